Background: an optimization exercise with open tools, aiming at a short achievable clock period and few clock cycles. Do not read the settings as production practice.
RTL that was checked went through simulation tests only; none was proved equivalent to the original.
Order is by start time. A run may have started before the one above it ended, and the first run may already hold edits.
Not every run is shown, and edits may drop behaviour that the tests do not exercise.
Function not checked in runs 1 and 2: the RTL went through the layout flow alone.
Power figures rest on the tool's default switching activity, not on a simulated workload.

==> flow/config.mk <==
export PLATFORM = sky130hd
export DESIGN_NAME = kgprisc_core
export DESIGN_NICKNAME = kgprisc_core
export VERILOG_FILES = /design/flow/design.v
export SDC_FILE = /design/flow/constraint.sdc
export NUM_CORES = 4
export LEC_CHECK = 0
export CAP_MARGIN = 20
export CORE_MARGIN = 2
export CORE_UTILIZATION = 25
export SETUP_SLACK_MARGIN = 0.6
export SLEW_MARGIN = 20
==> flow/constraint.sdc <==
create_clock -name core_clock -period 16.0 [get_ports {clk}]
set_input_delay 3.2000 -clock core_clock [delete_from_list [all_inputs] [get_ports {clk}]]
set_output_delay 3.2000 -clock core_clock [all_outputs]
set_load 0.01 [all_outputs]
==> flow/design.v <==
`timescale 1ns / 1ps
module kgprisc_core (
    input clk,
    input reset,
    output [9:0] imem_addr,
    input [31:0] imem_rdata,
    output [9:0] dmem_addr,
    output [31:0] dmem_wdata,
    output dmem_we,
    input [31:0] dmem_rdata
    );
    reg [31:0] fa;           
    reg [31:0] pc_d;         
    reg        dv;           
    reg [31:0] rf [0:31];    
    reg [31:0] rv;           
    reg [31:0] zf;           
    reg        cf;           
    reg [31:0] xa, xb, xs, xpred;
    reg [4:0]  xd;
    reg        xwen, xload, xstore, xsetc, xbr;
    reg        xadd, xneg, xand, xxor, xshl, xshr;
    reg [31:0] mres;
    reg        mz;
    reg [4:0]  md;
    reg        mwen, mload;
    reg [9:0]  da;
    reg [31:0] dwd;
    reg        dwe;
    assign imem_addr  = fa[9:0];
    assign dmem_addr  = da;
    assign dmem_wdata = dwd;
    assign dmem_we    = dwe;
    wire [32:0] sum = {1'b0, xa} + {1'b0, xb};
    wire [31:0] neg = (~xb) + 32'd1;
    wire        sh_big = |xb[31:5];
    wire [31:0] shl = sh_big ? 32'd0 : (xa << xb[4:0]);
    wire [31:0] shr = sh_big ? 32'd0 : (xa >> xb[4:0]);
    wire [31:0] xres = ({32{xadd}} & sum[31:0]) |
                       ({32{xneg}} & neg) |
                       ({32{xand}} & (xa & xb)) |
                       ({32{xxor}} & (xa ^ xb)) |
                       ({32{xshl}} & shl) |
                       ({32{xshr}} & shr);
    wire        xzero = (xres == 32'd0);
    wire        xcarry = sum[32];
    wire        xfwd = xwen & ~xload;
    wire        xredir = xbr & (xa != xpred);
    wire [31:0] mval = mload ? dmem_rdata : mres;
    wire        mzero = mload ? (dmem_rdata == 32'd0) : mz;
    wire [31:0] iw = imem_rdata;
    wire [2:0]  op = iw[31:29];
    wire [4:0]  rs = iw[28:24];
    wire [4:0]  rt = iw[23:19];
    wire [3:0]  rf4 = iw[13:10];    
    wire [3:0]  lf4 = iw[3:0];      
    wire opR  = (op == 3'b000);
    wire opI  = (op == 3'b001);
    wire opLS = (op == 3'b010);
    wire opB1 = (op == 3'b011);
    wire opB2 = (op == 3'b100);
    wire opB3 = (op == 3'b101);
    wire r_add  = opR & (rf4 == 4'd0);
    wire r_comp = opR & (rf4 == 4'd1);
    wire r_and  = opR & (rf4 == 4'd2);
    wire r_xor  = opR & (rf4 == 4'd3);
    wire r_shli = opR & (rf4 == 4'd4);
    wire r_shri = opR & ((rf4 == 4'd5) | (rf4 == 4'd8));
    wire r_shlv = opR & (rf4 == 4'd6);
    wire r_shrv = opR & ((rf4 == 4'd7) | (rf4 == 4'd9));
    wire r_valid = r_add | r_comp | r_and | r_xor | r_shli | r_shri | r_shlv | r_shrv;
    wire i_addi  = opI & (lf4 == 4'd0);
    wire i_compi = opI & (lf4 == 4'd1);
    wire ls_lw   = opLS & ~iw[0];
    wire ls_sw   = opLS & iw[0];
    wire b_b     = opB1 & (lf4 == 4'd0);
    wire b_bl    = opB1 & (lf4 == 4'd1);
    wire b_bcy   = opB1 & (lf4 == 4'd2);
    wire b_bncy  = opB1 & (lf4 == 4'd3);
    wire b_br    = opB2;
    wire b_bltz  = opB3 & (lf4 == 4'd0);
    wire b_bz    = opB3 & (lf4 == 4'd1);
    wire b_bnz   = opB3 & (lf4 == 4'd2);
    wire use_rs = r_add | r_and | r_xor | r_shli | r_shri | r_shlv | r_shrv |
                  i_addi | opLS | b_br | b_bltz | b_bz | b_bnz;
    wire use_rt = r_add | r_comp | r_and | r_xor | r_shlv | r_shrv | ls_sw;
    wire selx_a = xfwd & (xd == rs);
    wire selm_a = mwen & (md == rs);
    wire selx_b = xfwd & (xd == rt);
    wire selm_b = mwen & (md == rt);
    wire [31:0] rfa = rv[rs] ? rf[rs] : 32'd0;
    wire [31:0] rfb = rv[rt] ? rf[rt] : 32'd0;
    wire [31:0] vala = selx_a ? xres : selm_a ? mval : rfa;
    wire [31:0] valb = selx_b ? xres : selm_b ? mval : rfb;
    wire [31:0] rf0  = rv[0] ? rf[0] : 32'd0;
    wire [31:0] val0 = (xfwd & (xd == 5'd0)) ? xres : (mwen & (md == 5'd0)) ? mval : rf0;
    wire [31:0] rf31 = rv[31] ? rf[31] : 32'd0;
    wire [31:0] val31 = (xfwd & (xd == 5'd31)) ? xres : (mwen & (md == 5'd31)) ? mval : rf31;
    wire z_rs = selx_a ? xzero : selm_a ? mzero : (~rv[rs] | zf[rs]);
    wire s_rs = vala[31];
    wire c_now = xsetc ? xcarry : cf;
    wire xl = xwen & xload;
    wire stall = xl & ((use_rs & (xd == rs)) | (use_rt & (xd == rt)) |
                       (b_bl & (xd == 5'd0)));
    wire taken = b_b | b_bl | b_br |
                 (b_bcy & c_now) | (b_bncy & ~c_now) |
                 (b_bltz & s_rs) | (b_bz & z_rs) | (b_bnz & ~z_rs);
    wire [31:0] pc1 = pc_d + 32'd1;
    wire [31:0] target = b_br ? val31 :
                         opB3 ? {12'd0, iw[23:4]} : {7'd0, iw[28:4]};
    wire go = dv & ~stall & ~xredir;
    wire wr_rs = r_valid | i_addi | i_compi;
    wire d_wen = wr_rs | ls_lw | b_bl;
    wire [4:0] d_dst = ls_lw ? rt : b_bl ? 5'd31 : rs;
    wire use_imm = r_shli | r_shri | opI | opLS | b_bl;
    wire [31:0] imm = opI  ? {{12{iw[23]}}, iw[23:4]} :
                      opLS ? {{14{iw[18]}}, iw[18:1]} :
                      b_bl ? pc1 : {27'd0, iw[18:14]};
    always @(posedge clk) begin
        if (reset)
            fa <= 32'd1;
        else if (xredir)
            fa <= xa;
        else if (dv & stall)
            fa <= pc_d;
        else if (dv & taken)
            fa <= target;
        else
            fa <= fa + 32'd1;
        pc_d <= fa;
    end
    always @(posedge clk or posedge reset) begin
        if (reset)
            dv <= 1'b0;
        else
            dv <= ~(xredir | (dv & (stall | taken)));
    end
    always @(posedge clk) begin
        xa <= b_bl ? val0 : vala;
        xb <= use_imm ? imm : valb;
        xs <= valb;
        xpred <= val31;
        xd <= d_dst;
        xadd <= r_add | i_addi | opLS | b_bl;
        xneg <= r_comp | i_compi;
        xand <= r_and;
        xxor <= r_xor;
        xshl <= r_shli | r_shlv;
        xshr <= r_shri | r_shrv;
    end
    always @(posedge clk or posedge reset) begin
        if (reset) begin
            xwen   <= 1'b0;
            xload  <= 1'b0;
            xstore <= 1'b0;
            xsetc  <= 1'b0;
            xbr    <= 1'b0;
        end else begin
            xwen   <= go & d_wen;
            xload  <= go & ls_lw;
            xstore <= go & ls_sw;
            xsetc  <= go & (r_add | i_addi | opLS | b_bl);
            xbr    <= go & b_br;
        end
    end
    always @(posedge clk) begin
        mres <= xres;
        mz   <= xzero;
        md   <= xd;
        da   <= sum[9:0];
        dwd  <= xs;
    end
    always @(posedge clk or posedge reset) begin
        if (reset) begin
            mwen  <= 1'b0;
            mload <= 1'b0;
            dwe   <= 1'b0;
            cf    <= 1'b0;
        end else begin
            mwen  <= xwen;
            mload <= xload;
            dwe   <= xstore;
            if (xsetc)
                cf <= xcarry;
        end
    end
    always @(posedge clk) begin
        if (mwen) begin
            rf[md] <= mval;
            zf[md] <= mzero;
        end
    end
    always @(posedge clk or posedge reset) begin
        if (reset)
            rv <= 32'd0;
        else if (mwen)
            rv[md] <= 1'b1;
    end
endmodule
==> flow/run.sh <==
#!/bin/bash
# synth_recipe.tcl (not shown) runs the flow's synth.tcl, then flattens the netlist and writes it again
# the make line also repeats each setting of config.mk as NAME=value (left out here)
make -C /OpenROAD-flow-scripts/flow DESIGN_CONFIG=/design/flow/config.mk WORK_HOME=/design/flow/orfs CLKGATE_MAP_FILE= SYNTH_SCRIPT=/design/flow/synth_recipe.tcl finish
==> results of run 1 <==
==> cell type report <==
class	instances	area, um^2	area share, %
Timing Repair Buffer	270	2360	2.88
Inverter	94	353	0.431
Tap cell	3743	4680	5.72
Sequential cell	1381	38400	46.9
Antenna cell	23	57.6	0.0703
Clock buffer	186	3930	4.80
Multi-Input combinational cell	2967	30900	37.7
Clock inverter	84	1200	1.47
==> per-stage QoR <==
| stage | power [mW] | area (um^2) | std cells | hold slack, ns |
|---|---|---|---|---|
| after floorplan | 5.47 | 70900 | 4854 | 0.310 |
| final | 9.93 | 81900 | 8748 | 0.324 |
| after CTS | 9.92 | 81800 | 8724 | 0.322 |
| after detailed placement | 6.30 | 76700 | 8454 | 0.312 |
| after global placement | 6.29 | 76700 | 8453 | 0.313 |
| after global routing | 10.2 | 81900 | 8744 | 0.328 |
==> power by group through the flow <==
stage | registers [mW] | logic [mW] | clock network (mW)
3_5_place_dp | 4.37 | 1.93 | 0
6_report | 4.31 | 1.99 | 3.64
5_1_grt | 4.32 | 2.06 | 3.82
2_1_floorplan | 4.27 | 1.20 | 0
4_1_cts | 4.30 | 1.93 | 3.69
3_3_place_gp | 4.37 | 1.92 | 0
==> cells by family (layout without fill, tap and decap cells) <==
kind of cell    Yosys count  after routing
xor+xnor                155            155
buf+inv                 506            634
mux                     929            929
flops                  1381           1381
other cells               0             23
fa+ha+maj                43             43
compound gates          831            831
simple gates           1009           1009
==> layer usage <==
metal  global-route usage (%)  part of all wire, %  up-vias
met2                     29.3                   46     3545
met1                     23.3                   37    26200
met3                     4.93                   11      810
li1                         -                    -    19800
met5                        0                0.018        -
met4                     11.0                  6.6        8
==> worst max path at each step <==
stage	to
final	fa[4]
after global routing	fa[31]
after CTS	fa[31]
after detailed placement	fa[31]
after global placement	fa[31]
after floorplan	fa[24]
==> registers in the layout (all words and copies together) (netlist names), 5 cells and up <==
register,flops
rf,1024
dwd,32
fa,32
mres,32
pc_d,32
rv,32
xa,32
xb,32
xpred,32
xs,32
zf,32
da,10
md,5
xd,5
==> placed cells by master (no fill, tap or decap), types with 86 or more instances in the layout <==
| master | count |
|---|---|
| edfxtp_1 | 1056 |
| mux4_2 | 697 |
| nand2_1 | 309 |
| dfxtp_1 | 279 |
| o21ai_0 | 207 |
| mux2i_1 | 183 |
| nor2_1 | 178 |
| nand3_1 | 154 |
| buf_4 | 152 |
| clkbuf_16 | 149 |
| clkdlybuf4s50_1 | 108 |
| a21oi_1 | 107 |
| inv_1 | 86 |
==> impl_metrics.csv, run 1 <==
group,metric,value,unit
outcome,status,"timing/DRC/antenna clean",
timing,setup_tns,0,ns
timing,timing.fmax,129,MHz
cts,htree_levels,4,
timing,period_minus_slack,7.77,ns
die,start_util,25.1,%
routing,vias,50300,
cts,cts_setup_buffers,0,
power_and_ir_drop,vdd_drop_max,0.0815,mV
worst_setup_path,arrival,8.49,ns
synthesis,syn_avg_cell_area,14.6,um^2
power_and_ir_drop,p_leak,26.6,nW
cts,clockBufferDepth,3,
synthesis,syn_area,0.0709,mm^2
finish,nFillCells,27900,
placed_design,numPortBuffers,118,
synthesis,yosysMostFrequentCell,"edfxtp_1",
timing,skew,0.0721,ns
power_and_ir_drop,p_sw,3.04,mW
power_and_ir_drop,comb_power_share,20.0,%
timing,relSlewSlack,15.2,%
placed_design,place_congestion,0.976,
worst_setup_path,cp-end-kind,"register",
synthesis,yosys-top-cells-count,"edfxtp_1 (1,056), mux4_2 (697), nand2_1 (312)",
worst_hold_path,hp-start,"xs[25]",
worst_hold_path,min_path_cells,0,
synthesis,synth_area_leader_cell,"edfxtp_1",
worst_hold_path,worst_hold_path.endpoint,"dwd[25]",
worst_setup_path,path_buf_inv,2,
synthesis,synth_compound_area_share,7.93,%
power_and_ir_drop,p_per_area,121,mW/mm^2
finish,area_growth,15.5,%
die,die_width,537,um
global_routing,grt_pass1_wl,385000,um
worst_setup_path,cp.required,16.72,ns
die,coreArea,0.282,mm^2
finish,drive_gt1_share,24.7,%
die,die-area,0.288,mm^2
worst_setup_path,crit_family,"simple AND/OR/NAND/NOR gates",
finish,final_nets,4971,
placed_design,post-dp-hpwl,175000,um
synthesis,synth_fp_nets,4963,
power_and_ir_drop,intPower,6.89,mW
die,core.rowCount,195,
timing,tightest_slew,1.27,ns
finish,utilization,29.0,%
cts,root_buffer,"clkbuf_16",
worst_setup_path,reg2reg_slack,9.05,ns
cts,insertion_delay,0.85,ns
synthesis,synth_fa_ha_area_share,0.769,%
routing,wl,277000,um
synthesis,synth_top_family_by_area,"multiplexers",
power_and_ir_drop,switching_share,30.6,%
synthesis,synth.area.mux_share,25.5,%
worst_setup_path,worstSetupPathType,"input port to register",
die,boundaryPins,119,
worst_setup_path,timing.rr.start,"xb[2]",
global_routing,grt_util_all_layers,18.7,%
synthesis,synthTopCellsByArea,"edfxtp_1 (45%), mux4_2 (22%), dfxtp_1 (8.0%), mux2i_1 (2.6%), nand2_1 (1.7%)",
cts,cts-resized-gates,0,
synthesis,seq_area_frac_synth,54.2,%
worst_hold_path,min_path_type,"register to register",
routing,first_pass_iters,9,
worst_setup_path,reg2reg_to,"fa[19]",
worst_setup_path,crit_fanout,29,
synthesis,yosys_warnings,1,
cts,cts_tree,"done",
routing,antenna_left,0,
synthesis,yosys.area_share.simple,6.87,%
synthesis,async_reset_ff_share,3.04,%
timing,drv_slew,0,
routing,wl_per_cell,31.7,um
cts,cts_sinks,1381,
worst_setup_path,r2r_cells,14,
synthesis,synth-edff-count,1056,
worst_setup_path,cp_slowest_cell,"a31oi_4",
synthesis,synth_ff_type,"edfxtp_1",
routing,drcViolationCount,0,
global_routing,antenna_found_initial,19,
timing,hold_violations,0,
placed_design,dp_slack,7.57,ns
worst_setup_path,cp_common_cell,"or2_2",
power_and_ir_drop,p_seq_share,43.4,%
timing,setup_ws,8.23,ns
power_and_ir_drop,pwr-share-clk,36.6,%
worst_setup_path,start_kind,"input port",
worst_setup_path,critPathMaxStageDelay,0.90,ns
synthesis,postSynthCellCount,4854,
cts,cts_made_buffers,148,
timing,rsz0062_at_grt,"false",
cts,ctsHoldBuffers,0,
die,die_h,537,um
job,cap_violations,0,
worst_setup_path,crit_path_start,"dmem_rdata[26]",
synthesis,ys_ff_latch,1381,
global_routing,grt-ovfl-total,0,
routing,via_per_inst,5.75,
synthesis,synth.top_cell.area_share,44.7,%
cts,cts.clk_slew.worst_paths,0.06,ns
routing,drtIter0Drc,7619,
worst_setup_path,crit_chain,"clkdlybuf4s50_1 > nor4_2 > nand4_1 > o31ai_2 > buf_4 > or2_2 > a31oi_1 > nand4b_1 > o311ai_0 > or3b_1 > or2_2 > a31oi_4 > nand3_1 > a22o_1",
global_routing,grt_max_degree,89,
synthesis,synthXorXnorAreaFrac,1.91,%
synthesis,ys_types,87,
worst_setup_path,cp.depth,14,
global_routing,grt_pass1_vias,49000,
timing,setup_viol,0,
timing,fin_crit_sh,48.6,%
==> run 2, diff against run 1 <==
==> flow/flow/run.sh (new file) <==
#!/bin/bash
set -euo pipefail
bash standard.sh synth > synth.log 2>&1
bash standard.sh SETUP_SLACK_MARGIN=11 finish > layout.log 2>&1
==> flow/standard.sh (new file) <==
#!/bin/bash
# synth_recipe.tcl (not shown) runs the flow's synth.tcl, then flattens the netlist and writes it again
# the make line also repeats each setting of config.mk as NAME=value (left out here)
make -C /OpenROAD-flow-scripts/flow DESIGN_CONFIG=/design/flow/config.mk WORK_HOME=/design/flow/orfs CLKGATE_MAP_FILE= SYNTH_SCRIPT=/design/flow/synth_recipe.tcl "${@:-finish}"
--- a/flow/config.mk
+++ b/flow/config.mk
@@ -10,3 +10,2 @@
 export CORE_UTILIZATION = 25
-export SETUP_SLACK_MARGIN = 0.6
 export SLEW_MARGIN = 20
removed: flow/run.sh
==> impl_metrics.csv, run 2 <==
group,metric,value,unit
synthesis,synth_ff_type,"edfxtp_1",
global_routing,grt_pass1_wl,407000,um
timing,drv_slew,0,
placed_design,post-dp-hpwl,176000,um
timing,relSlewSlack,18.7,%
synthesis,synth.top_cell.area_share,44.7,%
synthesis,seq_area_frac_synth,54.2,%
placed_design,placed_area,0.0769,mm^2
routing,route.met2.wl,133000,um
cts,ctsHoldBuffers,0,
cts,clockBufferDepth,3,
die,coreArea,0.282,mm^2
power_and_ir_drop,p_per_area,116,mW/mm^2
routing,first_pass_iters,8,
finish,top_register,"rf",
timing,setup_viol,0,
synthesis,async_reset_ff_share,3.04,%
timing,rsz0062_at_grt,"true",
cts,insertion_delay,0.82,ns
synthesis,syn_area,0.0709,mm^2
synthesis,synthTopCellsByArea,"edfxtp_1 (45%), mux4_2 (22%), dfxtp_1 (8.0%), mux2i_1 (2.6%), nand2_1 (1.7%)",
synthesis,synth_area_leader_cell,"edfxtp_1",
cts,htree_levels,4,
finish,fin_area,0.0881,mm^2
worst_setup_path,cp.required,16.73,ns
routing,wl,301000,um
finish,final_nets,5253,
worst_setup_path,crit_fanout,31,
routing,vias,53100,
routing,drcViolationCount,0,
synthesis,synth-edff-count,1056,
power_and_ir_drop,total_power,10.2,mW
global_routing,grt_pass1_vias,50400,
finish,layout_common_cells,"edfxtp_1 (1,056), mux4_2 (697), nand2_1 (307), dfxtp_1 (266), buf_4 (221)",
synthesis,syn_avg_cell_area,14.6,um^2
power_and_ir_drop,p_leak,29.4,nW
timing,hold_violations,0,
finish,area_growth,24.3,%
job,cap_violations,0,
global_routing,grt-ovfl-total,0,
cts,cts_sinks,1381,
worst_setup_path,start_kind,"input port",
cts,root_buffer,"clkbuf_16",
cts,cts.clk_slew.worst_paths,0.06,ns
synthesis,synth_fp_nets,4963,
finish,final_common_cell,"edfxtp_1",
routing,met3_length,38500,um
die,die_h,537,um
timing,skew,0.0491,ns
timing,period_minus_slack,5.92,ns
worst_setup_path,arrival,6.65,ns
placed_design,numPortBuffers,118,
worst_hold_path,min_path_type,"register to register",
global_routing,antenna_found_initial,22,
routing,antenna_left,0,
synthesis,postSynthCellCount,4854,
routing,via_per_inst,5.88,
synthesis,yosys-top-cells-count,"edfxtp_1 (1,056), mux4_2 (697), nand2_1 (312)",
die,die-area,0.288,mm^2
die,core.rowCount,195,
outcome,status,"timing/DRC/antenna clean",
timing,setup_tns,0,ns
routing,drtIter0Drc,8625,
global_routing,grt_max_degree,68,
die,die_width,537,um
routing,wl_met1,108000,um
synthesis,ys_ff_latch,1381,
worst_setup_path,worstSetupPathType,"input port to register",
power_and_ir_drop,vdd_drop_max,0.101,mV
die,start_util,25.1,%
synthesis,yosys_warnings,1,
timing,fin_crit_sh,37.0,%
global_routing,grt_util_all_layers,20.0,%
cts,cts_tree,"done",
finish,largest_register_ffs,1024,
die,boundaryPins,119,
timing,timing.fmax,169,MHz
timing,tightest_slew,1.22,ns
routing,wl_per_cell,33.4,um
placed_design,place_congestion,0.941,
routing,highest_layer,"met5",
worst_setup_path,cp-end-kind,"register",
finish,drive_gt1_share,32.8,%
synthesis,ys_types,87,
cts,cts_made_buffers,152,
synthesis,yosysMostFrequentCell,"edfxtp_1",
## run 2: cell types whose count changed in the layout (fill, tap and decap cells not counted), sizes merged, moves of 2 or more
cell,before,now
buf,161,401
bufbuf,0,16
bufinv,19,10
clkbuf,187,237
clkdlybuf4s15,0,8
clkdlybuf4s50,108,49
clkinv,56,47
diode,23,20
dlygate4sd2,0,39
dlymetal6s2s,0,5
mux2,47,49
## run 2: area by class of cell
type / count / area [um^2]
Antenna cell: 20 / 50.0
Clock buffer: 213 / 4260
Clock inverter: 67 / 672
Fill cell: 27300 / 194000
Inverter: 94 / 357
Multi-Input combinational cell: 2973 / 32500
Sequential cell: 1381 / 38500
Tap cell: 3743 / 4680
Timing Repair Buffer: 542 / 7110
## run 2: final timing paths
path,slack [ns],startpoint,cells after the start,to
max in group asynchronous,11.89,reset,3,rv[0]
min in group asynchronous,2.95,reset,2,dwe
setup reg to reg,10.37,xb[0],15,fa[15]
setup / recovery,10.08,imem_rdata[26],14,fa[0]
hold / removal,0.32,xs[0],0,dwd[0]
hold reg to reg,0.32,xs[0],0,dwd[0]
## run 2: per-stage QoR
stage               setup WS (ns)  util (%)  instances  hold WS, ns
floorplan                    9.80         -       4854        0.310
global placement             6.93      27.2       8450        0.312
detailed placement           6.93      27.2       8451        0.312
CTS                         10.29      30.3       8881        0.318
global route                10.03      31.2       9027        0.320
finish                      10.08      31.2       9033        0.323
## run 2: critical path, cell delays in order
cell and delay [ns]:
buf_16 0.18, xor2_1 0.21, nor4_2 0.33, nand3_2 0.19
buf_12 0.29, or2_4 0.28, nor2_1 0.09, nand4b_1 0.11
o311ai_1 0.11, or3b_4 0.45, o21ai_1 0.39, mux2_4 0.44
nand3b_1 0.14, a41oi_2 0.18
## run 2: report_power, final
part	total, mW	internal [mW]	leakage, nW	switching [mW]
Sequential	4.30	4.10	12.6	0.199
Combinational	2.41	0.958	14.4	1.45
Clock	3.55	2.03	2.40	1.52
## run 2: per-layer routing
metal | track usage, % | up-vias
met5 | 0 | -
met3 | 5.61 | 972
li1 | - | 20400
met4 | 12.2 | 14
met2 | 30.4 | 4334
met1 | 25.3 | 27400
## run 2: repair_timing
action                     in CTS  in global routing
buffers inserted              110                104
setup endpoints to repair     190                121
pin swaps                      46                 77
resized for setup             451                183
gates cloned                   40                 28
## run 2: cell families (layout without fill, tap and decap cells)
kind of cell,after synthesis,in the layout,synth area share (%)
xor gates and xnor gates,155,155,1.91
and+or+nand+nor,1009,1011,6.87
AOI/OAI and AO/OA,831,832,7.93
muxes,929,932,25.5
buffers and inverters,506,916,2.81
adders and majority gates,43,43,0.769
other,0,20,0
DFF,1381,1381,54.2
==> run 3, diff against run 2 <==
--- a/flow/design.v
+++ b/flow/design.v
@@ -14,2 +14,9 @@
     reg        dv;           
+    reg        ptk_d;        
+    reg [31:0] ptg_d;        
+    localparam BN = 8;
+    localparam BI = 3;
+    reg [BN-1:0]   bval;
+    reg [9-BI:0]   btag [0:BN-1];
+    reg [31:0]     btgt [0:BN-1];
     reg [31:0] rf [0:31];    
@@ -110,2 +117,8 @@
                          opB3 ? {12'd0, iw[23:4]} : {7'd0, iw[28:4]};
+    wire [BI-1:0] fidx = fa[BI-1:0];
+    wire          fhit = bval[fidx] & (btag[fidx] == fa[9:BI]);
+    wire          lbl = opB1 | opB3;              
+    wire [31:0]   dnext = taken ? target : pc1;
+    wire          dmis = ptk_d ? (~taken | (target != ptg_d)) : taken;
+    wire [BI-1:0] didx = pc_d[BI-1:0];
     wire go = dv & ~stall & ~xredir;
@@ -125,4 +138,6 @@
             fa <= pc_d;
-        else if (dv & taken)
-            fa <= target;
+        else if (dv & dmis)
+            fa <= dnext;
+        else if (fhit)
+            fa <= btgt[fidx];
         else
@@ -130,2 +145,8 @@
         pc_d <= fa;
+        ptk_d <= fhit;
+        ptg_d <= btgt[fidx];
+        if (dv & ~stall & ~xredir & lbl & taken) begin
+            btag[didx] <= pc_d[9:BI];
+            btgt[didx] <= target;
+        end
     end
@@ -135,3 +156,13 @@
         else
-            dv <= ~(xredir | (dv & (stall | taken)));
+            dv <= ~(xredir | (dv & (stall | dmis)));
+    end
+    always @(posedge clk or posedge reset) begin
+        if (reset)
+            bval <= {BN{1'b0}};
+        else if (dv & ~stall & ~xredir) begin
+            if (lbl & taken)
+                bval[didx] <= 1'b1;
+            else if (ptk_d & ~taken)
+                bval[didx] <= 1'b0;
+        end
     end
==> flow/flow/run.sh (replaced) <==
#!/bin/bash
set -euo pipefail
bash standard.sh synth > synth.log 2>&1
bash standard.sh SETUP_SLACK_MARGIN=11.5 MATCH_CELL_FOOTPRINT=0 finish > layout.log 2>&1
==> impl_metrics.csv, run 3 <==
group,metric,value,unit
timing,hold_violations,0,
power_and_ir_drop,comb_power_share,23.9,%
finish,largest_register_ffs,1024,
synthesis,seq_area_frac_synth,55.4,%
routing,vias,65100,
synthesis,synth_ff_type,"edfxtp_1",
die,die_h,597,um
synthesis,yosys-top-cells-count,"edfxtp_1 (1,368), mux4_2 (782), clkbuf_1 (328)",
synthesis,syn_area,0.0879,mm^2
cts,cts_made_buffers,191,
synthesis,yosys_warnings,1,
cts,clockBufferDepth,4,
timing,skew,0.103,ns
die,coreArea,0.350,mm^2
routing,first_pass_iters,9,
placed_design,place_congestion,1.01,
synthesis,synth_fp_nets,6067,
placed_design,post-dp-hpwl,240000,um
synthesis,synth-edff-count,1368,
worst_setup_path,r2r_cells,21,
worst_setup_path,timing.rr.start,"xa[9]",
finish,area_growth,26.7,%
routing,drtIter0Drc,10200,
die,start_util,25.1,%
die,die-area,0.356,mm^2
worst_setup_path,cp-end-kind,"register",
synthesis,yosysMostFrequentCell,"edfxtp_1",
synthesis,synth.top_cell.area_share,46.8,%
power_and_ir_drop,pwr-share-clk,34.1,%
cts,htree_levels,4,
worst_setup_path,cp.required,16.76,ns
synthesis,ys_ff_latch,1734,
power_and_ir_drop,p_sw,4.00,mW
cts,ctsHoldBuffers,0,
worst_setup_path,crit_fanout,7,
die,core.rowCount,217,
cts,insertion_delay,0.91,ns
placed_design,dp_slack,6.92,ns
finish,drive_gt1_share,37.8,%
power_and_ir_drop,p_per_area,115,mW/mm^2
synthesis,ys_types,109,
timing,setup_tns,0,ns
global_routing,grt_util_all_layers,21.1,%
cts,root_buffer,"clkbuf_16",
job,cap_violations,0,
worst_setup_path,crit_path_start,"dmem_rdata[0]",
die,boundaryPins,119,
timing,setup_ws,9.62,ns
power_and_ir_drop,intPower,8.76,mW
routing,drcViolationCount,0,
timing,tightest_slew,1.19,ns
global_routing,antenna_found_initial,38,
timing,timing.fmax,157,MHz
global_routing,grt_pass1_wl,527000,um
routing,via_per_inst,5.80,
worst_hold_path,min_path_type,"register to register",
routing,antenna_left,0,
power_and_ir_drop,vdd_drop_max,0.0804,mV
synthesis,postSynthCellCount,5956,
power_and_ir_drop,switching_share,31.3,%
outcome,status,"timing/DRC/antenna clean",
global_routing,grt-ovfl-total,0,
timing,setup_viol,0,
power_and_ir_drop,p_seq_share,42.0,%
worst_setup_path,reg2reg_to,"fa[13]",
timing,relSlewSlack,20.1,%
worst_setup_path,reg2reg_slack,9.85,ns
power_and_ir_drop,total_power,12.8,mW
global_routing,grt_max_degree,65,
synthesis,synth_area_leader_cell,"edfxtp_1",
timing,period_minus_slack,6.38,ns
timing,rsz0062_at_grt,"true",
finish,nFillCells,33700,
timing,drv_slew,0,
placed_design,numPortBuffers,118,
worst_setup_path,worstSetupPathType,"input port to register",
timing,fin_crit_sh,39.9,%
power_and_ir_drop,p_leak,36.9,nW
routing,wl_per_cell,34.8,um
cts,cts_sinks,1734,
worst_setup_path,start_kind,"input port",
finish,final_common_cell,"edfxtp_1",
finish,final_nets,6567,
cts,cts_tree,"done",
routing,wl,391000,um
cts,cts.clk_slew.worst_paths,0.06,ns
finish,top_register,"rf",
finish,layout_common_cells,"edfxtp_1 (1,368), mux4_2 (782), buf_4 (335), dfxtp_1 (271), nand2_1 (268)",
worst_setup_path,arrival,7.13,ns
global_routing,grt_pass1_vias,62900,
synthesis,synthTopCellsByArea,"edfxtp_1 (47%), mux4_2 (20%), dfxtp_1 (7.2%), mux2i_1 (2.4%), dfrtp_1 (1.4%)",
synthesis,async_reset_ff_share,2.88,%
worst_setup_path,crit_path_end,"fa[13]",
die,die_width,597,um
synthesis,syn_avg_cell_area,14.8,um^2
[run 3: cell types whose count changed in the layout (fill, tap and decap cells not counted), sizes merged, moves of 45 or more]
| cell | before | now |
|---|---|---|
| mux4 | 697 | 782 |
| edfxtp | 1056 | 1368 |
| mux2 | 49 | 107 |
| buf | 401 | 662 |
| clkbuf | 237 | 321 |
| nor2 | 214 | 309 |
| clkdlybuf4s50 | 49 | 4 |
[run 3: metal layers]
layer  wire length, um  track usage, %
met1            141000            25.9
met2            177000            32.8
met3             43000            5.64
met4             29700            13.7
met5                82               0
[run 3: how the worst min path moves through the flow]
| stage | depth (start not counted) | end | from |
|---|---|---|---|
| 6_report | 0 | dwd[16] | xs[16] |
| 5_1_grt | 0 | dwd[31] | xs[31] |
| 4_1_cts | 0 | dwd[16] | xs[16] |
| 3_5_place_dp | 0 | dwd[20] | xs[20] |
| 3_3_place_gp | 0 | dwd[9] | xs[9] |
| 2_1_floorplan | 0 | dwd[0] | xs[0] |
[run 3: final cells by class]
cell class                 count  area (um^2)  area share [%]
sequential                  1734        48700            43.8
multi-input combinational   3626        40600            36.5
timing repair buffer         773         9650            8.67
tap                         4599         5750            5.17
clock buffer                 240         5080            4.56
clock inverter               100          898           0.807
inverter                     130          505           0.454
antenna                       27         67.6          0.0607
[run 3: power by group through the flow]
stage	Sequential, mW	Combinational, mW	Clock, mW
floorplan	5.29	1.54	0
global placement	5.45	2.41	0
detailed placement	5.45	2.41	0
CTS	5.34	2.86	4.42
global route	5.36	3.13	4.59
finish	5.36	3.05	4.36
[run 3: cell families (layout without fill, tap and decap cells)]
logic type / Yosys count / after routing / synth area share (%)
xor gates and xnor gates: 170 / 170 / 1.69
AOI/OAI and AO/OA: 1033 / 1033 / 8.18
buffers and inverters: 605 / 1243 / 2.84
DFF: 1734 / 1734 / 55.4
other: 0 / 27 / 0
muxes: 1103 / 1104 / 23.9
adders and majority gates: 45 / 45 / 0.649
and+or+nand+nor: 1266 / 1274 / 7.39
[run 3: repair_timing]
item	4_1_cts	5_1_grt
setup endpoints to repair	1225	628
cloned	97	18
hold endpoints to repair	0	0
buffers inserted	252	103
pin swaps	140	85
resized for setup	1115	211
[run 3: worst max-delay path, cell delays in order]
cell and delay, ns:
clkbuf_2 0.22, nor4_4 0.34, buf_4 0.21, nand4_1 0.31
nor4_2 0.27, nand4_1 0.20, o21ai_4 0.19, nor2_2 0.06
nor3_2 0.11, buf_4 0.16, a311oi_2 0.04, a21o_2 0.23
buf_4 0.14, nor4_4 0.31, buf_6 0.20, buf_12 0.12
buf_12 0.09, mux2i_4 0.40, o221a_1 0.25, o21ai_1 0.06
[run 3: through the flow]
| stage | area (um^2) | instances | hold slack [ns] | util, % |
|---|---|---|---|---|
| finish | 111000 | 11200 | 0.322 | 31.8 |
| global route | 111000 | 11200 | 0.326 | 31.8 |
| detailed placement | 95400 | 10400 | 0.314 | 27.3 |
| floorplan | 89500 | 5956 | 0.310 | - |
| global placement | 95400 | 10400 | 0.316 | 27.3 |
| CTS | 109000 | 11100 | 0.321 | 31.2 |
Testbench counts for the RTL of run 3, summed over its fixed seeds: cycles 19,322.
==> run 4, diff against run 3 <==
--- a/flow/design.v
+++ b/flow/design.v
@@ -23,5 +23,8 @@
     reg [31:0] rv;           
-    reg [31:0] zf;           
     reg        cf;           
-    reg [31:0] xa, xb, xs, xpred;
+    reg [31:0] xa, xb, xs, xbt, xnd;
+    reg [9:0]  xpc;
+    reg [31:0] xpc1;
+    reg        xiss, xlbl, xtke, xptk;
+    reg        xbltz, xbz, xbnz;
     reg [4:0]  xd;
@@ -30,3 +33,2 @@
     reg [31:0] mres;
-    reg        mz;
     reg [4:0]  md;
@@ -54,5 +56,7 @@
     wire        xfwd = xwen & ~xload;
-    wire        xredir = xbr & (xa != xpred);
+    wire        xact = (xbltz & xa[31]) | (xbz & ~(|xa)) | (xbnz & (|xa));
+    wire        xtk = xtke | xact;
+    wire [31:0] xrtgt = xbr ? xa : xtk ? xbt : xpc1;
+    wire        xredir = xiss & (xrtgt != xnd);
     wire [31:0] mval = mload ? dmem_rdata : mres;
-    wire        mzero = mload ? (dmem_rdata == 32'd0) : mz;
     wire [31:0] iw = imem_rdata;
@@ -104,5 +108,4 @@
     wire [31:0] rf31 = rv[31] ? rf[31] : 32'd0;
-    wire [31:0] val31 = (xfwd & (xd == 5'd31)) ? xres : (mwen & (md == 5'd31)) ? mval : rf31;
-    wire z_rs = selx_a ? xzero : selm_a ? mzero : (~rv[rs] | zf[rs]);
-    wire s_rs = vala[31];
+    wire [31:0] val31 = (xfwd & (xd == 5'd31)) ? xres :
+                        (mwen & ~mload & (md == 5'd31)) ? mres : rf31;
     wire c_now = xsetc ? xcarry : cf;
@@ -111,5 +114,7 @@
                        (b_bl & (xd == 5'd0)));
-    wire taken = b_b | b_bl | b_br |
-                 (b_bcy & c_now) | (b_bncy & ~c_now) |
-                 (b_bltz & s_rs) | (b_bz & z_rs) | (b_bnz & ~z_rs);
+    wire taken_e = b_b | b_bl | b_br | (b_bcy & c_now) | (b_bncy & ~c_now);
+    wire regc = b_bltz | b_bz | b_bnz;
+    wire act_x = (b_bltz & xres[31]) | (b_bz & xzero) | (b_bnz & ~xzero);
+    wire prd_r = selx_a ? act_x : (ptk_d | b_bnz);
+    wire taken = taken_e | (regc & prd_r);
     wire [31:0] pc1 = pc_d + 32'd1;
@@ -120,5 +125,10 @@
     wire          lbl = opB1 | opB3;              
-    wire [31:0]   dnext = taken ? target : pc1;
-    wire          dmis = ptk_d ? (~taken | (target != ptg_d)) : taken;
-    wire [BI-1:0] didx = pc_d[BI-1:0];
+    wire          ptk_l = ptk_d & ~b_br;
+    wire          mis_t = ~ptk_l;
+    wire          mis_n = ptk_d;
+    wire [31:0]   fseq = fhit ? btgt[fidx] : fa + 32'd1;
+    wire [31:0]   fa_t = reset ? 32'd1 : xredir ? xrtgt : (dv & stall) ? pc_d :
+                         (dv & mis_t) ? target : fseq;
+    wire [31:0]   fa_n = reset ? 32'd1 : xredir ? xrtgt : (dv & stall) ? pc_d :
+                         (dv & mis_n) ? pc1 : fseq;
     wire go = dv & ~stall & ~xredir;
@@ -132,14 +142,3 @@
     always @(posedge clk) begin
-        if (reset)
-            fa <= 32'd1;
-        else if (xredir)
-            fa <= xa;
-        else if (dv & stall)
-            fa <= pc_d;
-        else if (dv & dmis)
-            fa <= dnext;
-        else if (fhit)
-            fa <= btgt[fidx];
-        else
-            fa <= fa + 32'd1;
+        fa <= taken ? fa_t : fa_n;
         pc_d <= fa;
@@ -147,5 +146,5 @@
         ptg_d <= btgt[fidx];
-        if (dv & ~stall & ~xredir & lbl & taken) begin
-            btag[didx] <= pc_d[9:BI];
-            btgt[didx] <= target;
+        if (xlbl & xtk) begin
+            btag[xpc[BI-1:0]] <= xpc[9:BI];
+            btgt[xpc[BI-1:0]] <= xbt;
         end
@@ -156,3 +155,3 @@
         else
-            dv <= ~(xredir | (dv & (stall | dmis)));
+            dv <= ~(xredir | (dv & (stall | (taken ? mis_t : mis_n))));
     end
@@ -161,8 +160,6 @@
             bval <= {BN{1'b0}};
-        else if (dv & ~stall & ~xredir) begin
-            if (lbl & taken)
-                bval[didx] <= 1'b1;
-            else if (ptk_d & ~taken)
-                bval[didx] <= 1'b0;
-        end
+        else if (xlbl & xtk)
+            bval[xpc[BI-1:0]] <= 1'b1;
+        else if (xiss & xptk)
+            bval[xpc[BI-1:0]] <= 1'b0;
     end
@@ -172,3 +169,7 @@
         xs <= valb;
-        xpred <= val31;
+        xnd <= taken ? (ptk_l ? ptg_d : target) : pc1;
+        xbt <= target;
+        xpc1 <= pc1;
+        xpc <= pc_d[9:0];
+        xptk <= ptk_d;
         xd <= d_dst;
@@ -188,3 +189,15 @@
             xbr    <= 1'b0;
+            xiss   <= 1'b0;
+            xlbl   <= 1'b0;
+            xtke   <= 1'b0;
+            xbltz  <= 1'b0;
+            xbz    <= 1'b0;
+            xbnz   <= 1'b0;
         end else begin
+            xiss   <= go;
+            xlbl   <= go & lbl;
+            xtke   <= go & taken_e;
+            xbltz  <= go & b_bltz;
+            xbz    <= go & b_bz;
+            xbnz   <= go & b_bnz;
             xwen   <= go & d_wen;
@@ -198,3 +211,2 @@
         mres <= xres;
-        mz   <= xzero;
         md   <= xd;
@@ -220,3 +232,2 @@
             rf[md] <= mval;
-            zf[md] <= mzero;
         end
==> impl_metrics.csv, run 4 <==
group,metric,value,unit
routing,via_per_inst,5.82,
synthesis,ys_ff_latch,1782,
die,core.rowCount,215,
synthesis,yosys-top-cells-count,"edfxtp_1 (1,336), mux4_2 (779), dfxtp_1 (390)",
power_and_ir_drop,p_leak,36.1,nW
timing,timing.fmax,197,MHz
finish,final_nets,6306,
cts,root_buffer,"clkbuf_16",
routing,vias,63700,
worst_setup_path,cp_common_cell,"mux4_2",
routing,wl,374000,um
finish,layout_common_cells,"edfxtp_1 (1,336), mux4_2 (779), dfxtp_1 (332), nand2_1 (331), buf_4 (294)",
synthesis,synth.area.mux_share,24.2,%
routing,wl_per_cell,34.2,um
power_and_ir_drop,total_power,13.5,mW
timing,setup_tns,0,ns
timing,setup_viol,0,
global_routing,antenna_found_initial,28,
finish,area_growth,25.9,%
synthesis,synth-edff-count,1336,
worst_setup_path,worstSetupPathType,"input port to register",
routing,antenna_left,0,
global_routing,grt-ovfl-total,0,
synthesis,seq_area_frac_synth,57.1,%
synthesis,synth_compound_area_share,7.95,%
cts,cts_tree,"done",
cts,cts_made_buffers,188,
worst_setup_path,crit_family,"multiplexers",
die,die-area,0.351,mm^2
finish,largest_register_ffs,1024,
timing,drv_slew,0,
synthesis,synthTopCellsByArea,"edfxtp_1 (46%), mux4_2 (20%), dfxtp_1 (9.0%), mux2i_1 (2.8%), dfrtp_1 (1.6%)",
finish,fin_area,0.109,mm^2
finish,nFillCells,33100,
power_and_ir_drop,p_per_area,124,mW/mm^2
synthesis,synth_fa_ha_area_share,0.660,%
synthesis,syn_avg_cell_area,15.0,um^2
finish,final_common_cell,"edfxtp_1",
worst_setup_path,cp_slowest_cell,"mux4_2",
worst_hold_path,min_path_type,"register to register",
timing,tightest_slew,1.31,ns
synthesis,synthXorXnorAreaFrac,1.41,%
cts,insertion_delay,0.93,ns
cts,cts.clk_slew.worst_paths,0.06,ns
finish,top_register,"rf",
routing,drcViolationCount,0,
synthesis,yosys_warnings,1,
die,die_h,592,um
timing,hold_violations,0,
cts,clockBufferDepth,4,
synthesis,async_reset_ff_share,3.14,%
placed_design,placed_area,0.0933,mm^2
worst_setup_path,arrival,5.83,ns
synthesis,synth.top_cell.area_share,46.4,%
synthesis,yosysMostFrequentCell,"edfxtp_1",
worst_setup_path,critPathMaxStageDelay,0.51,ns
worst_setup_path,cp-end-kind,"register",
outcome,status,"timing/DRC/antenna clean",
timing,skew,0.135,ns
die,coreArea,0.344,mm^2
placed_design,post-dp-hpwl,208000,um
global_routing,grt_max_degree,75,
synthesis,postSynthCellCount,5766,
placed_design,place_congestion,0.985,
die,boundaryPins,119,
routing,first_pass_iters,9,
cts,htree_levels,4,
routing,drtIter0Drc,11100,
synthesis,yosys.area_share.simple,5.90,%
worst_setup_path,start_kind,"input port",
synthesis,synth_ff_type,"edfxtp_1",
cts,cts_sinks,1782,
global_routing,grt_pass1_wl,502000,um
die,start_util,25.2,%
placed_design,placedCellCount,10100,
synthesis,synth_area_leader_cell,"edfxtp_1",
synthesis,synth_top_family_by_area,"multiplexers",
global_routing,grt_pass1_vias,60700,
finish,fin_cells,10900,
synthesis,ys_types,93,
timing,period_minus_slack,5.07,ns
timing,relSlewSlack,11.5,%
synthesis,synth_fp_nets,5877,
power_and_ir_drop,vdd_drop_max,0.0931,mV
worst_setup_path,path_buf_inv,2,
worst_setup_path,crit_fanout,13,
placed_design,numPortBuffers,118,
finish,drive_gt1_share,37.3,%
timing,rsz0062_at_grt,"true",
synthesis,syn_area,0.0865,mm^2
worst_setup_path,crit_chain,"buf_16 > mux4_2 > mux4_2 > mux2_4 > nand2_8 > buf_4 > o221ai_1 > o21a_1 > a221o_1",
job,cap_violations,0,
timing,fin_crit_sh,31.7,%
worst_setup_path,cp.required,16.76,ns
die,die_width,592,um
global_routing,grt_util_all_layers,20.4,%
[run 4: cell count changes in the layout (fill, tap and decap cells not counted), moves of 34 or more]
cell	before	now
nor2_1	258	182
a21oi_1	124	193
nand2_1	268	331
dfxtp_1	271	332
xnor2_1	113	58
mux2i_1	131	173
buf_4	335	294
clkdlybuf4s50_1	4	44
buf_12	101	67
[run 4: repair_timing]
action                                  CTS  global route
hold buffers                              0             0
buffers inserted                        198            78
gates cloned                            122            27
pin swaps                               130           117
endpoints found under the setup margin  298           564
gates resized for setup                 849           354
[run 4: path summary, 6_finish.rpt]
kind / endpoint / from / cells past startpoint / slack [ns]
min in group asynchronous: dv / reset / 4 / 3.23
max in group asynchronous: rv[0] / reset / 4 / 12.03
max reg2reg: fa[22] / xa[0] / 19 / 11.09
max: xb[12] / imem_rdata[20] / 9 / 10.93
min reg2reg: dwd[3] / xs[3] / 0 / 0.33
min: dwd[3] / xs[3] / 0 / 0.33
[run 4: cells by family after synthesis]
kind of cell	count (synthesis)
DFF	1782
adders and majority gates	45
buffers and inverters	590
xor gates and xnor gates	139
muxes	1106
AOI/OAI and AO/OA	1039
and+or+nand+nor	1065
[run 4: area by class of cell]
cell class,count,area (um^2),area share [%]
Sequential cell,1782,49400,45.4
Tap cell,4557,5700,5.24
Clock buffer,243,5170,4.75
Multi-Input combinational cell,3421,38200,35.1
Timing Repair inverter,11,80.1,0.0736
Antenna cell,46,115,0.106
Clock inverter,97,1070,0.984
Inverter,123,524,0.482
Timing Repair Buffer,668,8510,7.82
[run 4: stage by stage]
step | hold WS, ns | setup slack (ns) | util, %
final | 0.327 | 10.93 | 31.7
after global routing | 0.332 | 10.95 | 31.7
after CTS | 0.328 | 11.01 | 30.9
after detailed placement | 0.315 | 7.18 | 27.1
after global placement | 0.315 | 7.27 | 27.1
after floorplan | 0.310 | 10.55 | -
[run 4: metal layers]
metal | wire length [um] | share of wire (%) | up-vias | track usage, %
met3 | 44600 | 12 | 1523 | 5.39
met5 | 108 | 0.029 | - | 0
li1 | - | - | 24300 | -
met1 | 123000 | 33 | 32500 | 23.5
met4 | 39500 | 11 | 20 | 17.5
met2 | 167000 | 45 | 5323 | 31.8
[run 4: power breakdown]
group / switching [mW] / total (mW) / internal (mW)
logic: 1.97 / 3.36 / 1.38
registers: 0.323 / 5.66 / 5.33
clock network: 1.93 / 4.52 / 2.59
total: 4.22 / 13.5 / 9.31
Testbench counts for the RTL of run 4, summed over its fixed seeds: cycles 19,458.
==> run 5, diff against run 4 <==
--- a/flow/design.v
+++ b/flow/design.v
@@ -53,3 +53,6 @@
                        ({32{xshr}} & shr);
-    wire        xzero = (xres == 32'd0);
+    wire [31:0] zchk = (xa ^ xb) ^ {xa[30:0] | xb[30:0], 1'b0};
+    wire        xzf = (xadd & ~(|zchk)) | (xneg & ~(|xb)) |
+                      (xand & ~(|(xa & xb))) | (xxor & (xa == xb));
+    wire        xshf = xshl | xshr;
     wire        xcarry = sum[32];
@@ -101,6 +104,22 @@
     wire selm_b = mwen & (md == rt);
-    wire [31:0] rfa = rv[rs] ? rf[rs] : 32'd0;
-    wire [31:0] rfb = rv[rt] ? rf[rt] : 32'd0;
-    wire [31:0] vala = selx_a ? xres : selm_a ? mval : rfa;
-    wire [31:0] valb = selx_b ? xres : selm_b ? mval : rfb;
+    wire [31:0] osa = (32'd1 << rs) & rv;
+    wire [31:0] osb = (32'd1 << rt) & rv;
+    reg  [31:0] rfa, rfb;
+    integer k;
+    always @(*) begin
+        rfa = 32'd0;
+        rfb = 32'd0;
+        for (k = 0; k < 32; k = k + 1) begin
+            rfa = rfa | ({32{osa[k]}} & rf[k]);
+            rfb = rfb | ({32{osb[k]}} & rf[k]);
+        end
+    end
+    wire [31:0] byp_a = selx_a ? xres : mval;
+    wire [31:0] byp_b = selx_b ? xres : mval;
+    wire        srf_a = ~b_bl & ~selx_a & ~selm_a;
+    wire        srf_b = ~use_imm & ~selx_b & ~selm_b;
+    wire        srf_s = ~selx_b & ~selm_b;
+    wire [31:0] oth_a = b_bl ? val0 : ((selx_a | selm_a) ? byp_a : 32'd0);
+    wire [31:0] oth_b = use_imm ? imm : ((selx_b | selm_b) ? byp_b : 32'd0);
+    wire [31:0] oth_s = (selx_b | selm_b) ? byp_b : 32'd0;
     wire [31:0] rf0  = rv[0] ? rf[0] : 32'd0;
@@ -116,4 +135,4 @@
     wire regc = b_bltz | b_bz | b_bnz;
-    wire act_x = (b_bltz & xres[31]) | (b_bz & xzero) | (b_bnz & ~xzero);
-    wire prd_r = selx_a ? act_x : (ptk_d | b_bnz);
+    wire act_x = (b_bz & xzf) | (b_bnz & ~xzf);
+    wire prd_r = (selx_a & ~xshf & ~b_bltz) ? act_x : (ptk_d | b_bnz);
     wire taken = taken_e | (regc & prd_r);
@@ -166,5 +185,5 @@
     always @(posedge clk) begin
-        xa <= b_bl ? val0 : vala;
-        xb <= use_imm ? imm : valb;
-        xs <= valb;
+        xa <= ({32{srf_a}} & rfa) | oth_a;
+        xb <= ({32{srf_b}} & rfb) | oth_b;
+        xs <= ({32{srf_s}} & rfb) | oth_s;
         xnd <= taken ? (ptk_l ? ptg_d : target) : pc1;
--- a/flow/config.mk
+++ b/flow/config.mk
@@ -10,2 +10,3 @@
 export CORE_UTILIZATION = 25
+export PLACE_DENSITY = 0.8
 export SLEW_MARGIN = 20
==> impl_metrics.csv, run 5 <==
group,metric,value,unit
die,die_h,582,um
outcome,status,"stopped before the end",
synthesis,yosys_warnings,1,
synthesis,ys_types,101,
die,core.rowCount,212,
synthesis,synth-edff-count,1336,
die,die_width,582,um
synthesis,synth_ff_type,"edfxtp_1",
cts,cts_sinks,1782,
cts,ctsHoldBuffers,0,
synthesis,yosys-top-cells-count,"edfxtp_1 (1,336), a22oi_1 (593), clkbuf_1 (476)",
outcome,stop_error,"[ERROR GRT-0232] Routing congestion too high. Check the congestion heatmap in the GUI.",
placed_design,post-dp-hpwl,251000,um
synthesis,synth_fp_nets,6929,
synthesis,postSynthCellCount,6787,
cts,clockBufferDepth,3,
synthesis,yosysMostFrequentCell,"edfxtp_1",
global_routing,grt_util_all_layers,34.4,%
global_routing,grt-ovfl-total,3,
synthesis,synthTopCellsByArea,"edfxtp_1 (48%), dfxtp_1 (9.3%), a22oi_1 (5.3%), mux4_2 (3.5%), a221oi_1 (2.7%)",
synthesis,syn_avg_cell_area,12.3,um^2
placed_design,place_congestion,1.04,
die,start_util,25.1,%
cts,root_buffer,"clkbuf_16",
synthesis,synth.top_cell.area_share,48.0,%
cts,htree_levels,4,
die,boundaryPins,119,
global_routing,grt_max_degree,61,
synthesis,syn_area,0.0836,mm^2
synthesis,ys_ff_latch,1782,
synthesis,synth_area_leader_cell,"edfxtp_1",
placed_design,numPortBuffers,118,
cts,cts_made_buffers,178,
outcome,failing_step,"global routing",
synthesis,async_reset_ff_share,3.14,%
synthesis,seq_area_frac_synth,59.0,%
-- run 5: cell count changes after synthesis, sizes merged, moves of 90 or more --
| cell | delta |
|---|---|
| mux4 | -650 |
| a22oi | +555 |
| a221oi | +243 |
| a22o | +220 |
| nand4 | +219 |
| clkbuf | +154 |
| mux2i | -114 |
| nor2 | +95 |
| nor3 | +90 |
-- run 5: layer usage --
layer	GRT overflow	global-route usage, %
met3	1	31.7
met1	0	31.1
met4	0	33.4
met2	1	41.4
met5	1	28.9
-- run 5: how the worst max path moves through the flow --
stage	start	end	cells after the start
4_1_cts	imem_rdata[28]	fa[10]	15
3_5_place_dp	imem_rdata[25]	fa[0]	14
3_3_place_gp	imem_rdata[26]	fa[0]	14
2_1_floorplan	xa[1]	btag[0][0]	8
-- run 5: power by group through the flow --
stage / registers [mW] / clock network [mW] / logic, mW
4_1_cts: 5.61 / 4.39 / 2.77
3_5_place_dp: 5.73 / 0 / 2.42
3_3_place_gp: 5.73 / 0 / 2.41
2_1_floorplan: 5.53 / 0 / 1.60
-- run 5: metrics by stage --
step / std cells / hold slack (ns) / setup WS (ns) / area, um^2 / power (mW)
2_1_floorplan: 6787 / 0.310 / 10.10 / 86800 / 7.13
3_3_place_gp: 10900 / 0.313 / 8.49 / 91700 / 8.13
3_5_place_dp: 10900 / 0.316 / 8.49 / 91700 / 8.14
4_1_cts: 11800 / 0.327 / 11.07 / 108000 / 12.8
-- run 5: cells by family after synthesis --
family / share of synthesized area (%)
AOI/OAI and AO/OA: 18.5
and+or+nand+nor: 9.70
DFF: 59.0
xor gates and xnor gates: 1.70
buffers and inverters: 3.71
adders and majority gates: 1.16
muxes: 6.17
-- run 5: repair_timing --
| item | CTS |
|---|---|
| pin swaps | 269 |
| setup endpoints to repair | 262 |
| gates resized for setup | 1164 |
| setup buffers | 451 |
| cloned | 105 |
Testbench counts for the RTL of run 5, summed over its fixed seeds: cycles 19,458.
==> run 6, diff against run 5 <==
--- a/flow/design.v
+++ b/flow/design.v
@@ -24,3 +24,4 @@
     reg        cf;           
-    reg [31:0] xa, xb, xs, xbt, xnd;
+    reg [31:0] xra, xrb, xba, xbb, xbs, xbt, xnd;
+    reg        xsa, xsb, xss;
     reg [9:0]  xpc;
@@ -42,2 +43,5 @@
     assign dmem_we    = dwe;
+    wire [31:0] xa = xsa ? xba : xra;
+    wire [31:0] xb = xsb ? xbb : xrb;
+    wire [31:0] xs = xss ? xbs : xrb;
     wire [32:0] sum = {1'b0, xa} + {1'b0, xb};
@@ -59,6 +63,8 @@
     wire        xfwd = xwen & ~xload;
-    wire        xact = (xbltz & xa[31]) | (xbz & ~(|xa)) | (xbnz & (|xa));
+    wire        xaz = xsa ? ~(|xba) : ~(|xra);
+    wire        xact = (xbltz & xa[31]) | (xbz & xaz) | (xbnz & ~xaz);
     wire        xtk = xtke | xact;
     wire [31:0] xrtgt = xbr ? xa : xtk ? xbt : xpc1;
-    wire        xredir = xiss & (xrtgt != xnd);
+    wire        xane = xsa ? (xba != xnd) : (xra != xnd);
+    wire        xredir = xiss & (xbr ? xane : xtk ? (xbt != xnd) : (xpc1 != xnd));
     wire [31:0] mval = mload ? dmem_rdata : mres;
@@ -121,5 +127,5 @@
     wire        srf_s = ~selx_b & ~selm_b;
-    wire [31:0] oth_a = b_bl ? val0 : ((selx_a | selm_a) ? byp_a : 32'd0);
-    wire [31:0] oth_b = use_imm ? imm : ((selx_b | selm_b) ? byp_b : 32'd0);
-    wire [31:0] oth_s = (selx_b | selm_b) ? byp_b : 32'd0;
+    wire [31:0] oth_a = b_bl ? val0 : byp_a;
+    wire [31:0] oth_b = use_imm ? imm : byp_b;
+    wire [31:0] oth_s = byp_b;
     wire [31:0] rf0  = rv[0] ? rf[0] : 32'd0;
@@ -185,5 +191,10 @@
     always @(posedge clk) begin
-        xa <= ({32{srf_a}} & rfa) | oth_a;
-        xb <= ({32{srf_b}} & rfb) | oth_b;
-        xs <= ({32{srf_s}} & rfb) | oth_s;
+        xra <= rfa;
+        xrb <= rfb;
+        xsa <= ~srf_a;
+        xsb <= ~srf_b;
+        xss <= ~srf_s;
+        xba <= oth_a;
+        xbb <= oth_b;
+        xbs <= oth_s;
         xnd <= taken ? (ptk_l ? ptg_d : target) : pc1;
--- a/flow/config.mk
+++ b/flow/config.mk
@@ -10,3 +10,2 @@
 export CORE_UTILIZATION = 25
-export PLACE_DENSITY = 0.8
 export SLEW_MARGIN = 20
==> impl_metrics.csv, run 6 <==
group,metric,value,unit
cts,insertion_delay,0.92,ns
power_and_ir_drop,pwr-share-clk,32.0,%
placed_design,place_congestion,1.05,
routing,vias,80000,
worst_setup_path,crit_chain,"buf_12 > buf_16 > mux2i_4 > buf_12 > clkinvlp_4 > fa_2 > buf_4 > a21o_1 > a21oi_1 > o21bai_1 > a21boi_0 > a211oi_2 > o21ai_2 > o21ai_0 > o21ai_1 > a2111oi_1 > a2111o_1 > o31ai_1",
finish,nFillCells,33300,
finish,final_common_cell,"edfxtp_1",
synthesis,synthTopCellsByArea,"edfxtp_1 (47%), dfxtp_1 (11%), a22oi_1 (6.0%), mux2i_1 (3.2%), a221oi_1 (2.2%)",
synthesis,postSynthCellCount,6961,
routing,first_pass_iters,14,
finish,largest_register_ffs,1024,
power_and_ir_drop,p_sw,5.45,mW
timing,hold_ws,0.352,ns
synthesis,async_reset_ff_share,3.03,%
synthesis,synth_ff_type,"edfxtp_1",
timing,timing.fmax,200,MHz
cts,root_buffer,"clkbuf_16",
worst_setup_path,crit_fanout,7,
cts,cts_tree,"done",
die,die_width,588,um
synthesis,syn_avg_cell_area,12.2,um^2
worst_setup_path,start_kind,"register",
global_routing,grt_max_degree,47,
synthesis,synth_area_leader_cell,"edfxtp_1",
placed_design,placed_area,0.0940,mm^2
synthesis,synth.top_cell.area_share,47.1,%
worst_setup_path,critPathMaxStageDelay,0.48,ns
timing,fin_crit_sh,31.3,%
cts,htree_levels,4,
worst_setup_path,cp_common_cell,"buf_12",
timing,drv_slew,0,
global_routing,antenna_found_initial,43,
outcome,status,"timing/DRC/antenna clean",
power_and_ir_drop,vdd_drop_max,0.127,mV
power_and_ir_drop,p_per_area,140,mW/mm^2
finish,multi_input_area,0.0370,mm^2
finish,layout_common_cells,"edfxtp_1 (1,336), a22oi_1 (575), buf_4 (431), dfxtp_1 (401), nand2_1 (360)",
timing,skew,0.107,ns
routing,drtIter0Drc,18200,
routing,antenna_left,0,
placed_design,numPortBuffers,118,
die,die-area,0.346,mm^2
power_and_ir_drop,intPower,10.1,mW
finish,utilization,32.7,%
power_and_ir_drop,comb_power_share,29.9,%
power_and_ir_drop,switching_share,35.0,%
timing,relSlewSlack,12.8,%
timing,setup_ws,11.00,ns
die,core.rowCount,214,
timing,tightest_slew,1.30,ns
worst_setup_path,arrival,5.75,ns
cts,cts.clk_slew.worst_paths,0.07,ns
worst_setup_path,cp_slowest_cell,"a2111oi_1",
synthesis,ys_ff_latch,1849,
global_routing,grt-ovfl-total,0,
cts,clockBufferDepth,3,
worst_setup_path,r2r_cells,18,
synthesis,seq_area_frac_synth,59.5,%
die,start_util,25.1,%
finish,area_growth,30.4,%
synthesis,yosys-top-cells-count,"edfxtp_1 (1,336), a22oi_1 (684), dfxtp_1 (457)",
power_and_ir_drop,p_leak,38.7,nW
synthesis,syn_area,0.0852,mm^2
finish,seqCellArea,0.0508,mm^2
routing,drcViolationCount,0,
worst_setup_path,path_buf_inv,5,
timing,setup_viol,0,
timing,setup_tns,0,ns
timing,hold_violations,0,
die,boundaryPins,119,
die,die_h,588,um
synthesis,ys_types,109,
worst_hold_path,min_path_cells,0,
finish,top_register,"rf",
cts,cts_sinks,1849,
finish,final_nets,7595,
global_routing,grt_pass1_vias,71600,
power_and_ir_drop,p_seq_share,38.1,%
synthesis,yosys_warnings,1,
worst_hold_path,min_path_type,"register to register",
worst_setup_path,reg2reg_slack,11.00,ns
worst_setup_path,cp.depth,18,
die,coreArea,0.340,mm^2
worst_setup_path,worstSetupPathType,"register to register",
cts,cts_made_buffers,190,
global_routing,grt_util_all_layers,27.6,%
placed_design,dp_slack,8.54,ns
placed_design,post-dp-hpwl,290000,um
routing,wl_per_cell,42.1,um
synthesis,synth_fp_nets,7103,
finish,drive_gt1_share,29.1,%
timing,rsz0062_at_grt,"true",
worst_setup_path,cp-end-kind,"register",
global_routing,grt_pass1_wl,652000,um
routing,wl,514000,um
synthesis,yosysMostFrequentCell,"edfxtp_1",
timing,period_minus_slack,5.00,ns
worst_setup_path,cp.required,16.75,ns
worst_setup_path,crit_family,"compound AO/OA/AOI/OAI gates",
routing,via_per_inst,6.55,
job,cap_violations,0,
cts,ctsHoldBuffers,0,
finish,fin_area,0.111,mm^2
synthesis,synth-edff-count,1336,
## run 6: layout make-up
class	count	area share [%]
antenna	48	0.108
clock buffer	244	4.68
clock inverter	113	1.58
inverter	196	0.780
multi-input combinational	4378	33.3
sequential	1849	45.7
tap	4536	5.11
timing repair buffer	820	8.57
timing repair inverter	18	0.122
## run 6: timing repair
| item | CTS | global route |
|---|---|---|
| cloned | 53 | 38 |
| endpoints found under the setup margin | 988 | 736 |
| gates resized for setup | 1079 | 370 |
| pin swaps | 114 | 142 |
| buffers inserted | 260 | 166 |
| hold endpoints to repair | 0 | 0 |
## run 6: worst paths after layout
check	start	end
worst min-delay path	xstore	dwe
max in group asynchronous	reset	xbr
worst max-delay path	xsb	fa[4]
min in group asynchronous	reset	rv[26]
worst max register to register	xsb	fa[4]
worst min register to register	xstore	dwe
## run 6: per-stage QoR
stage          cells  power [mW]
4_1_cts        11900        15.0
5_1_grt        12200        15.8
3_5_place_dp   11300        9.39
3_3_place_gp   11300        9.39
2_1_floorplan   6961        7.83
6_report       12200        15.6
## run 6: cell families after synthesis
kind of cell,synth area share [%]
AO/OA/AOI/OAI,17.7
flip-flops,59.5
AND/OR/NAND/NOR,9.94
buffers and inverters,3.51
multiplexers,6.55
XOR/XNOR,1.74
adder cells (fa/ha/maj),1.12
## run 6: metal layers
metal	wire [um]	up-vias	global-route usage [%]
met5	597	-	0
met4	61900	42	25.1
met3	81500	3043	12.3
met2	205000	8984	39.1
met1	165000	39000	30.9
li1	-	28900	-
## run 6: power groups by stage
stage,sequential (mW),combinational (mW),clock (mW)
floorplan,5.76,2.06,0
global placement,5.99,3.40,0
detailed placement,6.00,3.40,0
CTS,5.89,4.17,4.97
global route,5.93,4.69,5.16
finish,5.93,4.65,4.98
## run 6: worst reg2reg max path, delay by kind of cell (launching register included)
kind                     cells  cell delay, ns
AO/OA/AOI/OAI               11            2.92
adder cells (fa/ha/maj)      1            0.45
buffers and inverters        5            0.75
flip-flops                   1            0.47
multiplexers                 1            0.28
Testbench counts for the RTL of run 6, summed over its fixed seeds: cycles 19,458.
==> run 7, diff against run 6 <==
--- a/flow/config.mk
+++ b/flow/config.mk
@@ -10,2 +10,3 @@
 export CORE_UTILIZATION = 25
+export PLACE_DENSITY = 0.45
 export SLEW_MARGIN = 20
==> impl_metrics.csv, run 7 <==
group,metric,value,unit
worst_setup_path,reg2reg_slack,11.09,ns
timing,hold_violations,0,
die,die_h,588,um
outcome,status,"timing/DRC/antenna clean",
routing,wl,538000,um
routing,met3_length,68600,um
worst_setup_path,cp_common_cell,"buf_4",
routing,via_per_inst,6.29,
power_and_ir_drop,p_leak,39.2,nW
synthesis,synth_top_family_by_area,"compound AO/OA/AOI/OAI gates",
synthesis,synthTopCellsByArea,"edfxtp_1 (47%), dfxtp_1 (11%), a22oi_1 (6.0%), mux2i_1 (3.2%), a221oi_1 (2.2%)",
worst_setup_path,arrival,5.64,ns
worst_setup_path,r2r_cells,17,
timing,setup_viol,0,
placed_design,post-dp-hpwl,326000,um
die,die_width,588,um
die,boundaryPins,119,
cts,insertion_delay,0.96,ns
worst_hold_path,hp-start,"fa[31]",
routing,route.met2.wl,229000,um
timing,setup_tns,0,ns
finish,drive_gt1_share,30.1,%
synthesis,yosys.area_share.simple,9.94,%
routing,first_pass_iters,7,
finish,final_common_cell,"edfxtp_1",
finish,top_register,"rf",
global_routing,grt_max_degree,63,
worst_setup_path,critPathMaxStageDelay,0.71,ns
job,cap_violations,0,
power_and_ir_drop,p_per_area,139,mW/mm^2
finish,largest_register_ffs,1024,
routing,highest_layer,"met5",
routing,drcViolationCount,0,
finish,area_growth,31.9,%
worst_setup_path,crit_family,"simple AND/OR/NAND/NOR gates",
routing,wl_met1,187000,um
cts,ctsHoldBuffers,0,
synthesis,yosys-top-cells-count,"edfxtp_1 (1,336), a22oi_1 (684), dfxtp_1 (457)",
worst_setup_path,crit_fanout,8,
global_routing,antenna_found_initial,27,
synthesis,async_reset_ff_share,3.03,%
timing,rsz0062_at_grt,"true",
cts,htree_levels,4,
cts,cts.clk_slew.worst_paths,0.07,ns
worst_hold_path,worst_hold_path.endpoint,"pc_d[31]",
global_routing,grt_util_all_layers,29.2,%
routing,antenna_left,0,
synthesis,ys_ff_latch,1849,
worst_setup_path,cp-end-kind,"register",
synthesis,ys_types,109,
worst_hold_path,min_path_type,"register to register",
synthesis,syn_area,0.0852,mm^2
power_and_ir_drop,vdd_drop_max,0.103,mV
synthesis,yosys_warnings,1,
synthesis,synth.area.mux_share,6.55,%
worst_setup_path,worstSetupPathType,"register to register",
synthesis,postSynthCellCount,6961,
timing,fin_crit_sh,30.7,%
finish,layout_common_cells,"edfxtp_1 (1,336), a22oi_1 (572), buf_4 (499), dfxtp_1 (400), nand2_1 (365)",
worst_setup_path,cp.required,16.73,ns
synthesis,synth_ff_type,"edfxtp_1",
die,coreArea,0.340,mm^2
worst_hold_path,min_path_cells,0,
synthesis,syn_avg_cell_area,12.2,um^2
worst_setup_path,start_kind,"register",
cts,cts_made_buffers,208,
worst_setup_path,cp_slowest_cell,"nor4bb_4",
routing,drtIter0Drc,13800,
synthesis,seq_area_frac_synth,59.5,%
cts,root_buffer,"clkbuf_16",
worst_setup_path,reg2reg_to,"fa[18]",
synthesis,synth_compound_area_share,17.7,%
cts,clockBufferDepth,4,
cts,cts_tree,"done",
routing,vias,77500,
die,core.rowCount,214,
worst_setup_path,crit_chain,"buf_6 > clkbuf_16 > mux2i_4 > clkinvlp_4 > buf_12 > buf_4 > nor2_2 > buf_4 > a22oi_1 > a31oi_1 > nand2b_1 > nor4bb_4 > o31ai_1 > buf_4 > a2111o_1 > o2111ai_2 > a21oi_1",
timing,drv_slew,0,
synthesis,yosysMostFrequentCell,"edfxtp_1",
synthesis,synth-edff-count,1336,
cts,cts_sinks,1849,
placed_design,numPortBuffers,118,
die,die-area,0.346,mm^2
global_routing,grt-ovfl-total,0,
routing,wl_per_cell,43.7,um
finish,nFillCells,33700,
synthesis,synth_area_leader_cell,"edfxtp_1",
die,start_util,25.1,%
global_routing,grt_pass1_vias,71800,
finish,final_nets,7700,
timing,relSlewSlack,12.6,%
timing,period_minus_slack,4.91,ns
synthesis,synth.top_cell.area_share,47.1,%
timing,skew,0.108,ns
synthesis,synth_fa_ha_area_share,1.12,%
timing,timing.fmax,204,MHz
timing,tightest_slew,1.30,ns
worst_setup_path,path_buf_inv,7,
synthesis,synthXorXnorAreaFrac,1.74,%
placed_design,place_congestion,0.987,
synthesis,synth_fp_nets,7103,
global_routing,grt_pass1_wl,685000,um
power_and_ir_drop,total_power,15.7,mW
worst_setup_path,timing.rr.start,"xsb",
==> run 7: cell counts after synthesis <==
Identical to the previous run, type by type.
==> run 7: metrics by stage <==
stage | util (%) | hold slack, ns | setup slack, ns | instances | area, um^2
2_1_floorplan | - | 0.329 | 10.48 | 6961 | 88400
4_1_cts | 31.9 | 0.370 | 11.23 | 12000 | 108000
5_1_grt | 33.1 | 0.375 | 11.12 | 12300 | 112000
3_3_place_gp | 27.7 | 0.333 | 8.44 | 11300 | 94200
3_5_place_dp | 27.7 | 0.350 | 8.48 | 11300 | 94200
6_report | 33.1 | 0.374 | 11.09 | 12300 | 112000
==> run 7: how the worst max path moves through the flow <==
stage | to | startpoint | slack, ns | depth (start not counted)
5_1_grt | fa[29] | xra[16] | 11.12 | 16
6_report | fa[18] | xsb | 11.09 | 17
3_5_place_dp | fa[30] | imem_rdata[25] | 8.48 | 11
3_3_place_gp | fa[4] | imem_rdata[25] | 8.44 | 11
4_1_cts | fa[4] | imem_rdata[0] | 11.23 | 13
2_1_floorplan | fa[4] | imem_rdata[0] | 10.48 | 12
==> run 7: power breakdown <==
group	switching [mW]	internal, mW	leakage, nW
Clock	2.14	2.90	3.42
Sequential	0.445	5.52	16.9
Combinational	2.95	1.73	18.9
==> run 7: area by class of cell <==
cell class / instances / area, um^2 / area share (%)
flip-flops and latches: 1849 / 50800 / 45.2
multi-input cells: 4369 / 37100 / 33.0
repair buffers: 916 / 10800 / 9.57
clock buffers: 280 / 5780 / 5.14
well taps: 4536 / 5680 / 5.05
clock inverters: 110 / 1280 / 1.14
inverters: 196 / 872 / 0.776
repair inverters: 18 / 130 / 0.116
diodes: 40 / 100 / 0.0890
==> run 7: cell families (layout without fill, tap and decap cells) <==
family          Yosys count  in the layout
mux                     442            442
flops                  1849           1849
xor+xnor                169            169
buf+inv                 757           1520
other cells               0             40
simple gates           1658           1672
compound gates         2010           2010
fa+ha+maj                76             76
==> run 7: timing repair <==
item                                    in CTS  in global routing
hold endpoints to repair                     0                  0
resized for setup                         1131                410
cloned                                      52                 31
pin swaps                                  126                129
endpoints found under the setup margin    1208                620
buffers inserted                           274                205
==> run 7: layer usage <==
layer	vias to the layer above	GRT usage (%)
met2	7280	44.3
li1	29100	-
met5	-	0.0684
met1	39000	34.5
met4	22	21.8
met3	2168	9.44

## static timing again, ports no longer ideal
Ports are ideal in the flow. The routed layouts listed here were re-timed in OpenROAD.
Step 1, drivers: a clkbuf_16 drives clk and a buf_2 each remaining input, both assumed.
Step 2 also shifts input and output timing later by t, the mid clock arrival at the registers, as if the neighbouring blocks saw the same clock.
Three values: no drivers, after step 1, after step 2; two values: the first two.
run	t, ns	setup slack, ns	worst register clock-pin slew, ns	worst data-port slew with drivers (ns)
run 1	0.912	8.226 / 8.218 / 7.306	0.07 / 0.07	0.22
run 2	0.905	10.079 / 9.879 / 8.973	0.07 / 0.07	0.41
run 3	0.963	9.624 / 9.432 / 8.469	0.07 / 0.07	0.40
run 4	0.961	10.929 / 10.656 / 9.695	0.08 / 0.08	0.45
run 6	0.978	10.998 / 10.998 / 10.117	0.07 / 0.07	0.15
run 7	1.008	11.087 / 11.006 / 9.998	0.07 / 0.07	0.27
After both steps setup and hold are still met in every run listed. The setup slack of run 4, which loses most, moves by -0.273 ns with the drivers and by -1.234 ns with both steps.
